From an optimization exercise on the open Yosys and OpenROAD flow, aimed at small area; shortcuts taken in it are not production practice. RTL that was checked went through simulation tests only; none was proved equivalent to the original. Runs are listed by start time; runs that overlapped did not see each other's results, and the first one shown may already differ from the original design. Some runs may be left out. An edit can pass the tests and still lose a function that they never use. For runs 4 to 8, only the layout was checked, not whether the RTL still works. Power and IR drop assume default switching activity.

[flow/design.v]
module MULT18x12 (input [11:0] X, output wire[11:0] WX,  
                  input [17:0] W,
                  input clk);
  reg[27:0] P ;  
  wire SX=X[11] ;  
  wire SW=W[17] ;  
  wire SP= SX^SW ;  
  wire [10:0]mod_X = SX? -X : X ;  
  wire [16:0]mod_W = SW? -W : W ;  
  wire [27:0]mod_P = mod_X*mod_W;  
  assign WX = P>>16 ;  
  always @ (posedge clk) begin
    P <= SP? -mod_P : mod_P ;  
  end
endmodule
module ROM_18x100_Wre (input [6:0] k, output wire[17:0] Wre);
  reg [17:0]ROM[100:0] ;
  assign Wre = ROM[k] ;  
  initial  
  $readmemh ("Wr100.hex", ROM, 0, 100);
endmodule
module ROM_18x100_Wim (input [6:0] k, output wire[17:0] Wim);
  reg [17:0]ROM[100:0] ;
  assign Wim = ROM[k] ;  
  initial  
  $readmemh ("Wi100.hex", ROM, 0, 100);
endmodule
module SQRT_BL (input [2*18-1:0] X, output reg[18-1:0]Q,
                input st, output reg en,
                input rst,
                input clk);
  wire [2*18-1:0]M=Q*Q ;
  wire DI =(M<=X);
  reg[18:0] T ;  
  integer i ;
  always @ (posedge clk) begin
    if (rst) begin
      T <= 0 ; Q <= 0 ; en <= 0 ;
    end else begin
      T <= st? 1<<18 :en? T>>1 : T ;  
      Q[18-1] <= st? 1 : T[18]? DI : Q[18-1] ;  
      for (i=18-2 ; i>= 0; i=i-1)
      Q[i] <= st? 0 : T[i+2]? 1 : T[i+1]? DI : Q[i] ;  
      en<= st? 1 : (T[0] &en)? 0 :en ;  
    end
  end
endmodule
module DFTn (input[11:0]X, output wire [10:0]modY,  
             input ce,
             input clk,
             input rst,
             input st,
             input ce_bit,
             input [6:0]n);
  wire [17:0]Wre;  
  wire [17:0]Wim;  
  wire [11:0]WXre;  
  wire [11:0]WXim;  
  reg [18:0]Yre;  
  reg [18:0]Yim;  
  wire [35:0]SQreim;  
  wire [6:0]k;  
  reg [7:0]ACC;  
  assign k =(ACC>=100)? ACC-100 : ACC[6:0] ;  
  MULT18x12 DD1 (.X(X), .WX(WXre),
                 .W(Wre),
                 .clk(clk));
  MULT18x12 DD2 (.X(X), .WX(WXim),
                 .W(Wim),
                 .clk(clk));
  ROM_18x100_Wre DD3 (.k(k), .Wre(Wre));
  ROM_18x100_Wim DD4 (.k(k), .Wim(Wim));
  reg st_SQRT ;  
  reg tce_bit , tst;
  reg [18:0] bfYre ; reg [18:0] bfYim ;  
  wire CO = (ACC>=100) & ce ;  
  always @ (posedge clk) begin
    if (rst) begin
      tce_bit <= 0 ; tst <= 0 ; ACC <= 0 ; Yre <= 0 ; Yim <= 0 ;
      bfYre <= 0 ; bfYim <= 0 ; st_SQRT <= 0 ;
    end else begin
      tce_bit <= ce_bit ; tst <= st ;  
      ACC <= (ce_bit)? 0 : CO? (ACC+n)-100 : ce? ACC+n : ACC;
      Yre <= (tst | tce_bit)? {{7{WXre[11]}},WXre} : ce? Yre+{{7{WXre[11]}},WXre} : Yre ;
      Yim <= (tst | tce_bit)? {{7{WXim[11]}},WXim} : ce? Yim+{{7{WXim[11]}},WXim} : Yim ;
      bfYre <= ce_bit? Yre : bfYre ;
      bfYim <= ce_bit? Yim : bfYim ;
      st_SQRT <= tce_bit ;
    end
  end
  wire S_Yre=bfYre[18] ; wire S_Yim=bfYim[18] ;  
  wire [17:0]modYre = S_Yre? -bfYre : bfYre ;  
  wire [17:0]modYim = S_Yim? -bfYim : bfYim ;  
  wire [35:0]SQre = modYre[17:0]*modYre[17:0] ;  
  wire [35:0]SQim = modYim[17:0]*modYim[17:0] ;  
  assign SQreim = SQre+SQim ;  
  wire [17:0]SQRT ;
  wire SQRT_en ;
  assign modY = (SQRT*1310)>>16 ;  
  SQRT_BL DD5 (.X(SQreim), .Q(SQRT),
               .st(st_SQRT),
               .en(SQRT_en),
               .rst(rst),
               .clk(clk));
endmodule
module FSK_DFT2 (input clk,
                 input rst,
                 input [11:0] X,
                 input ce,
                 input st,
                 input ce_bit,
                 output wire [10:0] F1_AMP,
                 output wire [10:0] F2_AMP);
  wire [6:0]n1= 1 ;
  DFTn DD2 (.X(X), .modY(F1_AMP),
            .ce(ce), .clk(clk), .rst(rst),
            .st(st), .ce_bit(ce_bit), .n(n1));
  wire [6:0]n0= 2 ;
  DFTn DD3 (.X(X), .modY(F2_AMP),
            .ce(ce), .clk(clk), .rst(rst),
            .st(st), .ce_bit(ce_bit), .n(n0));
endmodule
[flow/Wi100.hex]
00000
01013
02015
02FF8
03FAA
04F1B
05E3D
06CFF
07B54
0892B
09679
0A32E
0AF3E
0BA9D
0C540
0CF1B
0D825
0E055
0E7A2
0EE05
0F378
0F7F5
0FB77
0FDFB
0FF7E
10000
0FF7E
0FDFB
0FB77
0F7F5
0F378
0EE05
0E7A2
0E055
0D825
0CF1B
0C540
0BA9D
0AF3E
0A32E
09679
0892B
07B54
06CFF
05E3D
04F1B
03FAA
02FF8
02015
01013
00000
3EFED
3DFEB
3D008
3C056
3B0E5
3A1C3
39301
384AC
376D5
36987
35CD2
350C2
34563
33AC0
330E5
327DB
31FAB
3185E
311FB
30C88
3080B
30489
30205
30082
30000
30082
30205
30489
3080B
30C88
311FB
3185E
31FAB
327DB
330E5
33AC0
34563
350C2
35CD2
36987
376D5
384AC
39301
3A1C3
3B0E5
3C056
3D008
3DFEB
3EFED
00000
[flow/Wr100.hex]
10000
0FF7E
0FDFB
0FB77
0F7F5
0F378
0EE05
0E7A2
0E055
0D825
0CF1B
0C540
0BA9D
0AF3E
0A32E
09679
0892B
07B54
06CFF
05E3D
04F1B
03FAA
02FF8
02015
01013
00000
3EFED
3DFEB
3D008
3C056
3B0E5
3A1C3
39301
384AC
376D5
36987
35CD2
350C2
34563
33AC0
330E5
327DB
31FAB
3185E
311FB
30C88
3080B
30489
30205
30082
30000
30082
30205
30489
3080B
30C88
311FB
3185E
31FAB
327DB
330E5
33AC0
34563
350C2
35CD2
36987
376D5
384AC
39301
3A1C3
3B0E5
3C056
3D008
3DFEB
3EFED
00000
01013
02015
02FF8
03FAA
04F1B
05E3D
06CFF
07B54
0892B
09679
0A32E
0AF3E
0BA9D
0C540
0CF1B
0D825
0E055
0E7A2
0EE05
0F378
0F7F5
0FB77
0FDFB
0FF7E
00000
[flow/run.sh]
#!/bin/bash
# synth_recipe.tcl (not shown) runs the flow's synth.tcl, then flattens the netlist and writes it again
# the make line also repeats each setting of config.mk as NAME=value (left out here)
make -C /OpenROAD-flow-scripts/flow DESIGN_CONFIG=/design/flow/config.mk WORK_HOME=/design/flow/orfs CLKGATE_MAP_FILE= SYNTH_SCRIPT=/design/flow/synth_recipe.tcl finish
[flow/config.mk]
export PLATFORM = sky130hd
export DESIGN_NAME = FSK_DFT2
export DESIGN_NICKNAME = FSK_DFT2
export VERILOG_FILES = /design/flow/design.v
export SDC_FILE = /design/flow/constraint.sdc
export NUM_CORES = 4
export LEC_CHECK = 0
export CAP_MARGIN = 20
export CORE_MARGIN = 2
export CORE_UTILIZATION = 40
export SLEW_MARGIN = 20
[flow/constraint.sdc]
create_clock -name core_clock -period 20.0 [get_ports {clk}]
set_input_delay 4.0000 -clock core_clock [delete_from_list [all_inputs] [get_ports {clk}]]
set_output_delay 4.0000 -clock core_clock [all_outputs]
set_load 0.01 [all_outputs]
==> impl_results.md, run 1 <==
- Slowest stage delay, CP: approximately 0.86 ns
- Port Buffers: 38
- Syn avg cell area: around 8.5 sq um
- CP endpoint kind: flop
- WL met1: 138 mm
- Routed met3 length: 23.6 mm
- MaxCap Viol Count: 0
- Fillers: 27700
- Tmin final: roughly 14 ns
- First-pass GRT wire length: around 510 mm
- Top-count cell post-synth: inv_1
- Post-Synthesis Cells: 13100
- Crit Path Max Fanout: 22
- Vias: between 80000 and 90000
- Core Box Area: 276000 sq um
- Hold WS: a little under 0.5 ns
- Reg2reg start: DD3.ACC[2]$_SDFFE_PP0P_
- Iter 0 DRT Violations: ~6600
- Least-Margin Pin Slew: ~1.3 ns
- Via/cell ratio: roughly 5.3
- Final ANT Viol Nets: 0
- Top_reg_cell synth: dfxtp_1
- Post-route cell area: about 120000 sq um
- Count of cell types in the netlist: between 100 and 150
- Largest net degree at the start of global routing: 78
- RSZ-0062 raised after global routing: no
- Highest routed layer: met4
- Clk sinks: slightly below 300
- Wire per inst: about 19 um
- Initial Util: around two fifths
- Cell row count: 193
- Area delta synth->final: 5.99%
- Worst-case clock skew: 0.0239 ns
- Final WS setup: roughly 6 ns
- Post_cts resized: 0
- Pre-Repair DR Iteration Count: 8
- Crit-path most repeated cell: inv_1
- H-tree depth: 2
- Period utilisation layout: 70.2%
- Final net count: ~16000
- Placed standard-cell area: ~120000 sq um
- Maximum vdd drop: about 0.14 mV
- Clock transition at path regs: ~0.06 ns
- Root buffer cell: clkbuf_16
- Final setup viols: 0
- Final hold violations: 0
- Cell Pwr Density: approximately 50 nW/um^2
- CTS Buf Count: 41
- CP arrival: between 10 and 15 ns
- Synth area leader: fa_1
- Status: no timing/DRC/antenna violations
- Die X: ~530 um
- Worst hold stages: 2
- DR WL met2: ~150 mm
- Async SR Flop Fraction: 0%
- Die area: between 200000 and 300000 sq um
- Postcts setup bufs: 0
- Leak pwr: ~0.06 uW
- Setup TNS: 0 ns
- Die height: 531 um
- Yosys top cell area share: 37.6%
- Synth Register Bits: around 300
- Initial antenna violation count: 5
- Worst Setup EP: DD3.DD1.P[27]$_DFF_P_
- Number of synthesis warnings: 5
- Top post-synthesis cells by area: fa_1 38%, ha_1 14%, inv_1 9.6%
- Sequential-to-total area share from yosys stat: around 5.3%
- Total gr overflow: 0
- FF-to-FF End: DD3.DD1.P[27]$_DFF_P_
- Post-Syn Nets: ~16000
- DP Worst Slack: 6.21 ns
- Flop-to-flop setup slack: about 6.0 ns
- Hold WC Path Type: reg2reg
- Final Util: 42.6%
- Critical path class: reg2reg
- Critical Path Source: DD3.ACC[2]$_SDFFE_PP0P_
- Number of synthesized flops with an enable pin: 0
- Layout cell share with drive strength beyond 1: 3.95%
- Data required, critical path: just over 20 ns
- Slowest-stage cell, CP: nor3_1
- CTS tree: yes
- Latest clock arrival within the worst-skew pair: 0.62 ns
- Most instantiated cells after synthesis: 2857 x inv_1, 2089 x fa_1, 1286 x ha_1, 1225 x nand2_1, 1144 x nor2_1
- I/O pin count: 39
- Routed wire length: 318 mm
- Max-slew violation count: 0
- Total GRT Usage: 22.8%
- Relative slew slack: 12.4%
- Post-Syn Area: 111000 sq um
- DRC errors left: 0
- Vias in the first global route: a little over 90000
- Max Fclk: just over 0.07 GHz
- Reg2reg path depth: between 40 and 50
- Hold-fix buffers, CTS: 0
- Post-DP HPWL: ~250 mm
- Startpoint types: flop
- Gpl congestion: roughly 0.97
- Bufs on Longest Clock Path: 3
==> critical path, delay by kind of cell, from the launching register on <==
| kind | cells | cell delay (ns) |
|---|---|---|
| adder cells (fa/ha/maj) | 9 | 4.17 |
| AND/OR/NAND/NOR | 11 | 3.88 |
| AO/OA/AOI/OAI | 11 | 2.58 |
| buffers and inverters | 8 | 1.37 |
| XOR/XNOR | 3 | 1.16 |
| flip-flops | 1 | 0.76 |
==> worst min path at each step <==
| stage | startpoint | to |
|---|---|---|
| 3_3_place_gp | DD3.DD5.T[0]$_SDFFE_PP0P_ | DD3.DD5.T[0]$_SDFFE_PP0P_ |
| 3_5_place_dp | DD2.DD5.T[8]$_SDFFE_PP0P_ | DD2.DD5.Q[6]$_SDFFE_PP0P_ |
| 4_1_cts | DD3.DD5.T[5]$_SDFFE_PP0P_ | DD3.DD5.Q[3]$_SDFFE_PP0P_ |
| 2_1_floorplan | DD2.DD2.P[17]$_DFF_P_ | DD2.Yim[1]$_SDFFE_PP0P_ |
| 5_1_grt | DD3.DD2.P[17]$_DFF_P_ | DD3.Yim[1]$_SDFFE_PP0P_ |
| 6_report | DD2.DD5.T[18]$_SDFFE_PP0P_ | DD2.DD5.Q[16]$_SDFFE_PP0P_ |
==> layout by cell type, fill, tap and decap left out, drive strengths merged, types with 189 or more instances in the layout <==
master / instances
ha: 1286
inv: 2876
nand2: 1225
nor2: 1146
fa: 2089
dfxtp: 294
xnor2: 356
o21ai: 357
xor2: 189
a21oi: 474
and2: 236
buf: 252
==> layer usage <==
layer	vias up	global-route usage, %
met5	-	0
met4	0	6.27
met3	607	3.56
met2	2927	37.1
met1	44100	31.2
li1	40800	-
==> power breakdown <==
part | internal, uW | switching (uW) | total, uW
logic | 1720 | 2730 | 4450
registers | 677 | 107 | 784
clock network | 491 | 324 | 816
==> through the flow <==
step,total power (uW),std cells
finish,6050,16600
CTS,6080,16600
global placement,5190,16500
detailed placement,5220,16500
global route,6700,16600
floorplan,3940,13100
==> sequential cells by signal, summed over array words and instances, names as in the netlist, 19 cells and up <==
signal and cells:
DD2.DD5.T 19, DD2.Yim 19, DD2.Yre 19, DD2.bfYim 19, DD2.bfYre 19, DD3.DD5.T 19, DD3.Yim 19, DD3.Yre 19
DD3.bfYim 19, DD3.bfYre 19
==> cell type report <==
cell class | count | area, sq um | share of cell area (%)
multi-input cells | 9354 | 92700 | 78.7
inverters | 2904 | 10900 | 9.25
flip-flops and latches | 294 | 5890 | 4.99
well taps | 3705 | 4640 | 3.93
repair buffers | 287 | 2240 | 1.90
clock buffers | 51 | 1140 | 0.971
clock inverters | 24 | 345 | 0.293
diodes | 5 | 12.5 | 0.0106
==> kinds of logic after synthesis <==
group	count (synthesis)	share of synthesized area, %
adders and majority gates	3375	52.1
and+or+nand+nor	3331	13.3
muxes	185	1.71
AOI/OAI and AO/OA	1918	11.7
DFF	294	5.29
buffers and inverters	3425	11.7
xor gates and xnor gates	545	4.29
==> inputs of run 2 (changes only) <==
==> flow/design.v (replaced) <==
module MULT18x12 #(parameter W = 8)
  (input [W-1:0] a, input [W-1:0] b, input ci, output [W:0] s);
  wire [W:0] c;
  assign c[0] = ci;
  genvar i;
  generate for (i = 0; i < W; i = i + 1) begin : fa
    assign s[i]   = a[i] ^ b[i] ^ c[i];
    assign c[i+1] = (a[i] & b[i]) | (c[i] & (a[i] ^ b[i]));
  end endgenerate
  assign s[W] = c[W];
endmodule
module ROM_18x100_Wre (input [4:0] m, output reg [16:0] q);
  always @* begin
    case (m)
      5'd0:  q = 17'd65536; 5'd1:  q = 17'd65406; 5'd2:  q = 17'd65019;
      5'd3:  q = 17'd64375; 5'd4:  q = 17'd63477; 5'd5:  q = 17'd62328;
      5'd6:  q = 17'd60933; 5'd7:  q = 17'd59298; 5'd8:  q = 17'd57429;
      5'd9:  q = 17'd55333; 5'd10: q = 17'd53019; 5'd11: q = 17'd50496;
      5'd12: q = 17'd47773; 5'd13: q = 17'd44862; 5'd14: q = 17'd41774;
      5'd15: q = 17'd38521; 5'd16: q = 17'd35115; 5'd17: q = 17'd31572;
      5'd18: q = 17'd27903; 5'd19: q = 17'd24125; 5'd20: q = 17'd20251;
      5'd21: q = 17'd16298; 5'd22: q = 17'd12280; 5'd23: q = 17'd8213;
      5'd24: q = 17'd4115;
      default: q = 17'd0;
    endcase
  end
endmodule
module FSK_DFT2 (input clk,
                 input rst,
                 input [11:0] X,
                 input ce,
                 input st,
                 input ce_bit,
                 output wire [10:0] F1_AMP,
                 output wire [10:0] F2_AMP);
  reg [10:0] xm;       
  reg        xs;       
  reg        rs;       
  reg        cb;       
  reg        fresh;    
  reg        z;        
  reg        busy;
  reg [2:0]  stp;      
  reg [4:0]  kr;       
  reg [1:0]  kq;
  wire [11:0] xabs;
  MULT18x12 #(11) XA (.a(X[10:0] ^ {11{X[11]}}), .b(11'd0), .ci(X[11]), .s(xabs));
  wire last = busy & (stp == 3'd7);
  always @(posedge clk) begin
    if (rst) begin
      busy <= 1'b0; stp <= 3'd0; kr <= 5'd0; kq <= 2'd0; fresh <= 1'b1;
    end else begin
      if (ce) begin
        busy <= 1'b1; stp <= 3'd0; fresh <= 1'b0;
      end else begin
        if (last) busy <= 1'b0;
        stp <= stp + 3'd1;
      end
      if (last) begin
        if (cb) begin kr <= 5'd0; kq <= 2'd0; end
        else if (kr == 5'd24) begin kr <= 5'd0; kq <= kq + 2'd1; end
        else kr <= kr + 5'd1;
      end
    end
    if (ce) begin
      xm <= xabs[10:0];
      xs <= X[11];
      rs <= st | ce_bit | fresh;
      cb <= ce_bit;
      z  <= fresh;
    end
  end
  wire       hi   = stp[0];
  wire       hsel = stp[2];      
  wire       sn   = stp[1];      
  wire [5:0] r2x  = {kr, 1'b0};
  wire       r2o  = (r2x >= 6'd25);
  wire [4:0] r    = hsel ? (r2o ? r2x - 6'd25 : r2x) : kr;
  wire [1:0] qd   = hsel ? {kq[0], r2o} : kq;
  wire       mir  = qd[0] ^ sn;
  wire [4:0] m    = mir ? 5'd25 - r : r;
  wire       neg  = sn ? qd[1] : (qd[1] ^ qd[0]);
  wire [16:0] q;
  ROM_18x100_Wre TAB (.m(m), .q(q));
  reg  [10:0] lc;
  wire        s    = xs ^ neg;
  wire [8:0]  qsel = hi ? q[16:8] : {1'b0, q[7:0]};
  wire [10:0] l0   = hi ? lc : 11'd0;
  wire [19:0] acc [0:8];
  wire [11:0] r0;
  MULT18x12 #(11) M0 (.a(l0), .b(xm & {11{qsel[0]}}), .ci(1'b0), .s(r0));
  assign acc[0] = {8'd0, r0};
  wire        rnd = s & (|acc[7][7:0]);
  genvar gi;
  generate for (gi = 1; gi <= 8; gi = gi + 1) begin : mrow
    wire [11:0] rr;
    wire [10:0] top = acc[gi-1][gi+10:gi];
    MULT18x12 #(11) MR (.a(top), .b(xm & {11{qsel[gi]}}),
                        .ci(gi == 8 ? rnd : 1'b0), .s(rr));
    if (gi + 12 <= 19)
      assign acc[gi] = {{(19-gi-11){1'b0}}, rr, acc[gi-1][gi-1:0]};
    else
      assign acc[gi] = {rr[19-gi:0], acc[gi-1][gi-1:0]};
  end endgenerate
  wire [10:0] c = acc[8][18:8];
  always @(posedge clk) lc <= c;
  reg [18:0] y0, y1, y2, y3;
  wire [18:0] yin = y0 & {19{~rs}};
  wire [19:0] ysum;
  MULT18x12 #(19) YA (.a(yin), .b({{8{s}}, c ^ {11{s}}}), .ci(s), .s(ysum));
  wire rot = busy & hi;
  always @(posedge clk) begin
    if (rot) begin
      y0 <= y1; y1 <= y2; y2 <= y3; y3 <= ysum[18:0];
    end
  end
  wire [18:0] yc = y0 & {19{~z}};
  wire [18:0] yabs;
  MULT18x12 #(18) YB (.a(yc[17:0] ^ {18{yc[18]}}), .b(18'd0), .ci(yc[18]), .s(yabs));
  wire [17:0] ya = yabs[17:0];
  wire cap  = rot & cb;
  wire cap3 = cap & stp[2] & stp[1];
  reg [6:0] mc;                  
  wire mh = mc[6];
  wire [5:0] u = mc[5:0];
  wire run = (mc != 7'd127);
  wire sq  = run & (u < 6'd18);
  wire sr  = run & (u >= 6'd18) & (u < 6'd36);
  wire sc  = run & (u >= 6'd36) & (u < 6'd54);
  wire sw  = run & ~mh & (u >= 6'd54) & (u < 6'd56);
  wire sh  = cap | sw;           
  reg [19:0] WA;
  reg [17:0] WB, ZA, ZB;
  reg [35:0] P;
  reg [17:0] mask;
  integer mi;
  always @* for (mi = 0; mi < 18; mi = mi + 1) mask[mi] = (u[4:0] > mi);
  wire [17:0] pa = WA[17:0] & mask & {18{WA[17]}};
  wire [17:0] pb = WB & mask & {18{WB[17]}};
  wire ab = WA[17] & sq, bb = WB[17] & sq;
  wire [18:0] s1;    
  MULT18x12 #(18) SQ1 (.a(P[17:0]), .b(pa & {18{sq}}), .ci(1'b0), .s(s1));
  wire [18:0] s2;
  MULT18x12 #(18) SQ2 (.a(s1[17:0]), .b(pb & {18{sq}}), .ci(1'b0), .s(s2));
  wire [16:0] s3;    
  MULT18x12 #(16) SQ3 (.a(P[33:18]), .b({15'd0, s1[18]}), .ci(s2[18]), .s(s3));
  wire [35:0] Pn = {s3[15:0], s2[17:0], ab & bb, ab ^ bb};
  wire [1:0] t  = P[35:34];
  wire       bi = (t == 2'd0);                  
  wire [20:0] d;                                
  MULT18x12 #(20) SR (.a(WA), .b(~{2'b00, WB}), .ci(~bi), .s(d));
  wire       qb = d[20];                        
  wire [19:0] Rn = qb ? {d[17:0], t - 2'd1} : {WA[17:0], t};
  wire [11:0] ac;
  MULT18x12 #(11) SC (.a(WA[10:0]), .b(WB[0] ? 11'd1310 : 11'd0), .ci(1'b0), .s(ac));
  wire lsq = (u == 6'd17), lsr = (u == 6'd35);
  always @(posedge clk) begin
    if (rst) mc <= 7'd127;
    else if (cap3) mc <= 7'd0;
    else if (run) mc <= mc + 7'd1;
    P <= Pn;
    if (rst) begin
      WA[8:0] <= 9'd0; WB[17:16] <= 2'd0; ZA[8:0] <= 9'd0; ZB[17:16] <= 2'd0;
    end else if (sh) begin
      WA <= {2'b00, WB}; WB <= ZA; ZA <= ZB; ZB <= cap ? ya : WA[17:0];
    end else if (sq) begin
      WA <= lsq ? 20'd0 : {2'b00, WA[16:0], WA[17]};
      WB <= lsq ? 18'd0 : {WB[16:0], WB[17]};
    end else if (sr) begin
      WA <= lsr ? 20'd0 : Rn;
      WB <= {WB[16:0], qb};
    end else if (sc) begin
      WA <= {9'd0, ac[11:1]};
      WB <= {ac[0], WB[17:1]};
    end
  end
  assign F1_AMP = {ZA[8:0], ZB[17:16]};
  assign F2_AMP = {WA[8:0], WB[17:16]};
endmodule
removed: flow/Wi100.hex
removed: flow/Wr100.hex
==> impl_results.md, run 2 <==
- Status: no timing/DRC/antenna violations
- Final hold violations: 0 (unchanged)
- Period utilisation layout: 95.7% (+25 points)
- Die X: 207 um (-61%)
- Post_cts resized: 0 (unchanged)
- CTS tree: yes
- Met2 Use GR: 30.1% (-7.0 points)
- GR peak layer: met2
- Wire per inst: 18.2 um (-4.7%)
- Cell row count: 74 (-62%)
- Final setup viols: 0 (unchanged)
- Vias: 11000 (-88%)
- Port Buffers: 38 (unchanged)
- Bufs on Longest Clock Path: 3 (unchanged)
- Top_reg_cell synth: edfxtp_1
- Total gr overflow: 0 (unchanged)
- Initial antenna violation count: 0 (-5)
- Critical path class: reg2reg
- I/O pin count: 39 (unchanged)
- Number of synthesis warnings: 2 (-3)
- Startpoint types: flop
- Max FFs per register: 36
- Met3 global-route usage: 2.53% (-1.0 points)
- Max-slew violation count: 0 (unchanged)
- First-pass GRT wire length: 61.7 mm (-88%)
- Clk sinks: 231 (-21%)
- Total GRT Usage: 17.8% (-5.0 points)
- CP arrival: 19.41 ns (+4.85 ns)
- Slowest stage delay, CP: 0.60 ns (-0.26 ns)
- Top-count cell post-synth: fa_1
- Root buffer cell: clkbuf_16
- Most common cell after layout, fill and taps aside: fa_1
- Postcts setup bufs: 0 (unchanged)
- Post-Syn Nets: 1779 (-89%)
- Most frequent cells in the layout: 165 x fa_1, 162 x inv_1, 143 x edfxtp_1, 95 x nand2_1, 88 x dfxtp_1
- Count of cell types in the netlist: 80 (-30%)
- Slowest-stage cell, CP: dfxtp_1
- Crit-path most repeated cell: fa_1
- Syn avg cell area: 10.8 sq um (+27%)
- DRC errors left: 0 (unchanged)
- Relative slew slack: 31.0% (+19 points)
- Synth area leader: edfxtp_1
- Final net count: 1752 (-89%)
- Maximum vdd drop: 0.0715 mV (-48%)
- Top post-synthesis cells by area: edfxtp_1 26%, fa_1 20%, dfxtp_1 11%
- Layout cell share with drive strength beyond 1: 8.72% (+4.8 points)
- Crit Path Max Fanout: 14 (-36%)
- Number of synthesized flops with an enable pin: 143 (+143)
- Final ANT Viol Nets: 0 (unchanged)
- Vias in the first global route: 11400 (-88%)
- Synth Register Bits: 231 (-21%)
- Area delta synth->final: 9.46%
- Top Registers: P (36), WA (20)
- Core Box Area: 40700 sq um (-85%)
- Yosys top cell area share: 26.0% (-12 points)
- RSZ-0062 raised after global routing: no
- Clock transition at path regs: 0.06 ns (about the same)
- Grt met1 use: 24.0% (-7.1 points)
- Iter 0 DRT Violations: 832 (-87%)
- Setup TNS: 0 ns (unchanged)
- Post-DP HPWL: 27.9 mm (-89%)
- N_diodes: 0 (-5)
- Cell Pwr Density: 110 nW/um^2 (+110%)
- Async SR Flop Fraction: 0% (unchanged)
- Latest clock arrival within the worst-skew pair: 0.56 ns (-0.06 ns)
- Tmin final: 19.13 ns (+5.08 ns)
- Leak pwr: 0.00708 uW (-88%)
- Gpl congestion: 0.859 (-12%)
- Least-Margin Pin Slew: 1.03 ns (-0.272 ns)
- Most instantiated cells after synthesis: 165 x fa_1, 162 x inv_1, 143 x edfxtp_1, 95 x nand2_1, 88 x dfxtp_1
- CP endpoint kind: flop
- Data required, critical path: 20.28 ns (-0.23 ns)
- Die area: 42900 sq um (-85%)
- Via/cell ratio: 5.36 (+0.74%)
- Hold-fix buffers, CTS: 0 (unchanged)
- Placed standard-cell area: 17200 sq um (-85%)
- Largest net degree at the start of global routing: 78 (unchanged)
- Initial Util: 40.5% (+0.25 points)
- Largest Register: P
- CTS Buf Count: 25 (-39%)
- Worst-case clock skew: 0.0313 ns (+0.00737 ns)
- Routed wire length: 37.3 mm (-88%)
- H-tree depth: 1 (-1)
- Max Fclk: 0.0523 GHz (-27%)
- Hold WC Path Type: reg2reg
- Pre-Repair DR Iteration Count: 6 (-2)
- Die height: 207 um (-61%)
- MaxCap Viol Count: 0 (unchanged)
- Sequential-to-total area share from yosys stat: 36.7% (+31 points)
- Post-route cell area: 18100 sq um (-85%)
- Post-Syn Area: 16500 sq um (-85%)
- Post-Synthesis Cells: 1521 (-88%)
[run 2: cell types whose count changed after synthesis, moves of 296 or more]
cell / change
clkbuf_1: -363
nand2_1: -1130
o21ai_0: -296
fa_1: -1924
inv_1: -2695
ha_1: -1210
xnor2_1: -320
nor2_1: -1070
a21oi_1: -414
[run 2: critical path: cells and delay by family (launching register included)]
kind,cells,cell delay [ns]
adder cells (fa/ha/maj),36,14.96
XOR/XNOR,3,0.48
flip-flops,1,0.60
AO/OA/AOI/OAI,6,1.57
AND/OR/NAND/NOR,2,0.45
buffers and inverters,10,0.79
[run 2: worst paths after layout]
check                                   startpoint                to  slack, ns  cells past startpoint
worst max-delay path            kr[2]$_SDFFE_PP0P_  y3[18]$_DFFE_PP_       0.87                     57
worst min-delay path               y1[6]$_DFFE_PP_   y0[6]$_DFFE_PP_       0.40                      0
worst max register to register  kr[2]$_SDFFE_PP0P_  y3[18]$_DFFE_PP_       0.87                     57
worst min register to register     y1[6]$_DFFE_PP_   y0[6]$_DFFE_PP_       0.40                      0
[run 2: cells by family (layout without fill, tap and decap cells)]
group | after synthesis | in the layout | synth area share, %
flip-flops | 231 | 231 | 36.7
AO/OA/AOI/OAI | 239 | 239 | 10.5
adder cells (fa/ha/maj) | 241 | 241 | 25.8
XOR/XNOR | 67 | 67 | 3.78
buffers and inverters | 289 | 281 | 7.65
multiplexers | 52 | 52 | 3.38
AND/OR/NAND/NOR | 402 | 402 | 12.2
[run 2: final cells by class]
class / instances / area (sq um)
well taps: 532 / 666
clock inverters: 17 / 243
inverters: 165 / 619
fillers: 3847 / 22700
repair buffers: 70 / 616
flip-flops and latches: 231 / 6060
multi-input cells: 1001 / 9210
clock buffers: 29 / 641
[run 2: power by group]
part | leakage, uW | total, uW | switching [uW] | internal (uW)
Sequential | 0.00203 | 712 | 93.7 | 618
Combinational | 0.00462 | 774 | 428 | 346
Clock | 0.000431 | 502 | 204 | 298
Total | 0.00708 | 1990 | 726 | 1260
[run 2: layer usage]
layer,vias to the layer above,wire (um),part of all wire (%)
met2,278,18400,49
met3,55,1740,4.7
met1,5531,16300,44
li1,5103,-,-
met5,-,0,0
met4,0,882,2.4
[run 2: stage by stage]
step,setup WS [ns],hold slack [ns],power (uW),std cells,util [%]
after detailed placement,0.589,0.405,1510,1999,42.1
after global placement,0.498,0.400,1490,1999,42.1
after global routing,0.0418,0.405,2160,2045,44.3
after floorplan,1.57,0.400,1310,1521,-
final,0.869,0.396,1990,2045,44.3
after CTS,0.576,0.390,2010,2045,44.3
==> inputs of run 3 (changes only) <==
--- a/flow/config.mk
+++ b/flow/config.mk
@@ -7,2 +7,3 @@
 export LEC_CHECK = 0
+export ABC_AREA = 1
 export CAP_MARGIN = 20
@@ -10,2 +11,4 @@
 export CORE_UTILIZATION = 40
+export CTS_BUF_LIST = sky130_fd_sc_hd__clkbuf_8
+export CTS_CLUSTER_SIZE = 30
 export SLEW_MARGIN = 20
==> impl_results.md, run 3 <==
- Status: no timing/DRC/antenna violations
- CP endpoint kind: flop
- Max-slew violation count: 0 (unchanged)
- Tmin final: 18.63 ns (-0.503 ns)
- Max Fclk: 0.0537 GHz (+2.7%)
- Period utilisation layout: 93.1% (-2.5 points)
- Vias in the first global route: 11200 (-1.2%)
- Maximum vdd drop: 0.0820 mV (+15%)
- Port Buffers: 38 (unchanged)
- Leak pwr: 0.00724 uW (+2.3%)
- Die height: 204 um (-1.5%)
- Count of cell types in the netlist: 53 (-34%)
- Hold WC Path Type: reg2reg
- Post-Syn Nets: 1885 (+6.0%)
- Critical path class: reg2reg
- Routed met3 length: 1.90 mm (+8.9%)
- WL met1: 15.9 mm (-2.5%)
- Largest Register: P
- Final net count: 1903 (+8.6%)
- Max FFs per register: 36 (unchanged)
- CTS Buf Count: 42 (+68%)
- Slowest stage delay, CP: 0.55 ns (-0.05 ns)
- Layout cell share with drive strength beyond 1: 8.52% (-0.21 points)
- Number of synthesized flops with an enable pin: 143 (unchanged)
- N_diodes: 0 (unchanged)
- Root buffer cell: clkbuf_8
- DRC errors left: 0 (unchanged)
- CP arrival: 18.95 ns (-0.46 ns)
- Number of synthesis warnings: 2 (unchanged)
- Core Box Area: 39500 sq um (-2.9%)
- Largest net degree at the start of global routing: 77 (-1.3%)
- Syn avg cell area: 9.83 sq um (-9.4%)
- Hold-fix buffers, CTS: 0 (unchanged)
- Total gr overflow: 0 (unchanged)
- Via/cell ratio: 5.04 (-6.0%)
- Post-DP HPWL: 27.8 mm (-0.40%)
- Crit Path Max Fanout: 11 (-3)
- MaxCap Viol Count: 0 (unchanged)
- Top_reg_cell synth: edfxtp_1
- Startpoint types: flop
- RSZ-0062 raised after global routing: no
- Routed wire length: 36.8 mm (-1.2%)
- Final setup viols: 0 (unchanged)
- Cell Pwr Density: 131 nW/um^2 (+19%)
- Sequential-to-total area share from yosys stat: 37.9% (+1.2 points)
- First-pass GRT wire length: 60.0 mm (-2.7%)
- Yosys top cell area share: 26.9% (+0.82 points)
- Clock transition at path regs: 0.06 ns (about the same)
- I/O pin count: 39 (unchanged)
- Final hold violations: 0 (unchanged)
- Flop-to-flop setup slack: 1.37 ns (+0.50 ns)
- Most common cell after layout, fill and taps aside: nand2_1
- Synth Register Bits: 231 (unchanged)
- Pre-Repair DR Iteration Count: 5 (-1)
- Setup TNS: 0 ns (unchanged)
- Crit-path most repeated cell: fa_1
- Area delta synth->final: 9.78%
- Data required, critical path: 20.32 ns (+0.04 ns)
- Fillers: 3820 (-0.70%)
- Slowest-stage cell, CP: fa_1
- Die area: 41600 sq um (-3.0%)
- Post-Syn Area: 16000 sq um (-3.1%)
- Highest routed layer: met4
- Iter 0 DRT Violations: 793 (-4.7%)
- Latest clock arrival within the worst-skew pair: 0.59 ns (+0.03 ns)
- Final ANT Viol Nets: 0 (unchanged)
- Initial antenna violation count: 0 (unchanged)
- Postcts setup bufs: 0 (unchanged)
- Post-Synthesis Cells: 1627 (+7.0%)
- Clk sinks: 231 (unchanged)
- Gpl congestion: 0.901 (+4.8%)
- Synth area leader: edfxtp_1
- Cell row count: 73 (-1.4%)
- Top Registers: P (36), WA (20)
- Relative slew slack: 37.0% (+6.0 points)
- Worst-case clock skew: 0.0357 ns (+0.00443 ns)
- Hold WS: 0.413 ns (+0.0174 ns)
- CTS tree: yes
- Least-Margin Pin Slew: 0.945 ns (-0.0887 ns)
- Top-count cell post-synth: nand2_1
- Total GRT Usage: 18.4% (+0.65 points)
- Vias: 11100 (+1.3%)
- Most instantiated cells after synthesis: 277 x nand2_1, 226 x inv_1, 165 x fa_1, 143 x edfxtp_1, 135 x nor2_1
- H-tree depth: 2 (+1)
- Die X: 204 um (-1.5%)
- Post_cts resized: 0 (unchanged)
- DR WL met2: 17.9 mm (-2.6%)
- Bufs on Longest Clock Path: 3 (unchanged)
- Top post-synthesis cells by area: edfxtp_1 27%, fa_1 21%, dfxtp_1 11%
- Most frequent cells in the layout: 277 x nand2_1, 232 x inv_1, 165 x fa_1, 143 x edfxtp_1, 133 x nor2_1
- Async SR Flop Fraction: 0% (unchanged)
- Wire per inst: 16.7 um (-8.3%)
- Initial Util: 40.4% (-0.057 points)
run 3: cell types whose count changed after synthesis, sizes merged, moves of 17 or more:
cell,delta
nand2,+206
buf,-19
and2,-39
o221ai,+27
clkbuf,-29
mux2i,-20
inv,+68
nand3,+38
a311oi,-17
and3,-24
nand2b,-26
mux2,-30
nor2,+67
o21ai,+35
run 3: area by class of cell:
| class | instances | area [sq um] | area share [%] |
|---|---|---|---|
| clock inverter | 27 | 186 | 1.06 |
| tap | 525 | 657 | 3.74 |
| timing repair buffer | 50 | 470 | 2.68 |
| clock buffer | 51 | 702 | 4.00 |
| multi-input combinational | 1086 | 8600 | 49.0 |
| inverter | 234 | 881 | 5.02 |
| sequential | 231 | 6060 | 34.5 |
run 3: metrics by stage:
| step | cell area, sq um | utilization, % | setup slack [ns] | total power (uW) | std cells |
|---|---|---|---|---|---|
| after detailed placement | 16700 | 42.1 | 1.38 | 1850 | 2126 |
| after floorplan | 16000 | - | 2.36 | 1590 | 1627 |
| after global routing | 17600 | 44.4 | 0.478 | 2530 | 2204 |
| after global placement | 16700 | 42.1 | 1.56 | 1820 | 2126 |
| after CTS | 17600 | 44.4 | 1.30 | 2330 | 2204 |
| final | 17600 | 44.4 | 1.37 | 2290 | 2204 |
run 3: worst max-delay path: cells and delay by family, from the launching register on:
| kind | cells | cell delay [ns] |
|---|---|---|
| adder cells (fa/ha/maj) | 37 | 15.23 |
| AND/OR/NAND/NOR | 11 | 1.39 |
| buffers and inverters | 12 | 0.80 |
| XOR/XNOR | 3 | 0.49 |
| flip-flops | 1 | 0.40 |
run 3: final timing paths:
kind / from / to / cells after the start
max: kr[0]$_SDFFE_PP0P_ / y3[18]$_DFFE_PP_ / 63
min: ZB[14]$_DFFE_PP_ / ZA[14]$_DFFE_PP_ / 0
max reg2reg: kr[0]$_SDFFE_PP0P_ / y3[18]$_DFFE_PP_ / 63
min reg2reg: ZB[14]$_DFFE_PP_ / ZA[14]$_DFFE_PP_ / 0
run 3: kinds of logic after synthesis:
logic type	Yosys count	synth area share, %
AOI/OAI and AO/OA	210	8.00
xor gates and xnor gates	45	2.47
and+or+nand+nor	588	16.5
muxes	2	0.125
DFF	231	37.9
buffers and inverters	310	8.40
adders and majority gates	241	26.6
run 3: power by group:
part	internal, uW	switching [uW]	total, uW
Sequential	652	80.4	732
Clock	260	209	469
Combinational	458	636	1090
Total	1370	926	2290
run 3: routing by layer:
metal	global-route usage, %	up-vias
met5	0	-
met4	6.75	0
met3	2.89	75
met2	30.8	306
met1	24.2	5394
li1	-	5337
==> inputs of run 4 (changes only) <==
==> flow/design.v (replaced) <==
module MULT18x12 #(parameter W = 8)
  (input [W-1:0] a, input [W-1:0] b, input ci, output [W:0] s);
  wire [W:0] c;
  assign c[0] = ci;
  genvar i;
  generate for (i = 0; i < W; i = i + 1) begin : fa
    assign s[i]   = a[i] ^ b[i] ^ c[i];
    assign c[i+1] = (a[i] & b[i]) | (c[i] & (a[i] ^ b[i]));
  end endgenerate
  assign s[W] = c[W];
endmodule
module ROM_18x100_Wre (input [4:0] m, output reg [15:0] q);
  always @* begin
    case (m)
      5'd0:  q = 16'd65280; 5'd1:  q = 16'd65406; 5'd2:  q = 16'd65019;
      5'd3:  q = 16'd64375; 5'd4:  q = 16'd63477; 5'd5:  q = 16'd62328;
      5'd6:  q = 16'd60933; 5'd7:  q = 16'd59298; 5'd8:  q = 16'd57429;
      5'd9:  q = 16'd55333; 5'd10: q = 16'd53019; 5'd11: q = 16'd50496;
      5'd12: q = 16'd47773; 5'd13: q = 16'd44862; 5'd14: q = 16'd41774;
      5'd15: q = 16'd38521; 5'd16: q = 16'd35115; 5'd17: q = 16'd31572;
      5'd18: q = 16'd27903; 5'd19: q = 16'd24125; 5'd20: q = 16'd20251;
      5'd21: q = 16'd16298; 5'd22: q = 16'd12280; 5'd23: q = 16'd8213;
      5'd24: q = 16'd4115;
      default: q = 16'd0;
    endcase
  end
endmodule
module FSK_DFT2 (input clk,
                 input rst,
                 input [11:0] X,
                 input ce,
                 input st,
                 input ce_bit,
                 output wire [10:0] F1_AMP,
                 output wire [10:0] F2_AMP);
  reg [10:0] xm;       
  reg        xs;       
  reg        rs;       
  reg        cb;       
  reg        fresh;    
  reg        z;        
  reg        busy;
  reg [2:0]  stp;      
  reg [4:0]  kr;       
  reg [1:0]  kq;
  wire [11:0] xabs;
  MULT18x12 #(11) XA (.a(X[10:0] ^ {11{X[11]}}), .b(11'd0), .ci(X[11]), .s(xabs));
  wire last = busy & (stp == 3'd7);
  always @(posedge clk) begin
    if (rst) begin
      busy <= 1'b0; stp <= 3'd0; kr <= 5'd0; kq <= 2'd0; fresh <= 1'b1;
    end else begin
      if (ce) begin
        busy <= 1'b1; stp <= 3'd0; fresh <= 1'b0;
      end else begin
        if (last) busy <= 1'b0;
        stp <= stp + 3'd1;
      end
      if (last) begin
        if (cb) begin kr <= 5'd0; kq <= 2'd0; end
        else if (kr == 5'd24) begin kr <= 5'd0; kq <= kq + 2'd1; end
        else kr <= kr + 5'd1;
      end
    end
    if (ce) begin
      xm <= xabs[10:0];
      xs <= X[11];
      rs <= st | ce_bit | fresh;
      cb <= ce_bit;
      z  <= fresh;
    end
  end
  wire       hi   = stp[0];
  wire       hsel = stp[2];      
  wire       sn   = stp[1];      
  wire [5:0] r2x  = {kr, 1'b0};
  wire       r2o  = (r2x >= 6'd25);
  wire [4:0] r    = hsel ? (r2o ? r2x - 6'd25 : r2x) : kr;
  wire [1:0] qd   = hsel ? {kq[0], r2o} : kq;
  wire       mir  = qd[0] ^ sn;
  wire [4:0] m    = mir ? 5'd25 - r : r;
  wire       neg  = sn ? qd[1] : (qd[1] ^ qd[0]);
  wire       big  = (m == 5'd0);   
  wire [15:0] q;
  ROM_18x100_Wre TAB (.m(m), .q(q));
  reg  [10:0] lc;
  wire        s    = xs ^ neg;
  wire [7:0]  qsel = hi ? q[15:8] : q[7:0];
  wire [10:0] l0   = hi ? (lc | (xm & {11{big}})) : 11'd0;
  wire [19:0] acc [0:7];
  wire [11:0] r0;
  MULT18x12 #(11) M0 (.a(l0), .b(xm & {11{qsel[0]}}), .ci(s), .s(r0));
  assign acc[0] = {8'd0, r0};
  genvar gi;
  generate for (gi = 1; gi <= 7; gi = gi + 1) begin : mrow
    wire [11:0] rr;
    MULT18x12 #(11) MR (.a(acc[gi-1][gi+10:gi]), .b(xm & {11{qsel[gi]}}),
                        .ci(s), .s(rr));
    assign acc[gi] = {{(8-gi){1'b0}}, rr, acc[gi-1][gi-1:0]};
  end endgenerate
  wire [10:0] c = acc[7][18:8];
  always @(posedge clk) lc <= c;
  reg [18:0] y0, y1, y2, y3;
  wire [18:0] yin = y0 & {19{~rs}};
  wire [19:0] ysum;
  MULT18x12 #(19) YA (.a(yin), .b({{8{s}}, c ^ {11{s}}}), .ci(s), .s(ysum));
  wire rot = busy & hi;
  always @(posedge clk) begin
    if (rot) begin
      y0 <= y1; y1 <= y2; y2 <= y3; y3 <= ysum[18:0];
    end
  end
  wire [18:0] yc = y0 & {19{~z}};
  wire [18:0] yabs;
  MULT18x12 #(18) YB (.a(yc[17:0] ^ {18{yc[18]}}), .b(18'd0), .ci(yc[18]), .s(yabs));
  wire [17:0] ya = yabs[17:0];
  wire cap  = rot & cb;
  wire cap3 = cap & stp[2] & stp[1];
  reg [7:0] mc;                  
  wire mh = mc[7];
  wire [6:0] u = mc[6:0];
  wire run = (mc != 8'd255);
  wire sq  = run & (u < 7'd18);                       
  wire sr  = run & (u >= 7'd32) & (u < 7'd50);        
  wire sc  = run & (u >= 7'd64) & (u < 7'd73);        
  wire sw  = run & ((u == 7'd73) | ((u == 7'd74) & ~mh));
  wire sh  = cap | sw;           
  reg [19:0] WA;
  reg [17:0] WB, ZA, ZB;
  reg [35:0] P;
  reg [17:0] mask;               
  integer mi;
  always @* for (mi = 0; mi < 18; mi = mi + 1) mask[mi] = (u[4:0] > mi);
  wire [3:0] si = u[3:0];
  wire qh = WB[5'd17 - {si, 1'b0}];
  wire ql = WB[5'd16 - {si, 1'b0}];
  wire ab = WA[17] & sq, bb = WB[17] & sq;
  wire [19:0] ta = {WA[17:0] & mask & {18{ab}}, 1'b0, ab} | ((sc & qh) ? 20'd2620 : 20'd0);
  wire [19:0] tb = {WB & mask & {18{bb}}, 1'b0, bb}      | ((sc & ql) ? 20'd1310 : 20'd0);
  wire [20:0] s1;
  MULT18x12 #(20) SQ1 (.a({P[17:0], 2'b00}), .b(ta), .ci(1'b0), .s(s1));
  wire [20:0] s2;
  MULT18x12 #(20) SQ2 (.a(s1[19:0]), .b(tb), .ci(1'b0), .s(s2));
  wire [16:0] s3;
  MULT18x12 #(16) SQ3 (.a(P[33:18]), .b({15'd0, s1[20]}), .ci(s2[20]), .s(s3));
  wire [35:0] Pn = {s3[15:0], s2[19:0]};
  wire [1:0]  t  = P[35:34];
  wire        bi = (t == 2'd0);                   
  wire [20:0] d;                                  
  MULT18x12 #(20) SR (.a(WA), .b(~{2'b00, WB & mask}), .ci(~bi), .s(d));
  wire        qb = d[20];                         
  wire [19:0] Rn = qb ? {d[17:0], t - 2'd1} : {WA[17:0], t};
  always @(posedge clk) begin
    if (rst) mc <= 8'd255;
    else if (cap3) mc <= 8'd0;
    else if (sq & (u == 7'd17)) mc <= {mh, 7'd32};    
    else if (run) mc <= mc + 8'd1;
    P <= Pn;
    if (rst) begin
      WB[10:0] <= 11'd0; ZB[10:0] <= 11'd0;
    end else if (sh) begin
      WA <= {2'b00, WB}; WB <= ZA; ZA <= ZB;
      ZB <= cap ? ya : {7'd0, P[26:16]};
    end else if (sq) begin
      WA <= (u == 7'd17) ? 20'd0 : {2'b00, WA[16:0], WA[17]};
      WB <= {WB[16:0], WB[17]};
    end else if (sr) begin
      WA <= Rn;
      WB <= {WB[16:0], qb};
    end
  end
  assign F1_AMP = WB[10:0];
  assign F2_AMP = ZB[10:0];
endmodule
--- a/flow/config.mk
+++ b/flow/config.mk
@@ -11,4 +11,5 @@
 export CORE_UTILIZATION = 40
-export CTS_BUF_LIST = sky130_fd_sc_hd__clkbuf_8
-export CTS_CLUSTER_SIZE = 30
+export CTS_BUF_LIST = sky130_fd_sc_hd__clkbuf_4
+export CTS_CLUSTER_DIAMETER = 30
+export CTS_CLUSTER_SIZE = 8
 export SLEW_MARGIN = 20
==> impl_results.md, run 4 <==
- Status: no timing/DRC/antenna violations
- Startpoint types: flop
- Final net count: 1845 (-3.0%)
- Cell Pwr Density: 176 nW/um^2 (+35%)
- CTS tree: yes
- Max Fclk: 0.0535 GHz (-0.42%)
- Number of synthesized flops with an enable pin: 143 (unchanged)
- Comb pwr share: 57.8% (+10 points)
- Post-route cell area: 17200 sq um (-2.3%)
- Synth Register Bits: 232 (+0.43%)
- Worst-case clock skew: 0.0598 ns (+0.0241 ns)
- Most frequent cells in the layout: 225 x nand2_1, 224 x inv_1, 162 x nor2_1, 151 x fa_1, 143 x edfxtp_1
- Max FFs per register: 36 (unchanged)
- P_int: 1800 uW (+32%)
- Vias: 10800 (-3.2%)
- Count of cell types in the netlist: 46 (-13%)
- Initial Util: 40.7% (+0.30 points)
- Synth area leader: edfxtp_1
- Yosys top cell area share: 27.9% (+1.1 points)
- Top_reg_cell synth: edfxtp_1
- Clock transition at path regs: 0.08 ns (+0.02 ns)
- Number of synthesis warnings: 2 (unchanged)
- Total gr overflow: 0 (unchanged)
- Hold WC Path Type: reg2reg
- CTS Buf Count: 60 (+43%)
- Area delta synth->final: 11.6%
- Slowest-stage cell, CP: dfxtp_1
- Clock share of power: 18.4% (-2.0 points)
- Tmin final: 18.71 ns (+0.0793 ns)
- Port Buffers: 38 (unchanged)
- Post-Syn Nets: 1807 (-4.1%)
- Worst hold stages: 0 (unchanged)
- Vias in the first global route: 11000 (-2.0%)
- Sequential-to-total area share from yosys stat: 39.5% (+1.6 points)
- Critical path class: reg2reg
- Routed wire length: 34.3 mm (-6.9%)
- I/O pin count: 39 (unchanged)
- Iter 0 DRT Violations: 784 (-1.1%)
- Layout cell share with drive strength beyond 1: 11.2% (+2.7 points)
- Post-Syn Area: 15400 sq um (-3.8%)
- Initial antenna violation count: 1 (+1)
- Maximum vdd drop: 0.250 mV (+200%)
- Bufs on Longest Clock Path: 3 (unchanged)
- Most common cell after layout, fill and taps aside: nand2_1
- Latest clock arrival within the worst-skew pair: 0.81 ns (+0.22 ns)
- Gpl congestion: 0.891 (-1.1%)
- Async SR Flop Fraction: 0% (unchanged)
- Final ANT Viol Nets: 0 (unchanged)
- Top-count cell post-synth: nand2_1
- Crit path buf inv count: 8 (-4)
- Final hold violations: 0 (unchanged)
- Core Box Area: 37800 sq um (-4.5%)
- Final Non-Filler Cells: 2167 (-1.7%)
- Max-slew violation count: 0 (unchanged)
- Die X: 200 um (-1.9%)
- Largest Register: P
- Post-DP HPWL: 25.8 mm (-7.2%)
- Total chip power: 3020 uW (+32%)
- Root buffer cell: clkbuf_4
- Crit-path most repeated cell: fa_1
- CP endpoint kind: flop
- Data required, critical path: 20.52 ns (+0.20 ns)
- Largest net degree at the start of global routing: 77 (unchanged)
- Reg2reg path depth: 63 (unchanged)
- Final setup viols: 0 (unchanged)
- MaxCap Viol Count: 0 (unchanged)
- Final Util: 45.4% (+1.1 points)
- Net Sw Frac: 40.4% (+0.062 points)
- Clk sinks: 232 (+0.43%)
- Most instantiated cells after synthesis: 227 x nand2_1, 225 x inv_1, 163 x nor2_1, 151 x fa_1, 143 x edfxtp_1
- Fillers: 3652 (-4.4%)
- Setup TNS: 0 ns (unchanged)
- Total GRT Usage: 18.1% (-0.29 points)
- Top Registers: P (36), WA (20)
- Least-Margin Pin Slew: 0.978 ns (+0.0332 ns)
- Placed standard-cell area: 16100 sq um (-3.5%)
- Crit Path Max Fanout: 13 (+2)
- Top post-synthesis cells by area: edfxtp_1 28%, fa_1 20%, dfxtp_1 12%
- DRC errors left: 0 (unchanged)
- Cell row count: 71 (-2.7%)
- Cell family with most CP delay: adder cells
- Syn avg cell area: 9.80 sq um (-0.27%)
- WP depth: 63 (unchanged)
- First-pass GRT wire length: 56.2 mm (-6.4%)
- Dpl cells: 2056 (-3.3%)
- H-tree depth: 2 (unchanged)
- Period utilisation layout: 93.5% (+0.40 points)
- Post_cts resized: 0 (unchanged)
- Postcts setup bufs: 0 (unchanged)
- Wire per inst: 15.8 um (-5.3%)
- Die height: 200 um (-1.9%)
- Sequential Power Share: 23.8% (-8.1 points)
- Pre-Repair DR Iteration Count: 7 (+2)
- Slowest stage delay, CP: 0.59 ns (+0.04 ns)
- Sw power: 1220 uW (+32%)
- Leak pwr: 0.00711 uW (-1.9%)
- Die area: 40000 sq um (-3.8%)
- Relative slew slack: 34.5% (-2.4 points)
- RSZ-0062 raised after global routing: no
- Post-Synthesis Cells: 1569 (-3.6%)
- Hold-fix buffers, CTS: 0 (unchanged)
- Via/cell ratio: 4.96 (-1.6%)
- CP arrival: 19.22 ns (+0.27 ns)
-- run 4: final cells by class --
class | instances | area [sq um] | area share (%)
Timing Repair Buffer | 50 | 470 | 2.74
Sequential cell | 232 | 6080 | 35.4
Antenna cell | 2 | 5.00 | 0.0292
Multi-Input combinational cell | 1022 | 8000 | 46.6
Inverter | 241 | 907 | 5.29
Clock inverter | 40 | 546 | 3.18
Tap cell | 511 | 639 | 3.73
Clock buffer | 69 | 518 | 3.02
-- run 4: cell families (layout without fill, tap and decap cells) --
kind of cell               Yosys count  in the layout  synth area share [%]
and+or+nand+nor                    557            557                  16.1
buffers and inverters              315            400                  8.57
DFF                                232            232                  39.5
adders and majority gates          221            221                  25.4
AOI/OAI and AO/OA                  195            195                  7.70
xor gates and xnor gates            48             48                  2.73
muxes                                1              1                0.0732
other                                0              2                     0
-- run 4: through the flow --
| stage | worst slack, ns | hold slack, ns |
|---|---|---|
| 2_1_floorplan | 2.59 | 0.400 |
| 3_3_place_gp | 1.55 | 0.401 |
| 3_5_place_dp | 1.26 | 0.405 |
| 4_1_cts | 1.24 | 0.384 |
| 5_1_grt | 0.413 | 0.403 |
| 6_report | 1.29 | 0.392 |
-- run 4: path summary, 6_finish.rpt --
| check | start | to | slack [ns] |
|---|---|---|---|
| worst max-delay path | stp[2]$_SDFF_PP0_ | y3[18]$_DFFE_PP_ | 1.29 |
| worst min-delay path | y2[12]$_DFFE_PP_ | y1[12]$_DFFE_PP_ | 0.39 |
| worst max register to register | stp[2]$_SDFF_PP0_ | y3[18]$_DFFE_PP_ | 1.29 |
| worst min register to register | y2[12]$_DFFE_PP_ | y1[12]$_DFFE_PP_ | 0.39 |
-- run 4: power groups by stage --
stage               clock (uW)  sequential [uW]  combinational, uW
global route               596              724               2050
global placement             0              729               1740
detailed placement           0              730               1820
floorplan                    0              707               1350
finish                     556              719               1750
CTS                        576              720               1830
-- run 4: per-layer routing --
metal / global-route usage, % / part of all wire (%) / up-vias / wire length, um
li1: - / - / 5184 / -
met1: 22.3 / 42 / 5214 / 14400
met2: 31.5 / 49 / 277 / 16900
met3: 3.11 / 5.2 / 77 / 1770
met4: 7.52 / 3.3 / 0 / 1120
met5: 0 / 0 / - / 0
==> inputs of run 5 (changes only) <==
--- a/flow/config.mk
+++ b/flow/config.mk
@@ -11,5 +11,3 @@
 export CORE_UTILIZATION = 40
-export CTS_BUF_LIST = sky130_fd_sc_hd__clkbuf_4
-export CTS_CLUSTER_DIAMETER = 30
-export CTS_CLUSTER_SIZE = 8
+export CTS_BUF_LIST = sky130_fd_sc_hd__clkbuf_4 sky130_fd_sc_hd__clkbuf_8
 export SLEW_MARGIN = 20
==> impl_results.md, run 5 <==
- Max-slew violation count: 0 (unchanged)
- Total GRT Usage: 18.1% (+0.026 points)
- Met2 Use GR: 31.5% (about the same)
- CP endpoint kind: flop
- DP Worst Slack: 1.26 ns (unchanged)
- Number of synthesized flops with an enable pin: 143 (unchanged)
- GR peak layer: met2
- Sequential Power Share: 24.4% (+0.6 points)
- Syn avg cell area: 9.80 sq um (unchanged)
- Total gr overflow: 0 (unchanged)
- Layout cell share with drive strength beyond 1: 9.83% (-1.4 points)
- H-tree depth: 2 (unchanged)
- Postcts setup bufs: 0 (unchanged)
- Die height: 200 um (unchanged)
- Gpl congestion: 0.891 (unchanged)
- Post-Syn Area: 15400 sq um (unchanged)
- Initial antenna violation count: 0 (-1)
- Pre-Repair DR Iteration Count: 6 (-1)
- Data required, critical path: 20.32 ns (-0.20 ns)
- Main combinational cell family by area after synthesis: adder cells
- Synth Register Bits: 232 (unchanged)
- CTS Buf Count: 44 (-27%)
- Via/cell ratio: 4.98 (+0.42%)
- Most common cell after layout, fill and taps aside: nand2_1
- Final WS setup: 1.28 ns (-0.0155 ns)
- Max Fclk: 0.0534 GHz (about the same)
- Slowest-stage cell, CP: dfxtp_1
- Cell Pwr Density: 173 nW/um^2 (-1.6%)
- DRC errors left: 0 (unchanged)
- Net Sw Frac: 40.4% (about the same)
- P_int: 1760 uW (-2.5%)
- Final net count: 1829 (-0.87%)
- Largest net degree at the start of global routing: 77 (unchanged)
- Hold-fix buffers, CTS: 0 (unchanged)
- Crit-path most repeated cell: fa_1
- Slowest stage delay, CP: 0.59 ns (about the same)
- Critical Path Source: stp[2]$_SDFF_PP0_
- MaxCap Viol Count: 0 (unchanged)
- Post-Syn Nets: 1807 (unchanged)
- Post-Synthesis Cells: 1569 (unchanged)
- RSZ-0062 raised after global routing: no
- Clk sinks: 232 (unchanged)
- Wire per inst: 16.0 um (+1.2%)
- Core Box Area: 37800 sq um (unchanged)
- Final ANT Viol Nets: 0 (unchanged)
- Worst-case clock skew: 0.0555 ns (-0.00433 ns)
- Reg2reg path depth: 63 (unchanged)
- Die X: 200 um (unchanged)
- Yosys top cell area share: 27.9% (unchanged)
- I/O pin count: 39 (unchanged)
- Final setup viols: 0 (unchanged)
- Least-Margin Pin Slew: 0.969 ns (-0.00918 ns)
- Count of cell types in the netlist: 46 (unchanged)
- Grt met1 use: 22.2% (-0.087 points)
- Sw power: 1190 uW (-2.4%)
- Synth area leader: edfxtp_1
- N_diodes: 0 (-2)
- Sequential-to-total area share from yosys stat: 39.5% (unchanged)
- Async SR Flop Fraction: 0% (unchanged)
- Clock share of power: 16.4% (-2.0 points)
- Simple-gate portion of the synthesized area: 16.1% (unchanged)
- Most frequent cells in the layout: 225 x nand2_1, 224 x inv_1, 162 x nor2_1, 151 x fa_1, 143 x edfxtp_1
- CTS tree: yes
- Flop-to-flop setup slack: 1.28 ns (-0.02 ns)
- Vias: 10700 (-0.92%)
- Port Buffers: 38 (unchanged)
- Setup TNS: 0 ns (unchanged)
- Tmin final: 18.72 ns (+0.0155 ns)
- Final hold violations: 0 (unchanged)
- Top-count cell post-synth: nand2_1
- Root buffer cell: clkbuf_8
- Routed wire length: 34.2 mm (-0.12%)
- Top Registers: P (36), WA (20)
- Latest clock arrival within the worst-skew pair: 0.62 ns (-0.19 ns)
- Max FFs per register: 36 (unchanged)
- Leak pwr: 0.00704 uW (-0.88%)
- Post-DP HPWL: 25.8 mm (unchanged)
- Largest Register: P
- Critical path class: reg2reg
- Period utilisation layout: 93.6% (about the same)
- Area delta synth->final: 10.6%
- Crit Path Max Fanout: 13 (unchanged)
- Comb pwr share: 59.2% (+1.4 points)
- Worst Setup EP: y3[18]$_DFFE_PP_
- FF-to-FF End: y3[18]$_DFFE_PP_
- Iter 0 DRT Violations: 659 (-16%)
- Number of synthesis warnings: 2 (unchanged)
- Die area: 40000 sq um (unchanged)
- Most instantiated cells after synthesis: 227 x nand2_1, 225 x inv_1, 163 x nor2_1, 151 x fa_1, 143 x edfxtp_1
- First-pass GRT wire length: 56.0 mm (-0.36%)
- Met3 global-route usage: 3.49% (+0.39 points)
- Cell row count: 71 (unchanged)
- XOR/XNOR Fraction of Synth Area: 2.73% (unchanged)
- Maximum vdd drop: 0.240 mV (-3.9%)
- Vias in the first global route: 10900 (-0.97%)
- Top post-synthesis cells by area: edfxtp_1 28%, fa_1 20%, dfxtp_1 12%
- Hold WC Path Type: reg2reg
- Top_reg_cell synth: edfxtp_1
- Synth Area in Adders: 25.4% (unchanged)
- Bufs on Longest Clock Path: 3 (unchanged)
- Initial Util: 40.7% (unchanged)
- Clock transition at path regs: 0.06 ns (-0.02 ns)
- Reg2reg start: stp[2]$_SDFF_PP0_
- CP arrival: 19.04 ns (-0.18 ns)
- Status: no timing/DRC/antenna violations
- Post-synthesis compound-gate area fraction: 7.70% (unchanged)
- Post-synthesis mux area share: 0.0732% (unchanged)
- Relative slew slack: 35.4% (+0.84 points)
- Startpoint types: flop
- Post_cts resized: 0 (unchanged)
[run 5: cell counts after synthesis]
Identical to the previous run, type by type.
[run 5: cell families (layout without fill, tap and decap cells)]
| kind of cell | Yosys count | in the layout |
|---|---|---|
| simple gates | 557 | 557 |
| xor+xnor | 48 | 48 |
| buf+inv | 315 | 373 |
| compound gates | 195 | 195 |
| fa+ha+maj | 221 | 221 |
| flops | 232 | 232 |
| mux | 1 | 1 |
[run 5: layout make-up]
| type | count | area, sq um |
|---|---|---|
| Timing Repair Buffer | 50 | 470 |
| Tap cell | 511 | 639 |
| Fill cell | 3672 | 20700 |
| Multi-Input combinational cell | 1022 | 8000 |
| Clock buffer | 73 | 867 |
| Inverter | 241 | 907 |
| Sequential cell | 232 | 6080 |
| Clock inverter | 9 | 55.1 |
[run 5: power groups by stage]
stage | clock network, uW | logic, uW | registers, uW
6_report | 484 | 1740 | 720
5_1_grt | 519 | 2050 | 725
4_1_cts | 500 | 1830 | 721
3_5_place_dp | 0 | 1820 | 730
3_3_place_gp | 0 | 1740 | 729
2_1_floorplan | 0 | 1350 | 707
[run 5: worst min-delay path by stage]
stage / cells after the start / endpoint / start / slack (ns)
after floorplan: 0 / ZA[11]$_DFFE_PP_ / ZB[11]$_SDFFCE_PN0P_ / 0.40
after global placement: 0 / y0[2]$_DFFE_PP_ / y1[2]$_DFFE_PP_ / 0.40
after detailed placement: 0 / ZA[17]$_DFFE_PP_ / ZB[17]$_SDFFCE_PN0P_ / 0.40
after CTS: 0 / y2[0]$_DFFE_PP_ / y3[0]$_DFFE_PP_ / 0.37
after global routing: 0 / y2[0]$_DFFE_PP_ / y3[0]$_DFFE_PP_ / 0.41
final: 0 / y2[0]$_DFFE_PP_ / y3[0]$_DFFE_PP_ / 0.39
[run 5: per-stage QoR]
| stage | util, % | hold slack (ns) | area (sq um) | power (uW) | cells |
|---|---|---|---|---|---|
| 3_3_place_gp | 42.6 | 0.401 | 16100 | 2470 | 2056 |
| 2_1_floorplan | - | 0.400 | 15400 | 2060 | 1569 |
| 3_5_place_dp | 42.6 | 0.405 | 16100 | 2550 | 2056 |
| 6_report | 45.1 | 0.390 | 17000 | 2950 | 2138 |
| 5_1_grt | 45.1 | 0.413 | 17000 | 3290 | 2138 |
| 4_1_cts | 45.0 | 0.373 | 17000 | 3050 | 2138 |
[run 5: routing by layer]
| layer | vias to the layer above | routed length [um] |
|---|---|---|
| met1 | 5168 | 14300 |
| met5 | - | 0 |
| li1 | 5125 | - |
| met2 | 281 | 16800 |
| met4 | 0 | 1230 |
| met3 | 79 | 1930 |
[run 5: critical path, delay by kind of cell (launching register included)]
kind | cells | cell delay [ns]
xor gates and xnor gates | 3 | 0.52
adders and majority gates | 35 | 13.12
DFF | 1 | 0.59
buffers and inverters | 8 | 0.81
AOI/OAI and AO/OA | 9 | 2.09
and+or+nand+nor | 8 | 1.29
==> inputs of run 6 (changes only) <==
--- a/flow/config.mk
+++ b/flow/config.mk
@@ -11,3 +11,5 @@
 export CORE_UTILIZATION = 40
-export CTS_BUF_LIST = sky130_fd_sc_hd__clkbuf_4 sky130_fd_sc_hd__clkbuf_8
+export CTS_BUF_LIST = sky130_fd_sc_hd__clkbuf_8
+export CTS_CLUSTER_DIAMETER = 60
+export CTS_CLUSTER_SIZE = 12
 export SLEW_MARGIN = 20
==> impl_results.md, run 6 <==
- Total GRT Usage: 17.8% (-0.32 points)
- Vias: 10500 (-1.1%)
- Most instantiated cells after synthesis: 227 x nand2_1, 225 x inv_1, 163 x nor2_1, 151 x fa_1, 143 x edfxtp_1
- CP endpoint kind: flop
- Final hold violations: 0 (unchanged)
- Via/cell ratio: 5.00 (+0.36%)
- Fillers: 3687 (+0.41%)
- Async SR Flop Fraction: 0% (unchanged)
- Startpoint types: flop
- Worst-case clock skew: 0.0287 ns (-0.0268 ns)
- Most common cell after layout, fill and taps aside: inv_1
- Final ANT Viol Nets: 0 (unchanged)
- Final setup viols: 0 (unchanged)
- Vias in the first global route: 10800 (-1.4%)
- RSZ-0062 raised after global routing: no
- Largest Register: P
- Postcts setup bufs: 0 (unchanged)
- CP arrival: 19.06 ns (+0.02 ns)
- Max FFs per register: 36 (unchanged)
- Count of cell types in the netlist: 46 (unchanged)
- Max Fclk: 0.0535 GHz (+0.11%)
- Max-slew violation count: 0 (unchanged)
- Layout cell share with drive strength beyond 1: 7.58% (-2.3 points)
- H-tree depth: 1 (-1)
- Hold WC Path Type: reg2reg
- Relative slew slack: 35.0% (-0.40 points)
- Number of synthesized flops with an enable pin: 143 (unchanged)
- Cell row count: 71 (unchanged)
- Synth Register Bits: 232 (unchanged)
- First-pass GRT wire length: 55.5 mm (-0.94%)
- Most frequent cells in the layout: 234 x inv_1, 225 x nand2_1, 162 x nor2_1, 151 x fa_1, 143 x edfxtp_1
- Setup TNS: 0 ns (unchanged)
- Cell Pwr Density: 171 nW/um^2 (-1.6%)
- Latest clock arrival within the worst-skew pair: 0.61 ns (about the same)
- Post_cts resized: 0 (unchanged)
- Wire per inst: 16.2 um (+0.89%)
- Die height: 200 um (unchanged)
- Hold-fix buffers, CTS: 0 (unchanged)
- Number of synthesis warnings: 2 (unchanged)
- Status: no timing/DRC/antenna violations
- Maximum vdd drop: 0.270 mV (+12%)
- Least-Margin Pin Slew: 0.975 ns (+0.00605 ns)
- Slowest-stage cell, CP: dfxtp_1
- Leak pwr: 0.00689 uW (-2.1%)
- Critical path class: reg2reg
- Top Registers: P (36), WA (20)
- Post-Syn Area: 15400 sq um (unchanged)
- Sequential-to-total area share from yosys stat: 39.5% (unchanged)
- I/O pin count: 39 (unchanged)
- Clk sinks: 232 (unchanged)
- Yosys top cell area share: 27.9% (unchanged)
- MaxCap Viol Count: 0 (unchanged)
- Routed wire length: 34.0 mm (-0.57%)
- Initial antenna violation count: 0 (unchanged)
- Gpl congestion: 0.891 (unchanged)
- Synth area leader: edfxtp_1
- Post-Synthesis Cells: 1569 (unchanged)
- Top-count cell post-synth: nand2_1
- Hold WS: 0.415 ns (+0.0246 ns)
- CTS tree: yes
- Die area: 40000 sq um (unchanged)
- Area delta synth->final: 8.59%
- Bufs on Longest Clock Path: 3 (unchanged)
- Iter 0 DRT Violations: 666 (+1.1%)
- Port Buffers: 38 (unchanged)
- Top post-synthesis cells by area: edfxtp_1 28%, fa_1 20%, dfxtp_1 12%
- Data required, critical path: 20.36 ns (+0.04 ns)
- Tmin final: 18.70 ns (-0.0197 ns)
- DRC errors left: 0 (unchanged)
- Core Box Area: 37800 sq um (unchanged)
- Total gr overflow: 0 (unchanged)
- CTS Buf Count: 28 (-36%)
- Post-DP HPWL: 25.8 mm (unchanged)
- Die X: 200 um (unchanged)
- N_diodes: 0 (unchanged)
- Clock transition at path regs: 0.09 ns (+0.03 ns)
- Initial Util: 40.7% (unchanged)
- Final net count: 1813 (-0.87%)
- Post-Syn Nets: 1807 (unchanged)
- Crit Path Max Fanout: 13 (unchanged)
- Top_reg_cell synth: edfxtp_1
- Pre-Repair DR Iteration Count: 5 (-1)
- Slowest stage delay, CP: 0.60 ns (about the same)
- Largest net degree at the start of global routing: 77 (unchanged)
- Period utilisation layout: 93.5% (-0.098 points)
- Crit-path most repeated cell: fa_1
- Root buffer cell: clkbuf_8
- Syn avg cell area: 9.80 sq um (unchanged)
-- run 6: area by class of cell --
cell class	instances	area, sq um	share of cell area (%)
clock buffer	30	413	2.47
clock inverter	21	196	1.18
inverter	241	907	5.43
multi-input combinational	1022	8000	47.9
sequential	232	6080	36.4
tap	511	639	3.83
timing repair buffer	50	470	2.82
-- run 6: per-layer routing --
metal	GRT usage, %	wire [um]
met5	0	0
met4	5.79	1090
met3	2.59	1580
met2	31.6	17000
met1	22.4	14400
-- run 6: final timing paths --
kind | startpoint | endpoint | slack (ns) | depth (start not counted)
worst min register to register | y2[8]$_DFFE_PP_ | y1[8]$_DFFE_PP_ | 0.41 | 0
worst min-delay path | y2[8]$_DFFE_PP_ | y1[8]$_DFFE_PP_ | 0.41 | 0
worst max-delay path | stp[2]$_SDFF_PP0_ | y3[18]$_DFFE_PP_ | 1.30 | 63
worst max register to register | stp[2]$_SDFF_PP0_ | y3[18]$_DFFE_PP_ | 1.30 | 63
-- run 6: cell families after synthesis --
group / Yosys count / synth area share, %
multiplexers: 1 / 0.0732
buffers and inverters: 315 / 8.57
flip-flops: 232 / 39.5
AO/OA/AOI/OAI: 195 / 7.70
XOR/XNOR: 48 / 2.73
adder cells (fa/ha/maj): 221 / 25.4
AND/OR/NAND/NOR: 557 / 16.1
-- run 6: report_power, final --
group	switching, uW	internal (uW)	leakage, uW	total, uW
logic	952	803	0.00451	1760
registers	38.7	680	0.00203	719
clock network	190	182	0.000346	373
-- run 6: critical path: cells and delay by family (launching register included) --
family	cells	cell delay, ns
AO/OA/AOI/OAI	9	2.09
AND/OR/NAND/NOR	8	1.29
adder cells (fa/ha/maj)	35	13.13
flip-flops	1	0.60
buffers and inverters	8	0.81
XOR/XNOR	3	0.52
-- run 6: through the flow --
| step | instances | util, % | worst slack, ns | power (uW) | cell area, sq um |
|---|---|---|---|---|---|
| after CTS | 2107 | 44.2 | 1.24 | 2940 | 16700 |
| after global placement | 2056 | 42.6 | 1.55 | 2470 | 16100 |
| after global routing | 2107 | 44.2 | 0.411 | 3180 | 16700 |
| after floorplan | 1569 | - | 2.59 | 2060 | 15400 |
| after detailed placement | 2056 | 42.6 | 1.26 | 2550 | 16100 |
| final | 2107 | 44.2 | 1.30 | 2850 | 16700 |
==> inputs of run 7 (changes only) <==
--- a/flow/config.mk
+++ b/flow/config.mk
@@ -11,5 +11,5 @@
 export CORE_UTILIZATION = 40
-export CTS_BUF_LIST = sky130_fd_sc_hd__clkbuf_8
-export CTS_CLUSTER_DIAMETER = 60
-export CTS_CLUSTER_SIZE = 12
+export CTS_BUF_LIST = sky130_fd_sc_hd__clkbuf_16
+export CTS_CLUSTER_DIAMETER = 100
+export CTS_CLUSTER_SIZE = 20
 export SLEW_MARGIN = 20
==> impl_results.md, run 7 <==
- Post-Synthesis Cells: 1569 (unchanged)
- Hold-fix buffers, CTS: 0 (unchanged)
- Top_reg_cell synth: edfxtp_1
- Tmin final: 18.71 ns (+0.00721 ns)
- CTS tree: yes
- Initial Util: 40.7% (unchanged)
- Synth area leader: edfxtp_1
- Critical path class: reg2reg
- Dpl cells: 2056 (unchanged)
- Number of synthesized flops with an enable pin: 143 (unchanged)
- Largest net degree at the start of global routing: 77 (unchanged)
- Yosys top cell area share: 27.9% (unchanged)
- Postcts setup bufs: 0 (unchanged)
- Post-Syn Nets: 1807 (unchanged)
- Crit-path most repeated cell: fa_1
- CTS Buf Count: 17 (-39%)
- MaxCap Viol Count: 0 (unchanged)
- Leak pwr: 0.00682 uW (-1.1%)
- Synth Register Bits: 232 (unchanged)
- Layout cell share with drive strength beyond 1: 6.54% (-1.0 points)
- Max Fclk: 0.0534 GHz (about the same)
- Reg2reg path depth: 63 (unchanged)
- Post_cts resized: 0 (unchanged)
- Maximum vdd drop: 0.259 mV (-3.9%)
- Initial antenna violation count: 0 (unchanged)
- Final hold violations: 0 (unchanged)
- Final setup viols: 0 (unchanged)
- Final net count: 1802 (-0.61%)
- Syn avg cell area: 9.80 sq um (unchanged)
- Area delta synth->final: 7.93%
- Max-slew violation count: 0 (unchanged)
- Vias in the first global route: 10600 (-1.1%)
- Max FFs per register: 36 (unchanged)
- Clk sinks: 232 (unchanged)
- Latest clock arrival within the worst-skew pair: 0.51 ns (-0.10 ns)
- I/O pin count: 39 (unchanged)
- Top post-synthesis cells by area: edfxtp_1 28%, fa_1 20%, dfxtp_1 12%
- Largest Register: P
- Clock transition at path regs: 0.08 ns (about the same)
- Cell row count: 71 (unchanged)
- Slowest-stage cell, CP: dfxtp_1
- Period utilisation layout: 93.6% (about the same)
- Die X: 200 um (unchanged)
- CP endpoint kind: flop
- Worst Setup EP: y3[18]$_DFFE_PP_
- Die height: 200 um (unchanged)
- Wire per inst: 16.2 um (+0.47%)
- Most frequent cells in the layout: 230 x inv_1, 225 x nand2_1, 162 x nor2_1, 151 x fa_1, 143 x edfxtp_1
- Vias: 10500 (+0.057%)
- Via/cell ratio: 5.06 (+1.1%)
- Core Box Area: 37800 sq um (unchanged)
- Iter 0 DRT Violations: 696 (+4.5%)
- Post-Syn Area: 15400 sq um (unchanged)
- Least-Margin Pin Slew: 0.972 ns (-0.00356 ns)
- CP arrival: 18.97 ns (-0.09 ns)
- Pre-Repair DR Iteration Count: 5 (unchanged)
- Most common cell after layout, fill and taps aside: inv_1
- Sequential-to-total area share from yosys stat: 39.5% (unchanged)
- Status: no timing/DRC/antenna violations
- Async SR Flop Fraction: 0% (unchanged)
- Final ANT Viol Nets: 0 (unchanged)
- Worst-case clock skew: 0.0211 ns (-0.00753 ns)
- RSZ-0062 raised after global routing: no
- Count of cell types in the netlist: 46 (unchanged)
- Slowest stage delay, CP: 0.60 ns (about the same)
- Final Non-Filler Cells: 2085 (-1.0%)
- Critical Path Source: stp[2]$_SDFF_PP0_
- Total gr overflow: 0 (unchanged)
- FF-to-FF End: y3[18]$_DFFE_PP_
- Gpl congestion: 0.891 (unchanged)
- H-tree depth: 1 (unchanged)
- Data required, critical path: 20.26 ns (-0.10 ns)
- Crit Path Max Fanout: 13 (unchanged)
- N_diodes: 0 (unchanged)
- Most instantiated cells after synthesis: 227 x nand2_1, 225 x inv_1, 163 x nor2_1, 151 x fa_1, 143 x edfxtp_1
- Setup TNS: 0 ns (unchanged)
- Top-count cell post-synth: nand2_1
- Bufs on Longest Clock Path: 3 (unchanged)
- DRC errors left: 0 (unchanged)
- Total GRT Usage: 17.7% (-0.15 points)
- Relative slew slack: 35.2% (+0.24 points)
- Reg2reg start: stp[2]$_SDFF_PP0_
- Hold WC Path Type: reg2reg
- Flop-to-flop setup slack: 1.29 ns (about the same)
- First-pass GRT wire length: 55.1 mm (-0.70%)
- Root buffer cell: clkbuf_16
- Routed wire length: 33.8 mm (-0.58%)
- Port Buffers: 38 (unchanged)
- Cell Pwr Density: 170 nW/um^2 (-0.49%)
- Die area: 40000 sq um (unchanged)
- Top Registers: P (36), WA (20)
- Number of synthesis warnings: 2 (unchanged)
- Startpoint types: flop
- Post-DP HPWL: 25.8 mm (unchanged)
-- run 7: layer usage --
layer	wire length (um)	part of all wire (%)	global-route usage (%)
met3	1680	5.0	2.45
met4	894	2.6	4.91
met2	16900	50	31.4
met1	14400	42	22.6
met5	0	0	0
-- run 7: how the worst min path moves through the flow --
stage / startpoint / to / slack (ns) / depth (start not counted)
global placement: y1[2]$_DFFE_PP_ / y0[2]$_DFFE_PP_ / 0.40 / 0
CTS: y2[15]$_DFFE_PP_ / y1[15]$_DFFE_PP_ / 0.42 / 0
finish: y2[15]$_DFFE_PP_ / y1[15]$_DFFE_PP_ / 0.42 / 0
floorplan: ZB[11]$_SDFFCE_PN0P_ / ZA[11]$_DFFE_PP_ / 0.40 / 0
global route: y2[13]$_DFFE_PP_ / y1[13]$_DFFE_PP_ / 0.42 / 0
detailed placement: ZB[17]$_SDFFCE_PN0P_ / ZA[17]$_DFFE_PP_ / 0.40 / 0
-- run 7: power by group --
group          leakage [uW]  switching, uW  internal (uW)
registers           0.00203           39.1            680
logic               0.00451            954            803
clock network      0.000272            179            160
-- run 7: per-stage QoR --
step                instance area (sq um)  setup slack (ns)  total power (uW)  utilization, %  hold WS (ns)
global placement                    16100              1.55              2470            42.6         0.401
floorplan                           15400              2.59              2060               -         0.400
detailed placement                  16100              1.26              2550            42.6         0.405
global route                        16600             0.417              3140            44.0         0.422
CTS                                 16600              1.25              2900            44.0         0.420
finish                              16600              1.29              2820            44.0         0.418
-- run 7: kinds of logic (layout without fill, tap and decap cells) --
| kind of cell | after synthesis | in the layout | synth area share [%] |
|---|---|---|---|
| compound gates | 195 | 195 | 7.70 |
| buf+inv | 315 | 320 | 8.57 |
| xor+xnor | 48 | 48 | 2.73 |
| mux | 1 | 1 | 0.0732 |
| fa+ha+maj | 221 | 221 | 25.4 |
| flops | 232 | 232 | 39.5 |
| simple gates | 557 | 557 | 16.1 |
-- run 7: worst max-delay path, delay by kind of cell, from the launching register on --
kind            cells  cell delay, ns
compound gates      9            2.09
xor+xnor            3            0.51
fa+ha+maj          35           13.14
buf+inv             8            0.82
flops               1            0.60
simple gates        8            1.28
-- run 7: area by class of cell --
type                            count  area, sq um
Tap cell                          511          639
Multi-Input combinational cell   1022         8000
Sequential cell                   232         6080
Fill cell                        3670        21200
Clock inverter                     12         82.6
Inverter                          241          907
Clock buffer                       17          425
Timing Repair Buffer               50          470
==> inputs of run 8 (changes only) <==
--- a/flow/config.mk
+++ b/flow/config.mk
@@ -13,3 +13,3 @@
 export CTS_CLUSTER_DIAMETER = 100
-export CTS_CLUSTER_SIZE = 20
+export CTS_CLUSTER_SIZE = 26
 export SLEW_MARGIN = 20
==> impl_results.md, run 8 <==
- Tmin final: 18.73 ns (+0.0191 ns)
- Max Fclk: 0.0534 GHz (-0.10%)
- MaxCap Viol Count: 0 (unchanged)
- Routed wire length: 33.8 mm (about the same)
- DRC errors left: 0 (unchanged)
- Max FFs per register: 36 (unchanged)
- Gpl congestion: 0.891 (unchanged)
- Final WS setup: 1.27 ns (-0.0191 ns)
- CP arrival: 19.00 ns (+0.03 ns)
- Pre-Repair DR Iteration Count: 5 (unchanged)
- First-pass GRT wire length: 55.2 mm (about the same)
- I/O pin count: 39 (unchanged)
- N_diodes: 0 (unchanged)
- Reg2reg path depth: 63 (unchanged)
- Relative slew slack: 35.1% (-0.11 points)
- Die X: 200 um (unchanged)
- Hold Path Origin: y3[17]$_DFFE_PP_
- Largest Register: P
- Crit path buf inv count: 8 (unchanged)
- Final net count: 1800 (-0.11%)
- Top_reg_cell synth: edfxtp_1
- Startpoint types: flop
- Via/cell ratio: 5.01 (-0.94%)
- Top-count cell post-synth: nand2_1
- Maximum vdd drop: 0.248 mV (-4.4%)
- Vias: 10400 (-1.1%)
- Total GRT Usage: 17.7% (+0.043 points)
- FF-to-FF End: y3[18]$_DFFE_PP_
- Postcts setup bufs: 0 (unchanged)
- Hold-fix buffers, CTS: 0 (unchanged)
- Final setup viols: 0 (unchanged)
- Count of cell types in the netlist: 46 (unchanged)
- Post-Syn Nets: 1807 (unchanged)
- Final hold violations: 0 (unchanged)
- Clock transition at path regs: 0.10 ns (+0.02 ns)
- Die area: 40000 sq um (unchanged)
- Iter 0 DRT Violations: 724 (+4.0%)
- Post-Syn Area: 15400 sq um (unchanged)
- Least-Margin Pin Slew: 0.973 ns (+0.00161 ns)
- Setup TNS: 0 ns (unchanged)
- Flop-to-flop setup slack: 1.27 ns (-0.02 ns)
- Slowest-stage cell, CP: dfxtp_1
- Top post-synthesis cells by area: edfxtp_1 28%, fa_1 20%, dfxtp_1 12%
- Leak pwr: 0.00682 uW (about the same)
- Final Util: 44.0% (+0.073 points)
- Status: no timing/DRC/antenna violations
- Top Registers: P (36), WA (20)
- Syn avg cell area: 9.80 sq um (unchanged)
- Cell Pwr Density: 170 nW/um^2 (about the same)
- CTS Buf Count: 15 (-2)
- Sequential-to-total area share from yosys stat: 39.5% (unchanged)
- Post-Synthesis Cells: 1569 (unchanged)
- Die height: 200 um (unchanged)
- Async SR Flop Fraction: 0% (unchanged)
- DP Worst Slack: 1.26 ns (unchanged)
- Most common cell after layout, fill and taps aside: inv_1
- Latest clock arrival within the worst-skew pair: 0.54 ns (+0.03 ns)
- CTS tree: yes
- Worst hold stages: 0 (unchanged)
- Number of synthesis warnings: 2 (unchanged)
- Port Buffers: 38 (unchanged)
- Vias in the first global route: 10600 (-0.15%)
- Area delta synth->final: 8.11%
- Wire per inst: 16.2 um (+0.10%)
- Crit-path most repeated cell: fa_1
- Most frequent cells in the layout: 227 x inv_1, 225 x nand2_1, 162 x nor2_1, 151 x fa_1, 143 x edfxtp_1
- Initial Util: 40.7% (unchanged)
- Layout cell share with drive strength beyond 1: 6.56% (+0.012 points)
- Post-route cell area: 16600 sq um (+0.17%)
- Max-slew violation count: 0 (unchanged)
- Data required, critical path: 20.27 ns (about the same)
- Fillers: 3667 (-0.082%)
- Critical path class: reg2reg
- Hold Crit Endpoint: y2[17]$_DFFE_PP_
- Number of synthesized flops with an enable pin: 143 (unchanged)
- Hold WS: 0.414 ns (-0.00376 ns)
- Cell family with most CP delay: adder cells
- Crit Path Max Fanout: 13 (unchanged)
- Period utilisation layout: 93.6% (+0.095 points)
- Post_cts resized: 0 (unchanged)
- Total gr overflow: 0 (unchanged)
- Hold WC Path Type: reg2reg
- Initial antenna violation count: 0 (unchanged)
- Final ANT Viol Nets: 0 (unchanged)
- Placed standard-cell area: 16100 sq um (unchanged)
- Clk sinks: 232 (unchanged)
- RSZ-0062 raised after global routing: no
- Reg2reg start: stp[2]$_SDFF_PP0_
- Bufs on Longest Clock Path: 3 (unchanged)
- Yosys top cell area share: 27.9% (unchanged)
- Post-DP HPWL: 25.8 mm (unchanged)
- Slowest stage delay, CP: 0.60 ns (about the same)
- Most instantiated cells after synthesis: 227 x nand2_1, 225 x inv_1, 163 x nor2_1, 151 x fa_1, 143 x edfxtp_1
- Root buffer cell: clkbuf_16
- Synth area leader: edfxtp_1
- Worst-case clock skew: 0.0479 ns (+0.0268 ns)
- Synth Register Bits: 232 (unchanged)
- Core Box Area: 37800 sq um (unchanged)
- Largest net degree at the start of global routing: 77 (unchanged)
- Cell row count: 71 (unchanged)
- H-tree depth: 1 (unchanged)
- CP endpoint kind: flop
==> run 8: cell count changes in the layout (fill, tap and decap cells not counted) <==
| cell | delta |
|---|---|
| inv_16 | +1 |
| inv_12 | +2 |
| clkinv_8 | +1 |
| inv_4 | -1 |
| clkbuf_16 | -1 |
| inv_8 | -1 |
| inv_1 | -3 |
| bufinv_16 | +1 |
| clkinv_4 | -2 |
==> run 8: power by group <==
group	leakage [uW]	switching [uW]	internal (uW)
Combinational	0.00451	944	799
Sequential	0.00203	39.1	680
Clock	0.000270	187	169
==> run 8: layout make-up <==
class / count / area (sq um) / area share [%]
sequential: 232 / 6080 / 36.5
clock buffer: 16 / 400 / 2.41
multi-input combinational: 1022 / 8000 / 48.1
timing repair buffer: 50 / 470 / 2.83
tap: 511 / 639 / 3.85
clock inverter: 10 / 135 / 0.813
inverter: 241 / 907 / 5.46
==> run 8: kinds of logic after synthesis <==
kind of cell / after synthesis / synth area share (%)
mux: 1 / 0.0732
xor+xnor: 48 / 2.73
compound gates: 195 / 7.70
buf+inv: 315 / 8.57
flops: 232 / 39.5
fa+ha+maj: 221 / 25.4
simple gates: 557 / 16.1
==> run 8: worst max-delay path by stage <==
stage                                   from               end  slack [ns]  cells after the start
after floorplan           kr[2]$_SDFFE_PP0P_  y3[18]$_DFFE_PP_        2.59                     69
after global placement     stp[2]$_SDFF_PP0_  y3[18]$_DFFE_PP_        1.55                     64
after detailed placement   stp[2]$_SDFF_PP0_  y3[18]$_DFFE_PP_        1.26                     63
after CTS                  stp[2]$_SDFF_PP0_  y3[18]$_DFFE_PP_        1.22                     63
after global routing       stp[2]$_SDFF_PP0_  y3[18]$_DFFE_PP_        0.35                     64
final                      stp[2]$_SDFF_PP0_  y3[18]$_DFFE_PP_        1.27                     63
==> run 8: metrics by stage <==
stage,total power [uW],instances
2_1_floorplan,2060,1569
3_3_place_gp,2470,2056
3_5_place_dp,2550,2056
4_1_cts,2920,2082
5_1_grt,3160,2082
6_report,2820,2082
==> run 8: worst register-to-register path: cells and delay by family, from the launching register on <==
family          cells  cell delay (ns)
flops               1             0.60
compound gates      9             2.09
simple gates        8             1.31
fa+ha+maj          35            13.14
xor+xnor            3             0.51
buf+inv             8             0.81
==> run 8: per-layer routing <==
metal  vias to the layer above  track usage, %  part of all wire (%)
li1                       5043               -                     -
met1                      5089            22.7                    43
met2                       247            31.5                    50
met3                        49            2.12                   4.7
met4                         0            5.13                   2.6
met5                         -               0                     0
==> inputs of run 9 (changes only) <==
--- a/flow/design.v
+++ b/flow/design.v
@@ -112,3 +112,3 @@
   end
-  wire [18:0] yc = y0 & {19{~z}};
+  wire [18:0] yc = y0;
   wire [18:0] yabs;
@@ -116,3 +116,3 @@
   wire [17:0] ya = yabs[17:0];
-  wire cap  = rot & cb;
+  wire cap  = rot & cb & ~z;     
   wire cap3 = cap & stp[2] & stp[1];
@@ -127,3 +127,3 @@
   wire sh  = cap | sw;           
-  reg [19:0] WA;
+  reg [18:0] WA;
   reg [17:0] WB, ZA, ZB;
@@ -148,6 +148,6 @@
   wire        bi = (t == 2'd0);                   
-  wire [20:0] d;                                  
-  MULT18x12 #(20) SR (.a(WA), .b(~{2'b00, WB & mask}), .ci(~bi), .s(d));
-  wire        qb = d[20];                         
-  wire [19:0] Rn = qb ? {d[17:0], t - 2'd1} : {WA[17:0], t};
+  wire [19:0] d;                                  
+  MULT18x12 #(19) SR (.a(WA), .b(~{1'b0, WB & mask}), .ci(~bi), .s(d));
+  wire        qb = d[19];                         
+  wire [18:0] Rn = qb ? {d[16:0], t - 2'd1} : {WA[16:0], t};
   always @(posedge clk) begin
@@ -161,6 +161,6 @@
     end else if (sh) begin
-      WA <= {2'b00, WB}; WB <= ZA; ZA <= ZB;
+      WA <= {1'b0, WB}; WB <= ZA; ZA <= ZB;
       ZB <= cap ? ya : {7'd0, P[26:16]};
     end else if (sq) begin
-      WA <= (u == 7'd17) ? 20'd0 : {2'b00, WA[16:0], WA[17]};
+      WA <= (u == 7'd17) ? 19'd0 : {1'b0, WA[16:0], WA[17]};
       WB <= {WB[16:0], WB[17]};
--- a/flow/config.mk
+++ b/flow/config.mk
@@ -13,3 +13,3 @@
 export CTS_CLUSTER_DIAMETER = 100
-export CTS_CLUSTER_SIZE = 26
+export CTS_CLUSTER_SIZE = 20
 export SLEW_MARGIN = 20
==> impl_results.md, run 9 <==
- Data required, critical path: 20.25 ns (-0.02 ns)
- Met2 Use GR: 29.2% (-2.3 points)
- Layout cell share with drive strength beyond 1: 6.78% (+0.23 points)
- Bufs on Longest Clock Path: 3 (unchanged)
- Gpl congestion: 0.929 (+4.3%)
- Max FFs per register: 36 (unchanged)
- Crit-path most repeated cell: fa_1
- Max Fclk: 0.0538 GHz (+0.80%)
- Largest Register: P
- Total GRT Usage: 17.2% (-0.50 points)
- Hold-fix buffers, CTS: 0 (unchanged)
- Vias: 10300 (-1.6%)
- Most instantiated cells after synthesis: 237 x nand2_1, 231 x inv_1, 150 x fa_1, 149 x nor2_1, 142 x edfxtp_1
- Reg2reg path depth: 65 (+3.2%)
- Slowest-stage cell, CP: dfxtp_1
- Die height: 200 um (about the same)
- Async SR Flop Fraction: 0% (unchanged)
- Cell family with most CP delay: adder cells
- Setup TNS: 0 ns (unchanged)
- CTS tree: yes
- FF-to-FF End: y3[18]$_DFFE_PP_
- Relative slew slack: 33.2% (-2.0 points)
- Hold Path Origin: y1[5]$_DFFE_PP_
- Most common cell after layout, fill and taps aside: inv_1
- Top-count cell post-synth: nand2_1
- Initial antenna violation count: 0 (unchanged)
- Number of synthesis warnings: 2 (unchanged)
- Port Buffers: 38 (unchanged)
- Crit path buf inv count: 8 (unchanged)
- Post-synthesis compound-gate area fraction: 7.74% (+0.045 points)
- Main combinational cell family by area after synthesis: adder cells
- RSZ-0062 raised after global routing: no
- Final setup viols: 0 (unchanged)
- Die area: 40000 sq um (-0.15%)
- Synth area leader: edfxtp_1
- Die X: 200 um (about the same)
- Clk sinks: 231 (-0.43%)
- Post-Syn Nets: 1803 (-0.22%)
- Via/cell ratio: 4.95 (-1.2%)
- Period utilisation layout: 92.9% (-0.74 points)
- Status: no timing/DRC/antenna violations
- Hold Crit Endpoint: y0[5]$_DFFE_PP_
- Vias in the first global route: 10500 (-1.6%)
- Final net count: 1791 (-0.50%)
- Crit Path Max Fanout: 14 (+1)
- Syn avg cell area: 9.81 sq um (+0.10%)
- Post-Syn Area: 15400 sq um (-0.15%)
- Cell row count: 71 (unchanged)
- XOR/XNOR Fraction of Synth Area: 2.80% (+0.061 points)
- CTS Buf Count: 16 (+1)
- Hold WC Path Type: reg2reg
- Area delta synth->final: 7.56%
- Routed wire length: 32.7 mm (-3.3%)
- Synth Area in Adders: 25.3% (about the same)
- Number of synthesized flops with an enable pin: 142 (-0.70%)
- Grt met1 use: 23.0% (+0.29 points)
- I/O pin count: 39 (unchanged)
- Hold WS: 0.420 ns (+0.00566 ns)
- Worst-case clock skew: 0.0364 ns (-0.0115 ns)
- Total chip power: 2570 uW (-8.8%)
- Most frequent cells in the layout: 237 x inv_1, 234 x nand2_1, 150 x fa_1, 147 x nor2_1, 142 x edfxtp_1
- Final hold violations: 0 (unchanged)
- First-pass GRT wire length: 54.5 mm (-1.2%)
- Simple-gate portion of the synthesized area: 15.8% (-0.26 points)
- GR peak layer: met2
- Post-DP HPWL: 25.2 mm (-2.2%)
- CP arrival: 18.84 ns (-0.16 ns)
- Synth Register Bits: 231 (-0.43%)
- Top_reg_cell synth: edfxtp_1
- Iter 0 DRT Violations: 714 (-1.4%)
- Total gr overflow: 0 (unchanged)
- Cell Pwr Density: 156 nW/um^2 (-8.2%)
- Top post-synthesis cells by area: edfxtp_1 28%, fa_1 20%, dfxtp_1 12%
- Sequential-to-total area share from yosys stat: 39.4% (-0.13 points)
- H-tree depth: 1 (unchanged)
- Root buffer cell: clkbuf_16
- Met3 global-route usage: 1.97% (-0.15 points)
- Final WS setup: 1.42 ns (+0.148 ns)
- Least-Margin Pin Slew: 1.00 ns (+0.0282 ns)
- Final ANT Viol Nets: 0 (unchanged)
- DRC errors left: 0 (unchanged)
- Yosys top cell area share: 27.8% (-0.15 points)
- Largest net degree at the start of global routing: 77 (unchanged)
- Pre-Repair DR Iteration Count: 5 (unchanged)
- Flop-to-flop setup slack: 1.42 ns (+0.15 ns)
- Critical path class: reg2reg
- Leak pwr: 0.00688 uW (+0.87%)
- Count of cell types in the netlist: 47 (+2.2%)
- MaxCap Viol Count: 0 (unchanged)
- Maximum vdd drop: 0.215 mV (-13%)
- Post-synthesis mux area share: 0% (-0.073 points)
- DP Worst Slack: 1.36 ns (+0.107 ns)
- Slowest stage delay, CP: 0.62 ns (+0.02 ns)
- CP endpoint kind: flop
- Initial Util: 40.7% (-0.063 points)
- Clock transition at path regs: 0.09 ns (about the same)
- Core Box Area: 37800 sq um (unchanged)
- Post-Synthesis Cells: 1565 (-0.25%)
- Max-slew violation count: 0 (unchanged)
- N_diodes: 0 (unchanged)
- Wire per inst: 15.8 um (-3.0%)
- Latest clock arrival within the worst-skew pair: 0.51 ns (-0.03 ns)
- Post_cts resized: 0 (unchanged)
- Worst hold stages: 0 (unchanged)
- Postcts setup bufs: 0 (unchanged)
- Tmin final: 18.58 ns (-0.148 ns)
- Startpoint types: flop
- Reg2reg start: stp[2]$_SDFF_PP0_
-- run 9: cell count changes after synthesis, sizes merged, moves of 10 or more --
| cell | delta |
|---|---|
| nor2 | -11 |
| xnor2 | -16 |
| a211oi | +17 |
| nand2 | +13 |
| o21ai | -10 |
| inv | +11 |
| a31oi | +12 |
| xor2 | +17 |
| o211ai | -18 |
-- run 9: worst reg2reg max path, delay by kind of cell (launching register included) --
family	cells	cell delay, ns
buffers and inverters	8	0.65
flip-flops	1	0.62
adder cells (fa/ha/maj)	35	13.38
AO/OA/AOI/OAI	7	1.56
AND/OR/NAND/NOR	12	1.58
XOR/XNOR	3	0.52
-- run 9: how the worst max path moves through the flow --
stage	to	cells after the start	from	slack [ns]
floorplan	y3[18]$_DFFE_PP_	69	kr[2]$_SDFFE_PP0P_	2.64
global placement	y3[18]$_DFFE_PP_	67	stp[2]$_SDFF_PP0_	1.60
detailed placement	y3[18]$_DFFE_PP_	67	stp[2]$_SDFF_PP0_	1.36
CTS	y3[18]$_DFFE_PP_	67	stp[2]$_SDFF_PP0_	1.31
global route	y3[18]$_DFFE_PP_	65	stp[2]$_SDFF_PP0_	0.58
finish	y3[18]$_DFFE_PP_	65	stp[2]$_SDFF_PP0_	1.42
-- run 9: logic make-up (layout without fill, tap and decap cells) --
group           Yosys count  after routing
xor+xnor                 49             49
fa+ha+maj               221            221
compound gates          197            197
simple gates            544            544
buf+inv                 323            321
flops                   231            231
-- run 9: stage by stage --
stage	instance area (sq um)	cells	util (%)
after CTS	16500	2073	43.7
after detailed placement	16000	2045	42.3
after global routing	16500	2074	43.7
after floorplan	15400	1565	-
final	16500	2074	43.7
after global placement	16000	2045	42.3
-- run 9: report_power, final --
part | leakage (uW) | switching (uW) | internal [uW]
Sequential | 0.00202 | 38.5 | 676
Combinational | 0.00457 | 829 | 692
Clock | 0.000278 | 170 | 165
-- run 9: layer usage --
layer / wire, um / vias to the layer above
met1: 14600 / 4982
met2: 15800 / 215
met5: 0 / -
met3: 1230 / 52
met4: 1100 / 0
li1: - / 5016
-- run 9: layout make-up --
cell class / count / area (sq um)
inverters: 250 / 943
fillers: 3677 / 21200
well taps: 511 / 639
clock buffers: 18 / 450
clock inverters: 10 / 57.6
repair buffers: 43 / 425
flip-flops and latches: 231 / 6050
multi-input cells: 1011 / 7950
==> inputs of run 10 (changes only) <==
--- a/flow/config.mk
+++ b/flow/config.mk
@@ -11,5 +11,5 @@
 export CORE_UTILIZATION = 40
-export CTS_BUF_LIST = sky130_fd_sc_hd__clkbuf_16
-export CTS_CLUSTER_DIAMETER = 100
-export CTS_CLUSTER_SIZE = 20
+export CTS_BUF_LIST = sky130_fd_sc_hd__clkbuf_8
+export CTS_CLUSTER_DIAMETER = 80
+export CTS_CLUSTER_SIZE = 18
 export SLEW_MARGIN = 20
==> impl_results.md, run 10 <==
- Number of synthesis warnings: 2 (unchanged)
- Final hold violations: 0 (unchanged)
- Most frequent cells in the layout: 236 x inv_1, 234 x nand2_1, 150 x fa_1, 147 x nor2_1, 142 x edfxtp_1
- Count of cell types in the netlist: 47 (unchanged)
- Clock share of power: 10.5% (-2.5 points)
- Yosys top cell area share: 27.8% (unchanged)
- Dpl cells: 2045 (unchanged)
- Cell row count: 71 (unchanged)
- WL met1: 14.7 mm (+0.40%)
- P_int: 1470 uW (-4.2%)
- Register area: 6050 sq um (unchanged)
- Layout cell share with drive strength beyond 1: 7.09% (+0.31 points)
- Fillers: 3693 (+0.44%)
- Area of the multi-input gates: 7950 sq um (unchanged)
- Final setup viols: 0 (unchanged)
- Most common cell after layout, fill and taps aside: inv_1
- Crit Path Max Fanout: 14 (unchanged)
- Vias: 10300 (-0.14%)
- Postcts setup bufs: 0 (unchanged)
- Maximum vdd drop: 0.211 mV (-2.2%)
- Wire per inst: 15.7 um (-0.54%)
- Gpl congestion: 0.929 (unchanged)
- Least-Margin Pin Slew: 1.02 ns (+0.0158 ns)
- Final ANT Viol Nets: 0 (unchanged)
- First-pass GRT wire length: 54.2 mm (-0.58%)
- Setup TNS: 0 ns (unchanged)
- Slowest-stage cell, CP: dfxtp_1
- Via/cell ratio: 4.94 (-0.28%)
- Total gr overflow: 0 (unchanged)
- CP endpoint kind: flop
- RSZ-0062 raised after global routing: no
- Initial Util: 40.7% (unchanged)
- Worst-case clock skew: 0.0303 ns (-0.00614 ns)
- Hold-fix buffers, CTS: 0 (unchanged)
- Most instantiated cells after synthesis: 237 x nand2_1, 231 x inv_1, 150 x fa_1, 149 x nor2_1, 142 x edfxtp_1
- Initial antenna violation count: 0 (unchanged)
- I/O pin count: 39 (unchanged)
- CP arrival: 18.86 ns (+0.02 ns)
- Post-Syn Nets: 1803 (unchanged)
- Iter 0 DRT Violations: 682 (-4.5%)
- Core Box Area: 37800 sq um (unchanged)
- Flop-to-flop setup slack: 1.45 ns (+0.03 ns)
- Routed wire length: 32.6 mm (-0.40%)
- Sequential Power Share: 28.6% (+0.8 points)
- Die area: 40000 sq um (unchanged)
- DRC errors left: 0 (unchanged)
- Post-Synthesis Cells: 1565 (unchanged)
- Area delta synth->final: 6.52%
- Number of synthesized flops with an enable pin: 142 (unchanged)
- Total GRT Usage: 17.1% (-0.10 points)
- Critical path class: reg2reg
- Vias in the first global route: 10400 (-0.45%)
- Syn avg cell area: 9.81 sq um (unchanged)
- Die X: 200 um (unchanged)
- Crit-path most repeated cell: fa_1
- Final Non-Filler Cells: 2077 (+0.14%)
- N_diodes: 0 (unchanged)
- CTS Buf Count: 18 (+2)
- Largest net degree at the start of global routing: 77 (unchanged)
- Data required, critical path: 20.31 ns (+0.06 ns)
- Clk sinks: 231 (unchanged)
- DR WL met2: 15.7 mm (-0.42%)
- Synth Register Bits: 231 (unchanged)
- Hold WC Path Type: reg2reg
- Die height: 200 um (unchanged)
- Post_cts resized: 0 (unchanged)
- H-tree depth: 1 (unchanged)
- Tmin final: 18.55 ns (-0.0333 ns)
- Routed met3 length: 1.21 mm (-1.5%)
- Max FFs per register: 36 (unchanged)
- Max Fclk: 0.0539 GHz (+0.18%)
- MaxCap Viol Count: 0 (unchanged)
- Cell Pwr Density: 153 nW/um^2 (-1.9%)
- Top-count cell post-synth: nand2_1
- CTS tree: yes
- Bufs on Longest Clock Path: 3 (unchanged)
- Highest routed layer: met4
- Root buffer cell: clkbuf_8
- Sw power: 1030 uW (-0.80%)
- Top_reg_cell synth: edfxtp_1
- Net Sw Frac: 41.2% (+0.85 points)
- Max-slew violation count: 0 (unchanged)
- Top post-synthesis cells by area: edfxtp_1 28%, fa_1 20%, dfxtp_1 12%
- Leak pwr: 0.00681 uW (-1.0%)
- Comb pwr share: 60.9% (+1.7 points)
- Startpoint types: flop
- Port Buffers: 38 (unchanged)
- Async SR Flop Fraction: 0% (unchanged)
- Relative slew slack: 32.1% (-1.1 points)
- Synth area leader: edfxtp_1
- Period utilisation layout: 92.7% (-0.17 points)
- Pre-Repair DR Iteration Count: 6 (+1)
- Slowest stage delay, CP: 0.62 ns (about the same)
- Sequential-to-total area share from yosys stat: 39.4% (unchanged)
- Clock transition at path regs: 0.11 ns (+0.02 ns)
- Final net count: 1792 (+0.056%)
- Latest clock arrival within the worst-skew pair: 0.54 ns (+0.03 ns)
- Post-DP HPWL: 25.2 mm (unchanged)
- Status: no timing/DRC/antenna violations
- Post-Syn Area: 15400 sq um (unchanged)
- Largest Register: P
[run 10: cells by family (layout without fill, tap and decap cells)]
| family | count (synthesis) | count (layout) | share of synthesized area [%] |
|---|---|---|---|
| AO/OA/AOI/OAI | 197 | 197 | 7.74 |
| XOR/XNOR | 49 | 49 | 2.80 |
| buffers and inverters | 323 | 324 | 8.94 |
| AND/OR/NAND/NOR | 544 | 544 | 15.8 |
| adder cells (fa/ha/maj) | 221 | 221 | 25.3 |
| flip-flops | 231 | 231 | 39.4 |
[run 10: area by class of cell]
| cell class | count | area share [%] |
|---|---|---|
| Clock buffer | 21 | 1.77 |
| Clock inverter | 11 | 0.451 |
| Inverter | 250 | 5.77 |
| Multi-Input combinational cell | 1011 | 48.6 |
| Sequential cell | 231 | 37.0 |
| Tap cell | 511 | 3.91 |
| Timing Repair Buffer | 42 | 2.51 |
[run 10: critical path: cells and delay by family (launching register included)]
kind | cells | cell delay (ns)
DFF | 1 | 0.62
AOI/OAI and AO/OA | 7 | 1.56
xor gates and xnor gates | 3 | 0.52
and+or+nand+nor | 12 | 1.58
buffers and inverters | 8 | 0.64
adders and majority gates | 35 | 13.35
[run 10: path summary, 6_finish.rpt]
path | start | endpoint | depth (start not counted)
hold / removal | y2[1]$_DFFE_PP_ | y1[1]$_DFFE_PP_ | 0
setup / recovery | stp[2]$_SDFF_PP0_ | y3[18]$_DFFE_PP_ | 65
hold reg to reg | y2[1]$_DFFE_PP_ | y1[1]$_DFFE_PP_ | 0
setup reg to reg | stp[2]$_SDFF_PP0_ | y3[18]$_DFFE_PP_ | 65
[run 10: power by group through the flow]
stage	registers (uW)	clock network, uW	logic, uW
2_1_floorplan	704	0	1290
3_3_place_gp	726	0	1550
3_5_place_dp	726	0	1570
4_1_cts	716	276	1580
5_1_grt	720	292	1800
6_report	715	262	1520
[run 10: metrics by stage]
| step | util (%) | hold slack, ns | setup slack (ns) | total power (uW) | instance area, sq um |
|---|---|---|---|---|---|
| 4_1_cts | 43.3 | 0.418 | 1.34 | 2570 | 16300 |
| 6_report | 43.3 | 0.411 | 1.45 | 2500 | 16400 |
| 3_3_place_gp | 42.3 | 0.401 | 1.60 | 2280 | 16000 |
| 5_1_grt | 43.3 | 0.422 | 0.616 | 2810 | 16400 |
| 2_1_floorplan | - | 0.400 | 2.64 | 2000 | 15400 |
| 3_5_place_dp | 42.3 | 0.405 | 1.36 | 2300 | 16000 |
[run 10: routing by layer]
layer / up-vias / GRT usage, %
met5: - / 0
met1: 4990 / 22.8
met2: 199 / 29.3
li1: 5012 / -
met4: 0 / 5.10
met3: 50 / 2.08
==> inputs of run 11 (changes only) <==
==> flow/flow/run.sh (new file) <==
#!/bin/bash
# The standard layout (standard.sh, ORFS), with two placement/CTS choices:
# port buffers use sky130_fd_sc_hd__buf_1, and CTS inserts no dummy loads.
# make's full output goes to standard.log; each ORFS step logs under orfs/logs.
bash standard.sh finish \
  "BUFFER_PORTS_ARGS=-buffer_cell sky130_fd_sc_hd__buf_1" \
  "CTS_ARGS=-sink_clustering_enable -repair_clock_nets -dont_use_dummy_load -buf_list sky130_fd_sc_hd__clkbuf_8 -sink_clustering_size 15 -sink_clustering_max_diameter 70" \
  > standard.log 2>&1
st=$?
tail -5 standard.log
exit $st
==> flow/standard.sh (new file) <==
#!/bin/bash
# synth_recipe.tcl (not shown) runs the flow's synth.tcl, then flattens the netlist and writes it again
# the make line also repeats each setting of config.mk as NAME=value (left out here)
make -C /OpenROAD-flow-scripts/flow DESIGN_CONFIG=/design/flow/config.mk WORK_HOME=/design/flow/orfs CLKGATE_MAP_FILE= SYNTH_SCRIPT=/design/flow/synth_recipe.tcl "${@:-finish}"
--- a/flow/config.mk
+++ b/flow/config.mk
@@ -12,4 +12,4 @@
 export CTS_BUF_LIST = sky130_fd_sc_hd__clkbuf_8
-export CTS_CLUSTER_DIAMETER = 80
-export CTS_CLUSTER_SIZE = 18
+export CTS_CLUSTER_DIAMETER = 70
+export CTS_CLUSTER_SIZE = 15
 export SLEW_MARGIN = 20
removed: flow/run.sh
==> impl_results.md, run 11 <==
- Hold WC Path Type: reg2reg
- Vias: 10300 (+0.80%)
- Async SR Flop Fraction: 0% (unchanged)
- Final net count: 1795 (+0.17%)
- Wire per inst: 15.9 um (+1.3%)
- Core Box Area: 37800 sq um (unchanged)
- Most frequent cells in the layout: 234 x nand2_1, 229 x inv_1, 150 x fa_1, 147 x nor2_1, 142 x edfxtp_1
- Area delta synth->final: 4.49%
- Layout cell share with drive strength beyond 1: 6.88% (-0.21 points)
- Initial antenna violation count: 0 (unchanged)
- Top_reg_cell synth: edfxtp_1
- Max FFs per register: 36 (unchanged)
- Setup TNS: 0 ns (unchanged)
- H-tree depth: 1 (unchanged)
- Initial Util: 40.7% (unchanged)
- Post-Syn Area: 15400 sq um (unchanged)
- N_diodes: 0 (unchanged)
- Final hold violations: 0 (unchanged)
- Routed wire length: 32.8 mm (+0.72%)
- Final Util: 42.5% (-0.83 points)
- Worst Setup EP: y3[18]$_DFFE_PP_
- Number of synthesized flops with an enable pin: 142 (unchanged)
- Postcts setup bufs: 0 (unchanged)
- RSZ-0062 raised after global routing: no
- Synth area leader: edfxtp_1
- Die X: 200 um (unchanged)
- Top post-synthesis cells by area: edfxtp_1 28%, fa_1 20%, dfxtp_1 12%
- Latest clock arrival within the worst-skew pair: 0.56 ns (+0.02 ns)
- Final WS setup: 1.48 ns (+0.0327 ns)
- Gpl congestion: 0.906 (-2.5%)
- Critical Path Source: stp[2]$_SDFF_PP0_
- Slowest stage delay, CP: 0.63 ns (about the same)
- Iter 0 DRT Violations: 729 (+6.9%)
- Largest net degree at the start of global routing: 77 (unchanged)
- Cell row count: 71 (unchanged)
- Least-Margin Pin Slew: 1.03 ns (+0.0149 ns)
- Max Fclk: 0.0540 GHz (+0.18%)
- Startpoint types: flop
- Most common cell after layout, fill and taps aside: nand2_1
- Number of synthesis warnings: 2 (unchanged)
- Relative slew slack: 31.2% (-0.92 points)
- Die height: 200 um (unchanged)
- Clock transition at path regs: 0.10 ns (about the same)
- Status: no timing/DRC/antenna violations
- CTS Buf Count: 21 (+3)
- CTS tree: yes
- Area of the multi-input gates: 7950 sq um (unchanged)
- Post-Synthesis Cells: 1565 (unchanged)
- Pre-Repair DR Iteration Count: 5 (-1)
- Crit Path Max Fanout: 14 (unchanged)
- Via/cell ratio: 5.00 (+1.3%)
- Synth Register Bits: 231 (unchanged)
- Final ANT Viol Nets: 0 (unchanged)
- I/O pin count: 39 (unchanged)
- Post-DP HPWL: 25.3 mm (+0.49%)
- CP endpoint kind: flop
- Register area: 6050 sq um (unchanged)
- Clk sinks: 231 (unchanged)
- Die area: 40000 sq um (unchanged)
- Yosys top cell area share: 27.8% (unchanged)
- Total gr overflow: 0 (unchanged)
- Largest Register: P
- Most instantiated cells after synthesis: 237 x nand2_1, 231 x inv_1, 150 x fa_1, 149 x nor2_1, 142 x edfxtp_1
- Flop-to-flop setup slack: 1.48 ns (+0.03 ns)
- Post_cts resized: 0 (unchanged)
- Reg2reg path depth: 67 (+3.1%)
- Maximum vdd drop: 0.195 mV (-7.5%)
- DRC errors left: 0 (unchanged)
- MaxCap Viol Count: 0 (unchanged)
- Root buffer cell: clkbuf_8
- FF-to-FF End: y3[18]$_DFFE_PP_
- Worst-case clock skew: 0.0407 ns (+0.0104 ns)
- First-pass GRT wire length: 55.1 mm (+1.6%)
- Count of cell types in the netlist: 47 (unchanged)
- Vias in the first global route: 10600 (+1.7%)
- Max-slew violation count: 0 (unchanged)
- DP Worst Slack: 1.44 ns (+0.0796 ns)
- Reg2reg start: stp[2]$_SDFF_PP0_
- Post-Syn Nets: 1803 (unchanged)
- Tmin final: 18.52 ns (-0.0327 ns)
- Slowest-stage cell, CP: dfxtp_1
- Sequential-to-total area share from yosys stat: 39.4% (unchanged)
- Data required, critical path: 20.32 ns (about the same)
- Top-count cell post-synth: nand2_1
- Fillers: 3697 (+0.11%)
- Critical path class: reg2reg
- Hold-fix buffers, CTS: 0 (unchanged)
- Total GRT Usage: 17.5% (+0.39 points)
- Cell Pwr Density: 156 nW/um^2 (+2.3%)
- Leak pwr: 0.00665 uW (-2.2%)
- Hold WS: 0.420 ns (+0.00890 ns)
- Crit-path most repeated cell: fa_1
- Period utilisation layout: 92.6% (-0.16 points)
- Port Buffers: 38 (unchanged)
- CP arrival: 18.84 ns (-0.02 ns)
- Syn avg cell area: 9.81 sq um (unchanged)
- Bufs on Longest Clock Path: 3 (unchanged)
- Final setup viols: 0 (unchanged)
run 11: layout make-up:
cell class	instances	share of cell area, %
inverter	250	5.88
timing repair buffer	42	1.08
multi-input combinational	1011	49.6
clock buffer	21	1.80
tap	511	3.99
sequential	231	37.7
run 11: cells by family after synthesis:
group           Yosys count  share of synthesized area, %
xor+xnor                 49                          2.80
buf+inv                 323                          8.94
fa+ha+maj               221                          25.3
compound gates          197                          7.74
flops                   231                          39.4
simple gates            544                          15.8
run 11: metal layers:
layer | track usage (%) | part of all wire [%] | routed length (um) | vias up
met5 | 0 | 0 | 0 | -
met4 | 4.50 | 2.4 | 799 | 0
met3 | 2.77 | 4.6 | 1510 | 47
met2 | 30.6 | 49 | 16100 | 242
met1 | 22.7 | 44 | 14400 | 5046
li1 | - | - | - | 4998
run 11: worst min-delay path by stage:
stage                     cells after the start                to                  from
final                                         0  y2[11]$_DFFE_PP_      y3[11]$_DFFE_PP_
after global routing                          0  ZA[16]$_DFFE_PP_  ZB[16]$_SDFFCE_PN0P_
after CTS                                     1     P[35]$_DFF_P_         P[33]$_DFF_P_
after detailed placement                      0  ZA[15]$_DFFE_PP_  ZB[15]$_SDFFCE_PN0P_
after global placement                        0   y0[9]$_DFFE_PP_       y1[9]$_DFFE_PP_
after floorplan                               0  ZA[11]$_DFFE_PP_  ZB[11]$_SDFFCE_PN0P_
run 11: critical path: cells and delay by family, from the launching register on:
kind                     cells  cell delay, ns
AND/OR/NAND/NOR             13            1.47
buffers and inverters        9            0.77
flip-flops                   1            0.63
XOR/XNOR                     3            0.49
AO/OA/AOI/OAI                7            1.65
adder cells (fa/ha/maj)     35           13.24
run 11: power by group:
part           switching, uW  internal (uW)
Clock                    153           94.0
Sequential              38.6            676
Combinational            845            700
Total                   1040           1470
run 11: stage by stage:
step,cells,power [uW],instance area [sq um]
2_1_floorplan,1565,2000,15400
3_3_place_gp,2045,2270,15700
3_5_place_dp,2045,2310,15800
4_1_cts,2066,2570,16000
5_1_grt,2066,2830,16000
6_report,2066,2510,16000
==> inputs of run 12 (changes only) <==
--- a/flow/config.mk
+++ b/flow/config.mk
@@ -10,3 +10,3 @@
 export CORE_MARGIN = 2
-export CORE_UTILIZATION = 40
+export CORE_UTILIZATION = 60
 export CTS_BUF_LIST = sky130_fd_sc_hd__clkbuf_8
==> impl_results.md, run 12 <==
- Sequential-to-total area share from yosys stat: 39.4% (unchanged)
- Max FFs per register: 36 (unchanged)
- Die height: 164 um (-18%)
- Data required, critical path: 20.31 ns (about the same)
- Final ANT Viol Nets: 0 (unchanged)
- Worst-case clock skew: 0.104 ns (+0.0635 ns)
- DP Worst Slack: 1.39 ns (-0.0560 ns)
- Final hold violations: 0 (unchanged)
- Gpl congestion: 0.962 (+6.3%)
- CTS Buf Count: 22 (+4.8%)
- CTS tree: yes
- RSZ-0062 raised after global routing: no
- Core Box Area: 25200 sq um (-33%)
- Largest net degree at the start of global routing: 83 (+7.8%)
- Die X: 164 um (-18%)
- Via/cell ratio: 5.45 (+9.0%)
- DRC errors left: 0 (unchanged)
- Largest Register: P
- Max Fclk: 0.0542 GHz (+0.38%)
- Post-DP HPWL: 25.2 mm (-0.57%)
- Root buffer cell: clkbuf_8
- Final net count: 1801 (+0.33%)
- Final setup viols: 0 (unchanged)
- Hold WS: 0.377 ns (-0.0431 ns)
- Cell Pwr Density: 161 nW/um^2 (+3.0%)
- Post-Syn Area: 15400 sq um (unchanged)
- Least-Margin Pin Slew: 1.05 ns (+0.0197 ns)
- Top_reg_cell synth: edfxtp_1
- Tmin final: 18.45 ns (-0.0692 ns)
- Final WS setup: 1.55 ns (+0.0692 ns)
- Postcts setup bufs: 0 (unchanged)
- Most frequent cells in the layout: 235 x nand2_1, 229 x inv_1, 150 x fa_1, 147 x nor2_1, 142 x edfxtp_1
- First-pass GRT wire length: 53.7 mm (-2.4%)
- Synth area leader: edfxtp_1
- Period utilisation layout: 92.2% (-0.35 points)
- Maximum vdd drop: 0.236 mV (+21%)
- Clk sinks: 231 (unchanged)
- I/O pin count: 39 (unchanged)
- Number of synthesized flops with an enable pin: 142 (unchanged)
- Pre-Repair DR Iteration Count: 7 (+2)
- CP arrival: 18.76 ns (-0.08 ns)
- Async SR Flop Fraction: 0% (unchanged)
- Wire per inst: 17.3 um (+9.1%)
- Hold-fix buffers, CTS: 0 (unchanged)
- Cell row count: 58 (-18%)
- Clock transition at path regs: 0.09 ns (about the same)
- Top post-synthesis cells by area: edfxtp_1 28%, fa_1 20%, dfxtp_1 12%
- Number of synthesis warnings: 2 (unchanged)
- Most instantiated cells after synthesis: 237 x nand2_1, 231 x inv_1, 150 x fa_1, 149 x nor2_1, 142 x edfxtp_1
- Total gr overflow: 0 (unchanged)
- Layout cell share with drive strength beyond 1: 7.11% (+0.23 points)
- Vias in the first global route: 10600 (+0.19%)
- Synth Register Bits: 231 (unchanged)
- Max-slew violation count: 0 (unchanged)
- Crit Path Max Fanout: 14 (unchanged)
- Port Buffers: 38 (unchanged)
- Yosys top cell area share: 27.8% (unchanged)
- Total GRT Usage: 25.6% (+8.1 points)
- Crit-path most repeated cell: fa_1
- Relative slew slack: 29.8% (-1.4 points)
- Post-Synthesis Cells: 1565 (unchanged)
- Status: no timing/DRC/antenna violations
- Most common cell after layout, fill and taps aside: nand2_1
- Setup TNS: 0 ns (unchanged)
- Initial antenna violation count: 0 (unchanged)
- H-tree depth: 1 (unchanged)
- Die area: 26900 sq um (-33%)
- Hold WC Path Type: reg2reg
- Area delta synth->final: 3.43%
- MaxCap Viol Count: 0 (unchanged)
- Top-count cell post-synth: nand2_1
- Post-Syn Nets: 1803 (unchanged)
- Dpl cells: 1868 (-8.7%)
- Initial Util: 61.0% (+20 points)
- Bufs on Longest Clock Path: 3 (unchanged)
- Slowest-stage cell, CP: dfxtp_1
- Post_cts resized: 0 (unchanged)
- Critical path class: reg2reg
- Leak pwr: 0.00669 uW (+0.50%)
- Startpoint types: flop
- Latest clock arrival within the worst-skew pair: 0.57 ns (about the same)
- Slowest stage delay, CP: 0.61 ns (-0.02 ns)
- Count of cell types in the netlist: 47 (unchanged)
- CP endpoint kind: flop
- Routed wire length: 32.8 mm (-0.11%)
- Vias: 10300 (-0.22%)
- Syn avg cell area: 9.81 sq um (unchanged)
- N_diodes: 0 (unchanged)
- Iter 0 DRT Violations: 729 (unchanged)
- Final Non-Filler Cells: 1891 (-8.5%)
run 12: changes by cell type in the layout (fill, tap and decap cells not counted), sizes merged:
cell	before	now
buf	42	47
inv	248	247
clkbuf	21	22
clkinv	2	3
run 12: layer usage:
metal,part of all wire (%),vias to the layer above,wire length [um],global-route usage (%)
li1,-,5012,-,-
met1,43,4976,13900,32.9
met2,49,263,16100,44.8
met3,4.6,59,1520,3.26
met4,3.7,0,1200,9.21
met5,0,-,0,0
run 12: cells by family after synthesis:
| kind of cell | count (synthesis) | synth area share, % |
|---|---|---|
| and+or+nand+nor | 544 | 15.8 |
| buffers and inverters | 323 | 8.94 |
| DFF | 231 | 39.4 |
| adders and majority gates | 221 | 25.3 |
| AOI/OAI and AO/OA | 197 | 7.74 |
| xor gates and xnor gates | 49 | 2.80 |
run 12: path summary, 6_finish.rpt:
path,start,end,slack (ns),cells past startpoint
worst max-delay path,stp[2]$_SDFF_PP0_,y3[18]$_DFFE_PP_,1.55,66
worst min-delay path,y3[3]$_DFFE_PP_,y2[3]$_DFFE_PP_,0.38,0
worst max register to register,stp[2]$_SDFF_PP0_,y3[18]$_DFFE_PP_,1.55,66
worst min register to register,y3[3]$_DFFE_PP_,y2[3]$_DFFE_PP_,0.38,0
run 12: final cells by class:
cell class	count	area (sq um)
flip-flops and latches	231	6050
multi-input cells	1011	7940
inverters	250	943
fillers	2149	9300
clock buffers	22	303
well taps	330	413
repair buffers	47	230
run 12: power by group:
group,internal (uW),switching [uW],leakage (uW)
logic,714,879,0.00450
clock network,98.0,150,0.000158
registers,676,38.6,0.00202
run 12: critical path, delay by kind of cell, from the launching register on:
kind / cells / cell delay (ns)
xor+xnor: 3 / 0.55
fa+ha+maj: 35 / 13.13
simple gates: 13 / 1.40
compound gates: 8 / 1.89
flops: 1 / 0.61
buf+inv: 7 / 0.67
run 12: through the flow:
stage	utilization [%]	power (uW)	instance area, sq um
2_1_floorplan	-	2000	15400
3_3_place_gp	61.7	2340	15500
3_5_place_dp	61.7	2350	15500
4_1_cts	62.9	2620	15800
5_1_grt	63.1	2890	15900
6_report	63.1	2560	15900
==> inputs of run 13 (changes only) <==
--- a/flow/flow/run.sh
+++ b/flow/flow/run.sh
@@ -6,3 +6,3 @@
   "BUFFER_PORTS_ARGS=-buffer_cell sky130_fd_sc_hd__buf_1" \
-  "CTS_ARGS=-sink_clustering_enable -repair_clock_nets -dont_use_dummy_load -buf_list sky130_fd_sc_hd__clkbuf_8 -sink_clustering_size 15 -sink_clustering_max_diameter 70" \
+  "CTS_ARGS=-sink_clustering_enable -repair_clock_nets -dont_use_dummy_load -buf_list sky130_fd_sc_hd__clkbuf_4 -sink_clustering_size 10 -sink_clustering_max_diameter 50" \
   > standard.log 2>&1
--- a/flow/config.mk
+++ b/flow/config.mk
@@ -10,3 +10,3 @@
 export CORE_MARGIN = 2
-export CORE_UTILIZATION = 60
+export CORE_UTILIZATION = 40
 export CTS_BUF_LIST = sky130_fd_sc_hd__clkbuf_8
==> impl_results.md, run 13 <==
- Initial Util: 40.7% (-20 points)
- Clock transition at path regs: 0.10 ns (about the same)
- Postcts setup bufs: 0 (unchanged)
- CP endpoint kind: flop
- Die height: 200 um (+22%)
- Total gr overflow: 0 (unchanged)
- Cell Pwr Density: 156 nW/um^2 (-3.0%)
- Top-count cell post-synth: nand2_1
- Die area: 40000 sq um (+49%)
- Count of cell types in the netlist: 47 (unchanged)
- Post-Syn Area: 15400 sq um (unchanged)
- Pre-Repair DR Iteration Count: 7 (unchanged)
- Final ANT Viol Nets: 0 (unchanged)
- Hold WC Path Type: reg2reg
- Top_reg_cell synth: edfxtp_1
- Area delta synth->final: 4.29%
- Max-slew violation count: 0 (unchanged)
- Max FFs per register: 36 (unchanged)
- Post_cts resized: 0 (unchanged)
- Max Fclk: 0.0540 GHz (-0.35%)
- First-pass GRT wire length: 55.5 mm (+3.2%)
- Sequential Power Share: 28.6% (+0.6 points)
- Initial antenna violation count: 1 (+1)
- Most frequent cells in the layout: 234 x nand2_1, 229 x inv_1, 150 x fa_1, 147 x nor2_1, 142 x edfxtp_1
- Status: no timing/DRC/antenna violations
- Via/cell ratio: 5.00 (-8.2%)
- Tmin final: 18.51 ns (+0.0652 ns)
- DRC errors left: 0 (unchanged)
- Hold-fix buffers, CTS: 0 (unchanged)
- Clock share of power: 9.4% (-0.3 points)
- Net Sw Frac: 41.8% (about the same)
- Final setup viols: 0 (unchanged)
- CTS Buf Count: 34 (+55%)
- Setup TNS: 0 ns (unchanged)
- Synth Register Bits: 231 (unchanged)
- Least-Margin Pin Slew: 1.02 ns (-0.0362 ns)
- RSZ-0062 raised after global routing: no
- MaxCap Viol Count: 0 (unchanged)
- Total GRT Usage: 17.7% (-7.9 points)
- Post-Synthesis Cells: 1565 (unchanged)
- Number of synthesized flops with an enable pin: 142 (unchanged)
- Critical path class: reg2reg
- Sequential-to-total area share from yosys stat: 39.4% (unchanged)
- Largest Register: P
- Synth area leader: edfxtp_1
- Period utilisation layout: 92.6% (+0.33 points)
- Clk sinks: 231 (unchanged)
- Post-Syn Nets: 1803 (unchanged)
- Crit Path Max Fanout: 14 (unchanged)
- Startpoint types: flop
- Worst-case clock skew: 0.0547 ns (-0.0496 ns)
- Port Buffers: 38 (unchanged)
- Hold WS: 0.421 ns (+0.0436 ns)
- Vias in the first global route: 10700 (+1.2%)
- Relative slew slack: 32.3% (+2.5 points)
- Cell row count: 71 (+22%)
- Post-DP HPWL: 25.3 mm (+0.58%)
- Leak pwr: 0.00666 uW (-0.41%)
- Layout cell share with drive strength beyond 1: 7.65% (+0.54 points)
- Yosys top cell area share: 27.8% (unchanged)
- Latest clock arrival within the worst-skew pair: 0.65 ns (+0.08 ns)
- Root buffer cell: clkbuf_4
- Async SR Flop Fraction: 0% (unchanged)
- P_int: 1460 uW (-2.2%)
- Critical Path Source: stp[2]$_SDFF_PP0_
- Slowest stage delay, CP: 0.62 ns (about the same)
- Gpl congestion: 0.906 (-5.9%)
- I/O pin count: 39 (unchanged)
- Routed wire length: 33.1 mm (+1.0%)
- Number of synthesis warnings: 2 (unchanged)
- Vias: 10400 (+0.96%)
- Most common cell after layout, fill and taps aside: nand2_1
- Final hold violations: 0 (unchanged)
- Comb pwr share: 62.0% (-0.3 points)
- Crit-path most repeated cell: fa_1
- CP arrival: 18.92 ns (+0.16 ns)
- Data required, critical path: 20.41 ns (+0.10 ns)
- Die X: 200 um (+22%)
- Wire per inst: 15.9 um (-8.1%)
- Top post-synthesis cells by area: edfxtp_1 28%, fa_1 20%, dfxtp_1 12%
- Final net count: 1808 (+0.39%)
- Hold Path Origin: P[33]$_DFF_P_
- Core Box Area: 37800 sq um (+50%)
- Maximum vdd drop: 0.198 mV (-16%)
- Iter 0 DRT Violations: 719 (-1.4%)
- Reg2reg start: stp[2]$_SDFF_PP0_
- Bufs on Longest Clock Path: 3 (unchanged)
- Most instantiated cells after synthesis: 237 x nand2_1, 231 x inv_1, 150 x fa_1, 149 x nor2_1, 142 x edfxtp_1
- Largest net degree at the start of global routing: 77 (-7.2%)
- Sw power: 1040 uW (-2.1%)
- Slowest-stage cell, CP: dfxtp_1
- Syn avg cell area: 9.81 sq um (unchanged)
- CTS tree: yes
- H-tree depth: 2 (+1)
run 13: layout make-up:
class	instances	area, sq um
Sequential cell	231	6050
Clock buffer	34	255
Tap cell	511	639
Antenna cell	1	2.50
Inverter	250	943
Multi-Input combinational cell	1011	7950
Fill cell	3713	21700
Timing Repair Buffer	42	173
run 13: final timing paths:
| kind | end | slack [ns] | cells after the start |
|---|---|---|---|
| setup / recovery | y3[18]$_DFFE_PP_ | 1.49 | 67 |
| hold / removal | P[35]$_DFF_P_ | 0.42 | 1 |
| setup reg to reg | y3[18]$_DFFE_PP_ | 1.49 | 67 |
| hold reg to reg | P[35]$_DFF_P_ | 0.42 | 1 |
run 13: kinds of logic after synthesis:
kind of cell / share of synthesized area [%]
AO/OA/AOI/OAI: 7.74
flip-flops: 39.4
buffers and inverters: 8.94
adder cells (fa/ha/maj): 25.3
AND/OR/NAND/NOR: 15.8
XOR/XNOR: 2.80
run 13: critical path, delay by kind of cell (launching register included):
| family | cells | cell delay [ns] |
|---|---|---|
| buffers and inverters | 9 | 0.78 |
| AND/OR/NAND/NOR | 13 | 1.47 |
| AO/OA/AOI/OAI | 7 | 1.65 |
| XOR/XNOR | 3 | 0.49 |
| adder cells (fa/ha/maj) | 35 | 13.24 |
| flip-flops | 1 | 0.62 |
run 13: metal layers:
metal	GRT usage [%]	vias to the layer above	wire (um)
met2	30.6	222	16100
met4	5.82	0	835
li1	-	5043	-
met3	2.77	58	1380
met5	0	-	0
met1	22.8	5086	14700
run 13: power groups by stage:
stage | clock [uW] | combinational [uW] | sequential, uW
3_3_place_gp | 0 | 1550 | 725
6_report | 236 | 1550 | 715
2_1_floorplan | 0 | 1290 | 704
4_1_cts | 249 | 1600 | 715
5_1_grt | 265 | 1840 | 720
3_5_place_dp | 0 | 1590 | 726
run 13: through the flow:
step	worst slack [ns]	area [sq um]	utilization [%]	cells	total power (uW)
floorplan	2.64	15400	-	1565	2000
global placement	1.68	15700	41.7	2045	2270
detailed placement	1.44	15800	41.7	2045	2310
CTS	1.43	16000	42.4	2079	2560
global route	0.658	16000	42.4	2080	2820
finish	1.49	16000	42.4	2080	2500
==> inputs of run 14 (changes only) <==
--- a/flow/design.v
+++ b/flow/design.v
@@ -86,2 +86,3 @@
   reg  [10:0] lc;
+  reg         lz;                
   wire        s    = xs ^ neg;
@@ -89,15 +90,28 @@
   wire [10:0] l0   = hi ? (lc | (xm & {11{big}})) : 11'd0;
-  wire [19:0] acc [0:7];
-  wire [11:0] r0;
-  MULT18x12 #(11) M0 (.a(l0), .b(xm & {11{qsel[0]}}), .ci(s), .s(r0));
-  assign acc[0] = {8'd0, r0};
+  wire [12:0] m1   = {2'b00, xm};
+  wire [12:0] m2   = {1'b0, xm, 1'b0};
+  wire [13:0] m3s;
+  MULT18x12 #(13) M3 (.a(m1), .b(m2), .ci(1'b0), .s(m3s));
+  wire [12:0] m3   = m3s[12:0];
+  wire [18:0] acc [0:3];
   genvar gi;
-  generate for (gi = 1; gi <= 7; gi = gi + 1) begin : mrow
-    wire [11:0] rr;
-    MULT18x12 #(11) MR (.a(acc[gi-1][gi+10:gi]), .b(xm & {11{qsel[gi]}}),
-                        .ci(s), .s(rr));
-    assign acc[gi] = {{(8-gi){1'b0}}, rr, acc[gi-1][gi-1:0]};
+  generate for (gi = 0; gi < 4; gi = gi + 1) begin : mrow
+    wire [1:0]  dg = qsel[2*gi+1:2*gi];
+    wire [12:0] pp = (m1 & {13{dg == 2'd1}}) | (m2 & {13{dg == 2'd2}}) |
+                     (m3 & {13{dg == 2'd3}});
+    wire [13:0] rr;
+    if (gi == 0) begin : r0
+      MULT18x12 #(13) MR (.a({2'b00, l0}), .b(pp), .ci(1'b0), .s(rr));
+      assign acc[0] = {5'd0, rr};
+    end else begin : rn
+      MULT18x12 #(13) MR (.a(acc[gi-1][2*gi+12:2*gi]), .b(pp), .ci(1'b0), .s(rr));
+      if (gi < 3)
+        assign acc[gi] = {{(5-2*gi){1'b0}}, rr, acc[gi-1][2*gi-1:0]};
+      else
+        assign acc[gi] = {rr[12:0], acc[gi-1][2*gi-1:0]};
+    end
   end endgenerate
-  wire [10:0] c = acc[7][18:8];
-  always @(posedge clk) lc <= c;
+  wire [10:0] c  = acc[3][18:8];
+  wire        z8 = ~|acc[3][7:0];
+  always @(posedge clk) begin lc <= c; lz <= z8; end
   reg [18:0] y0, y1, y2, y3;
@@ -105,3 +119,3 @@
   wire [19:0] ysum;
-  MULT18x12 #(19) YA (.a(yin), .b({{8{s}}, c ^ {11{s}}}), .ci(s), .s(ysum));
+  MULT18x12 #(19) YA (.a(yin), .b({{8{s}}, c ^ {11{s}}}), .ci(s & z8 & lz), .s(ysum));
   wire rot = busy & hi;
==> impl_results.md, run 14 <==
- Initial Util: 40.8% (+0.13 points)
- Largest Register: P
- Fillers: 3823 (+3.0%)
- Hold WC Path Type: reg2reg
- Leak pwr: 0.00660 uW (-0.96%)
- Pre-Repair DR Iteration Count: 6 (-1)
- DRC errors left: 0 (unchanged)
- CP arrival: 16.46 ns (-2.46 ns)
- Crit Path Max Fanout: 14 (unchanged)
- Critical path class: reg2reg
- Bufs on Longest Clock Path: 3 (unchanged)
- Max FFs per register: 36 (unchanged)
- Most instantiated cells after synthesis: 294 x nand2_1, 251 x inv_1, 170 x nor2_1, 142 x edfxtp_1, 123 x fa_1
- Die area: 40200 sq um (+0.54%)
- Wire per inst: 16.1 um (+1.0%)
- Die height: 200 um (+0.27%)
- Status: no timing/DRC/antenna violations
- Post-Synthesis Cells: 1687 (+7.8%)
- Clk sinks: 232 (+0.43%)
- Top-count cell post-synth: nand2_1
- Most frequent cells in the layout: 293 x nand2_1, 249 x inv_1, 168 x nor2_1, 142 x edfxtp_1, 123 x fa_1
- Setup TNS: 0 ns (unchanged)
- Vias: 11000 (+6.0%)
- Gpl congestion: 0.889 (-1.8%)
- Total gr overflow: 0 (unchanged)
- Most common cell after layout, fill and taps aside: nand2_1
- Tmin final: 15.93 ns (-2.58 ns)
- Number of synthesized flops with an enable pin: 142 (unchanged)
- Worst-case clock skew: 0.109 ns (+0.0542 ns)
- Syn avg cell area: 9.15 sq um (-6.7%)
- Largest net degree at the start of global routing: 77 (unchanged)
- Number of synthesis warnings: 2 (unchanged)
- Max-slew violation count: 0 (unchanged)
- Port Buffers: 38 (unchanged)
- Initial antenna violation count: 1 (unchanged)
- Relative slew slack: 31.4% (-0.88 points)
- Final ANT Viol Nets: 0 (unchanged)
- Core Box Area: 37800 sq um (+0.24%)
- Count of cell types in the netlist: 47 (unchanged)
- Latest clock arrival within the worst-skew pair: 0.76 ns (+0.11 ns)
- Hold WS: 0.357 ns (-0.0636 ns)
- Via/cell ratio: 5.03 (+0.58%)
- Top post-synthesis cells by area: edfxtp_1 28%, fa_1 16%, dfxtp_1 12%
- Cell Pwr Density: 89.6 nW/um^2 (-43%)
- DP Worst Slack: 3.97 ns (+2.53 ns)
- Hold-fix buffers, CTS: 0 (unchanged)
- Data required, critical path: 20.53 ns (+0.12 ns)
- Post_cts resized: 0 (unchanged)
- Maximum vdd drop: 0.0661 mV (-67%)
- Least-Margin Pin Slew: 1.03 ns (+0.0132 ns)
- CTS Buf Count: 31 (-8.8%)
- Startpoint types: flop
- Yosys top cell area share: 27.6% (-0.15 points)
- Post-DP HPWL: 26.9 mm (+6.4%)
- Routed wire length: 35.3 mm (+6.5%)
- Sequential-to-total area share from yosys stat: 39.3% (-0.084 points)
- Die X: 200 um (+0.27%)
- Vias in the first global route: 10900 (+1.1%)
- Postcts setup bufs: 0 (unchanged)
- Top_reg_cell synth: edfxtp_1
- Synth Register Bits: 232 (+0.43%)
- Final setup viols: 0 (unchanged)
- CP endpoint kind: flop
- Synth area leader: edfxtp_1
- Period utilisation layout: 79.7% (-13 points)
- Async SR Flop Fraction: 0% (unchanged)
- H-tree depth: 1 (-1)
- Post-Syn Nets: 1901 (+5.4%)
- I/O pin count: 39 (unchanged)
- First-pass GRT wire length: 57.4 mm (+3.4%)
- RSZ-0062 raised after global routing: no
- Root buffer cell: clkbuf_4
- Iter 0 DRT Violations: 944 (+31%)
- Slowest-stage cell, CP: dfxtp_1
- Layout cell share with drive strength beyond 1: 6.25% (-1.4 points)
- Slowest stage delay, CP: 0.61 ns (about the same)
- Final net count: 1897 (+4.9%)
- Clock transition at path regs: 0.10 ns (about the same)
- Total GRT Usage: 17.6% (-0.079 points)
- Final WS setup: 4.07 ns (+2.58 ns)
- Max Fclk: 0.0628 GHz (+16%)
- Final hold violations: 0 (unchanged)
- MaxCap Viol Count: 0 (unchanged)
- Cell row count: 71 (unchanged)
- Area delta synth->final: 4.00%
- Post-Syn Area: 15400 sq um (+0.55%)
- CTS tree: yes
- Crit-path most repeated cell: fa_1
==> run 14: cell count changes in the layout (fill, tap and decap cells not counted), moves of 10 or more <==
| cell | change |
|---|---|
| nand2_1 | +59 |
| fa_1 | -27 |
| nor2_1 | +21 |
| nand4_1 | +10 |
| nand3_1 | +12 |
| buf_4 | +10 |
| o21ai_0 | +27 |
| inv_1 | +20 |
==> run 14: worst paths after layout <==
kind         slack [ns]  cells past startpoint               from          endpoint
max                4.07                     57  stp[2]$_SDFF_PP0_  y3[18]$_DFFE_PP_
min                0.36                      0   y3[10]$_DFFE_PP_  y2[10]$_DFFE_PP_
max reg2reg        4.07                     57  stp[2]$_SDFF_PP0_  y3[18]$_DFFE_PP_
min reg2reg        0.36                      0   y3[10]$_DFFE_PP_  y2[10]$_DFFE_PP_
==> run 14: worst max-delay path, delay by kind of cell (launching register included) <==
kind | cells | cell delay [ns]
adders and majority gates | 30 | 11.87
DFF | 1 | 0.61
AOI/OAI and AO/OA | 2 | 0.31
and+or+nand+nor | 12 | 1.28
xor gates and xnor gates | 4 | 0.84
buffers and inverters | 9 | 0.83
==> run 14: where the power goes <==
group          internal (uW)  leakage [uW]  total [uW]  switching [uW]
combinational            223       0.00442         587             364
clock                   70.5      0.000143         222             152
sequential               587       0.00203         629            42.1
==> run 14: area by class of cell <==
type | count | area, sq um | share of cell area (%)
multi-input combinational | 1098 | 7860 | 48.9
inverter | 268 | 1010 | 6.28
sequential | 232 | 6070 | 37.8
antenna | 1 | 2.50 | 0.0156
timing repair buffer | 52 | 248 | 1.54
tap | 511 | 639 | 3.98
clock buffer | 31 | 233 | 1.45
==> run 14: metrics by stage <==
stage                     util [%]  area (sq um)  cells  power, uW
final                         42.4         16100   2193       1440
after global routing          42.4         16100   2193       1580
after CTS                     42.4         16100   2192       1460
after detailed placement      41.8         15800   2161       1230
after global placement        41.8         15800   2161       1220
after floorplan                  -         15400   1687       1100
==> run 14: cells by family (layout without fill, tap and decap cells) <==
| group | after synthesis | in the layout | synth area share, % |
|---|---|---|---|
| compound gates | 215 | 215 | 8.11 |
| xor+xnor | 49 | 49 | 2.83 |
| fa+ha+maj | 197 | 197 | 22.0 |
| buf+inv | 357 | 351 | 9.85 |
| flops | 232 | 232 | 39.3 |
| other cells | 0 | 1 | 0 |
| simple gates | 637 | 637 | 18.0 |
==> run 14: metal layers <==
layer	GRT usage [%]	routed length, um	up-vias
met5	0	0	-
met4	4.74	790	0
met3	2.95	1890	55
met2	29.6	16800	272
met1	23.7	15800	5312
li1	-	-	5399

afterwards: timing with drivers on the ports:
The flow's constraints put no driver on any port. The routed layouts listed below were extracted and timed again, unchanged, in two steps.
Step 1 assumes that a clkbuf_16 drives the clock port and a buf_2 every other input.
Step 2 times the ports against the registers' clock, not the clock port: input delays grow and output delays shrink by t, the midpoint of the rising clock arrivals with the driver on.
a / b / c = ideal ports / drivers / drivers and shift; a / b = the first two.
run | t (ns) | setup WS [ns] | hold WS [ns] | slew at the worst register clock pin (ns) | pins driven straight from the clock port
run 1 | 0.708 | 5.953 / 5.953 / 5.953 | 0.489 / 0.489 / 0.489 | 0.06 / 0.06 | 1
run 2 | 0.595 | 0.869 / 0.869 / 0.869 | 0.396 / 0.396 / 0.396 | 0.07 / 0.07 | 1
run 3 | 0.626 | 1.372 / 1.372 / 1.372 | 0.413 / 0.413 / 0.413 | 0.06 / 0.06 | 1
run 4 | 0.829 | 1.292 / 1.292 / 1.292 | 0.392 / 0.392 / 0.392 | 0.09 / 0.09 | 1
run 5 | 0.641 | 1.277 / 1.277 / 1.277 | 0.390 / 0.390 / 0.390 | 0.06 / 0.06 | 1
run 6 | 0.648 | 1.296 / 1.297 / 1.297 | 0.415 / 0.415 / 0.415 | 0.09 / 0.09 | 1
run 7 | 0.558 | 1.289 / 1.289 / 1.289 | 0.418 / 0.418 / 0.418 | 0.09 / 0.09 | 1
run 8 | 0.565 | 1.270 / 1.270 / 1.270 | 0.414 / 0.414 / 0.414 | 0.11 / 0.11 | 1
run 9 | 0.539 | 1.418 / 1.418 / 1.418 | 0.420 / 0.420 / 0.420 | 0.10 / 0.10 | 1
run 10 | 0.573 | 1.452 / 1.452 / 1.452 | 0.411 / 0.411 / 0.411 | 0.12 / 0.12 | 1
run 11 | 0.588 | 1.484 / 1.484 / 1.484 | 0.420 / 0.420 / 0.420 | 0.10 / 0.10 | 1
run 12 | 0.561 | 1.554 / 1.554 / 1.554 | 0.377 / 0.377 / 0.377 | 0.10 / 0.10 | 1
run 13 | 0.676 | 1.488 / 1.488 / 1.488 | 0.421 / 0.421 / 0.421 | 0.10 / 0.10 | 1
run 14 | 0.762 | 4.069 / 4.069 / 4.069 | 0.357 / 0.357 / 0.357 | 0.11 / 0.11 | 1
After both steps every run listed still meets setup and hold.
